From an optimization exercise on the open Yosys and OpenROAD flow, aimed at small area; shortcuts taken in it are not production practice. Function was checked by simulation only, so behaviour that the tests miss may differ from the original. Order is by start time. A run may have started before the one above it ended, and the first run may already hold edits. The series may have gaps, and a smaller design here may also do less where the tests do not look. The clock cells of runs 5 and 6 come from the design's own scripts or RTL, not from TritonCTS. The flow treats the clock pin as an ideal source. Dropping or thinning the clock tree relies on that and would not hold on a real chip.

**design.v**
```verilog
module battleship (
    input            clk  ,
    input            rst  ,
    input            start,
    input      [1:0] X    ,
    input      [1:0] Y    ,
    input            pAb  ,
    input            pBb  ,
    output reg [7:0] disp0,
    output reg [7:0] disp1,
    output reg [7:0] disp2,
    output reg [7:0] disp3,
    output reg [7:0] led
);
  parameter IDLE        = 4'b0000;
  parameter SHOW_A      = 4'b0001;
  parameter A_IN        = 4'b0010;
  parameter ERROR_A     = 4'b0011;
  parameter SHOW_B      = 4'b0100;
  parameter B_IN        = 4'b0101;
  parameter ERROR_B     = 4'b0110;
  parameter SHOW_SCORE  = 4'b0111;
  parameter A_SHOOT     = 4'b1000;
  parameter B_SHOOT     = 4'b1001;
  parameter A_SINK      = 4'b1010;
  parameter B_SINK      = 4'b1011;
  parameter A_WIN       = 4'b1100;
  parameter B_WIN       = 4'b1101;
  parameter A_ROUND_WIN = 4'b1110;  
  parameter B_ROUND_WIN = 4'b1111;  
  parameter SSD_0     = 8'b00111111;  
  parameter SSD_1     = 8'b00000110;  
  parameter SSD_2     = 8'b01011011;  
  parameter SSD_3     = 8'b01001111;  
  parameter SSD_4     = 8'b01100110;  
  parameter SSD_5     = 8'b01101101;  
  parameter SSD_6     = 8'b01111101;  
  parameter SSD_7     = 8'b00000111;  
  parameter SSD_8     = 8'b01111111;  
  parameter SSD_9     = 8'b01101111;  
  parameter SSD_b     = 8'b01111100;  
  parameter SSD_A     = 8'b01110111;  
  parameter SSD_D     = 8'b01011110;  
  parameter SSD_I     = 8'b00000110;  
  parameter SSD_L     = 8'b00111000;  
  parameter SSD_E     = 8'b01111001;  
  parameter SSD_r     = 8'b01010000;  
  parameter SSD_o     = 8'b01011100;  
  parameter SSD_LINE  = 8'b01000000;  
  parameter SSD_BLANK = 8'b00000000;  
  parameter LED_IDLE  = 8'b10011001;  
  parameter LED_OFF   = 8'b00000000;  
  parameter timer_limit = 50;
  reg [3:0]  state;
  reg [15:0] mapA, mapB;      
  reg [3:0]  Score_A, Score_B;
  reg [31:0] timer;
  reg [3:0]  input_count;
  reg [3:0]  input_countB;
  reg        Z;  
  reg [1:0] roundWinsA;   
  reg [1:0] roundWinsB;   
  reg       next_starter; 
  always @(posedge clk or posedge rst) begin
    if (rst) begin
      state        <= IDLE;
      mapA         <= 16'b0;
      mapB         <= 16'b0;
      Score_A      <= 4'b0;
      Score_B      <= 4'b0;
      timer        <= 32'b0;
      input_count  <= 4'b0;
      input_countB <= 4'b0;
      Z            <= 1'b0;
      roundWinsA   <= 2'b00;
      roundWinsB   <= 2'b00;
      next_starter <= 1'b0;  
    end 
    else begin
      case (state)
        IDLE: begin
          if (start) begin
            state <= SHOW_A;   
          end
        end
        SHOW_A: begin
          if (timer < timer_limit) begin
            timer <= timer + 1;
            state <= SHOW_A;
          end 
          else begin
            timer <= 0;
            state <= A_IN;
          end
        end
        A_IN: begin
          if (pAb == 0) begin
            state <= A_IN;
          end 
          else begin
            if (mapA[{X, Y}] == 1) begin
              state <= ERROR_A;
            end 
            else begin
              mapA[{X, Y}] <= 1'b1;
              if (input_count >= 3) begin
                input_count <= 0;
                if(next_starter == 0 )
                  state       <= SHOW_B;
                else 
                  state <= SHOW_SCORE;
              end 
              else begin
                input_count <= input_count + 1;
                state       <= A_IN;
              end
            end
          end
        end
        ERROR_A: begin
          if (timer < timer_limit) begin
            timer <= timer + 1;
            state<= ERROR_A;
          end 
          else begin
            timer <= 0;
            state <= A_IN;
          end
        end
        SHOW_B: begin
          if (timer < timer_limit) begin
            timer <= timer + 1;
            state <= SHOW_B;
          end 
          else begin
            timer <= 0;
            state <= B_IN;
          end
        end
        B_IN: begin
          if (pBb == 0) begin
            state <= B_IN;
          end 
          else begin
            if (mapB[{X, Y}] == 1) begin
              state <= ERROR_B;
            end 
            else begin
              mapB[{X, Y}] <= 1'b1;
              if (input_countB >= 3) begin
                input_countB <= 0;
                if(next_starter == 0)
                  state        <= SHOW_SCORE;
                else
                  state <= SHOW_A;
              end 
              else begin
                input_countB <= input_countB + 1;
                state        <= B_IN;
              end
            end
          end
        end
        ERROR_B: begin
          if (timer < timer_limit) begin
            timer <= timer + 1;
            state <=ERROR_B;
          end 
          else begin
            timer <= 0;
            state <= B_IN;
          end
        end
        SHOW_SCORE: begin
          if (timer < timer_limit) begin
            timer <= timer + 1;
            state<= SHOW_SCORE;
          end 
          else begin
            timer <= 0;
            if(next_starter == 0)
              state <= A_SHOOT;   
            else
              state <= B_SHOOT;
          end
        end
        A_SHOOT: begin
          if (pAb == 0) begin
            state <= A_SHOOT;
          end 
          else begin
            if (mapB[{X, Y}] == 1) begin
              Score_A       <= Score_A + 1;
              Z             <= 1;
              mapB[{X, Y}]  <= 0;
              state         <= A_SINK;
            end 
            else begin
              Z     <= 0;
              state <= A_SINK;
            end
          end
        end
        A_SINK: begin
          if (timer < timer_limit) begin
            timer <= timer + 1;
            state <= A_SINK;
          end 
          else begin
            timer <= 0;
            if (Score_A > 3) begin
              state <= A_ROUND_WIN;   
            end 
            else begin
              state <= B_SHOOT;
            end
          end
        end
        B_SHOOT: begin
          if (pBb == 0) begin
            state <= B_SHOOT;
          end 
          else begin
            if (mapA[{X, Y}] == 1) begin
              Score_B      <= Score_B + 1;
              Z            <= 1;
              mapA[{X, Y}] <= 0;
              state        <= B_SINK;
            end 
            else begin
              Z     <= 0;
              state <= B_SINK;
            end
          end
        end
        B_SINK: begin
          if (timer < timer_limit) begin
            timer <= timer + 1;
            state <= B_SINK;
          end 
          else begin
            timer <= 0;
            if (Score_B > 3) begin
              state <= B_ROUND_WIN;  
            end 
            else begin
              state <= A_SHOOT;
            end
          end
        end
        A_ROUND_WIN: begin
          if (timer < timer_limit) begin
            timer <= timer + 1;
          end
          else begin
            next_starter <= 1'b0;
            timer <= 0;
            roundWinsA <= roundWinsA + 1;
            if (roundWinsA == 2'b01) begin
              state <= A_WIN;
            end
            else begin
              next_starter <= 1'b0;  
              mapA         <= 16'b0;
              mapB         <= 16'b0;
              Score_A      <= 4'b0;
              Score_B      <= 4'b0;
              Z            <= 1'b0;
              input_count  <= 4'b0;
              input_countB <= 4'b0;
              state <= SHOW_A;
            end
          end
        end
        B_ROUND_WIN: begin
          if (timer < timer_limit) begin
            timer <= timer + 1;
          end
          else begin
            next_starter <= 1'b1;
            timer <= 0;
            roundWinsB <= roundWinsB + 1;
            if (roundWinsB == 2'b01) begin
              state <= B_WIN;
            end
            else begin
              next_starter <= 1'b1;
              mapA         <= 16'b0;
              mapB         <= 16'b0;
              Score_A      <= 4'b0;
              Score_B      <= 4'b0;
              Z            <= 1'b0;
              input_count  <= 4'b0;
              input_countB <= 4'b0;
              state <= SHOW_B;
            end
          end
        end
        A_WIN: begin
          if (timer < timer_limit) begin
            timer <= timer + 1;
          end 
          else begin
            timer <= 0;
          end
        end
        B_WIN: begin
          if (timer < timer_limit) begin
            timer <= timer + 1;
          end 
          else begin
            timer <= 0;
          end
        end
        default: begin
          state <= IDLE;
        end
      endcase
    end
  end
  always @(*) begin
    disp3 = SSD_BLANK;
    disp2 = SSD_BLANK;
    disp1 = SSD_BLANK;
    disp0 = SSD_BLANK;
    led   = LED_OFF;
    case (state)
      IDLE: begin
        disp3 = SSD_I;
        disp2 = SSD_D;
        disp1 = SSD_L;
        disp0 = SSD_E;
        led   = LED_IDLE;
      end
      SHOW_A: begin
        disp3 = SSD_A;
        disp2 = SSD_BLANK;
        disp1 = SSD_BLANK;
        disp0 = SSD_BLANK;
        led   = LED_IDLE;
      end
      A_IN: begin
        disp2 = SSD_BLANK;
        disp3 = SSD_BLANK;
        if (X == 2'b00) disp1 = SSD_0;
        else if (X == 2'b01) disp1 = SSD_1;
        else if (X == 2'b10) disp1 = SSD_2;
        else                 disp1 = SSD_3;
        if (Y == 2'b00) disp0 = SSD_0;
        else if (Y == 2'b01) disp0 = SSD_1;
        else if (Y == 2'b10) disp0 = SSD_2;
        else                 disp0 = SSD_3;
        if(input_count==4'b0000)        led = 8'b10000000;
        else if(input_count==4'b0001)   led = 8'b10010000;
        else if(input_count==4'b0011)   led = 8'b10110000;
        else                            led = 8'b10100000;
      end
      ERROR_A: begin
        disp3 = SSD_E;
        disp2 = SSD_r;
        disp1 = SSD_r;
        disp0 = SSD_o;
        led   = LED_IDLE;
      end
      SHOW_B: begin
        disp2 = SSD_BLANK;
        disp1 = SSD_BLANK;
        disp0 = SSD_BLANK;
        disp3 = SSD_b;
        led   = LED_IDLE;
      end
      B_IN: begin
        if (X == 2'b00) disp1 = SSD_0;
        else if (X == 2'b01) disp1 = SSD_1;
        else if (X == 2'b10) disp1 = SSD_2;
        else                 disp1 = SSD_3;
        if (Y == 2'b00) disp0 = SSD_0;
        else if (Y == 2'b01) disp0 = SSD_1;
        else if (Y == 2'b10) disp0 = SSD_2;
        else                 disp0 = SSD_3;
        if      (input_countB==4'b0000) led = 8'b00110001;
        else if (input_countB==4'b0001) led = 8'b00110101;
        else if (input_countB==4'b0011) led = 8'b00111101;
        else                            led = 8'b00111001;
      end
      ERROR_B: begin
        disp3 = SSD_E;
        disp2 = SSD_r;
        disp1 = SSD_r;
        disp0 = SSD_o;
        led   = LED_IDLE;
      end
      SHOW_SCORE: begin
        disp3 = SSD_BLANK;
        disp2 = SSD_0;
        disp1 = SSD_LINE;
        disp0 = SSD_0;
        led   = LED_IDLE;
      end
      A_SHOOT: begin
        disp2 = SSD_BLANK;
        disp3 = SSD_BLANK;
        if (X == 2'b00) disp1 = SSD_0;
        else if (X == 2'b01) disp1 = SSD_1;
        else if (X == 2'b10) disp1 = SSD_2;
        else                 disp1 = SSD_3;
        if (Y == 2'b00) disp0 = SSD_0;
        else if (Y == 2'b01) disp0 = SSD_1;
        else if (Y == 2'b10) disp0 = SSD_2;
        else                 disp0 = SSD_3;
        if      (Score_A==0 && Score_B==0) led=8'b10000000;
        else if (Score_A==0 && Score_B==1) led=8'b10000100;
        else if (Score_A==0 && Score_B==2) led=8'b10001000;
        else if (Score_A==0 && Score_B==3) led=8'b10001100;
        else if (Score_A==1 && Score_B==0) led=8'b10010000;
        else if (Score_A==1 && Score_B==1) led=8'b10010100;
        else if (Score_A==1 && Score_B==2) led=8'b10011000;
        else if (Score_A==1 && Score_B==3) led=8'b10011100;
        else if (Score_A==2 && Score_B==0) led=8'b10100000;
        else if (Score_A==2 && Score_B==1) led=8'b10100100;
        else if (Score_A==2 && Score_B==2) led=8'b10101000;
        else if (Score_A==2 && Score_B==3) led=8'b10101100;
        else if (Score_A==3 && Score_B==0) led=8'b10110000;
        else if (Score_A==3 && Score_B==1) led=8'b10110100;
        else if (Score_A==3 && Score_B==2) led=8'b10111000;
        else if (Score_A==3 && Score_B==3) led=8'b10111100;
      end
      A_SINK: begin
        if (Score_A==0 && Score_B==0) begin
          disp3 = SSD_BLANK; disp2 = SSD_0; disp1 = SSD_LINE; disp0 = SSD_0;
        end else if (Score_A==0 && Score_B==1) begin
          disp3 = SSD_BLANK; disp2 = SSD_0; disp1 = SSD_LINE; disp0 = SSD_1;
        end else if (Score_A==0 && Score_B==2) begin
          disp3 = SSD_BLANK; disp2 = SSD_0; disp1 = SSD_LINE; disp0 = SSD_2;
        end else if (Score_A==0 && Score_B==3) begin
          disp3 = SSD_BLANK; disp2 = SSD_0; disp1 = SSD_LINE; disp0 = SSD_3;
        end else if (Score_A==1 && Score_B==0) begin
          disp3 = SSD_BLANK; disp2 = SSD_1; disp1 = SSD_LINE; disp0 = SSD_0;
        end else if (Score_A==1 && Score_B==1) begin
          disp3 = SSD_BLANK; disp2 = SSD_1; disp1 = SSD_LINE; disp0 = SSD_1;
        end else if (Score_A==1 && Score_B==2) begin
          disp3 = SSD_BLANK; disp2 = SSD_1; disp1 = SSD_LINE; disp0 = SSD_2;
        end else if (Score_A==1 && Score_B==3) begin
          disp3 = SSD_BLANK; disp2 = SSD_1; disp1 = SSD_LINE; disp0 = SSD_3;
        end else if (Score_A==2 && Score_B==0) begin
          disp3 = SSD_BLANK; disp2 = SSD_2; disp1 = SSD_LINE; disp0 = SSD_0;
        end else if (Score_A==2 && Score_B==1) begin
          disp3 = SSD_BLANK; disp2 = SSD_2; disp1 = SSD_LINE; disp0 = SSD_1;
        end else if (Score_A==2 && Score_B==2) begin
          disp3 = SSD_BLANK; disp2 = SSD_2; disp1 = SSD_LINE; disp0 = SSD_2;
        end else if (Score_A==2 && Score_B==3) begin
          disp3 = SSD_BLANK; disp2 = SSD_2; disp1 = SSD_LINE; disp0 = SSD_3;
        end else if (Score_A==3 && Score_B==0) begin
          disp3 = SSD_BLANK; disp2 = SSD_3; disp1 = SSD_LINE; disp0 = SSD_0;
        end else if (Score_A==3 && Score_B==1) begin
          disp3 = SSD_BLANK; disp2 = SSD_3; disp1 = SSD_LINE; disp0 = SSD_1;
        end else if (Score_A==3 && Score_B==2) begin
          disp3 = SSD_BLANK; disp2 = SSD_3; disp1 = SSD_LINE; disp0 = SSD_2;
        end else if (Score_A==3 && Score_B==3) begin
          disp3 = SSD_BLANK; disp2 = SSD_3; disp1 = SSD_LINE; disp0 = SSD_3;
        end else if (Score_A==4 && Score_B==0) begin
          disp3 = SSD_BLANK; disp2 = SSD_4; disp1 = SSD_LINE; disp0 = SSD_0;
        end else if (Score_A==4 && Score_B==1) begin
          disp3 = SSD_BLANK; disp2 = SSD_4; disp1 = SSD_LINE; disp0 = SSD_1;
        end else if (Score_A==4 && Score_B==2) begin
          disp3 = SSD_BLANK; disp2 = SSD_4; disp1 = SSD_LINE; disp0 = SSD_2;
        end else if (Score_A==4 && Score_B==3) begin
          disp3 = SSD_BLANK; disp2 = SSD_4; disp1 = SSD_LINE; disp0 = SSD_3;
        end
        if (timer < timer_limit) begin
          if (Z == 1) led = 8'b11111111;
          else        led = 8'b00000000;
        end 
        else begin
          led = 8'b00000000;
        end
      end
      B_SHOOT: begin
        disp2 = SSD_BLANK;
        disp3 = SSD_BLANK;
        if (X == 2'b00) disp1 = SSD_0;
        else if (X == 2'b01) disp1 = SSD_1;
        else if (X == 2'b10) disp1 = SSD_2;
        else                 disp1 = SSD_3;
        if (Y == 2'b00) disp0 = SSD_0;
        else if (Y == 2'b01) disp0 = SSD_1;
        else if (Y == 2'b10) disp0 = SSD_2;
        else                 disp0 = SSD_3;
        if      (Score_A==0 && Score_B==0) led=8'b00000001;
        else if (Score_A==0 && Score_B==1) led=8'b00000101;
        else if (Score_A==0 && Score_B==2) led=8'b00001001;
        else if (Score_A==0 && Score_B==3) led=8'b00001101;
        else if (Score_A==1 && Score_B==0) led=8'b00010001;
        else if (Score_A==1 && Score_B==1) led=8'b00010101;
        else if (Score_A==1 && Score_B==2) led=8'b00011001;
        else if (Score_A==1 && Score_B==3) led=8'b00011101;
        else if (Score_A==2 && Score_B==0) led=8'b00100001;
        else if (Score_A==2 && Score_B==1) led=8'b00100101;
        else if (Score_A==2 && Score_B==2) led=8'b00101001;
        else if (Score_A==2 && Score_B==3) led=8'b00101101;
        else if (Score_A==3 && Score_B==0) led=8'b00110001;
        else if (Score_A==3 && Score_B==1) led=8'b00110101;
        else if (Score_A==3 && Score_B==2) led=8'b00111001;
        else if (Score_A==3 && Score_B==3) led=8'b00111101;
      end
      B_SINK: begin
        if (Score_A==0 && Score_B==0) begin
          disp3=SSD_BLANK; disp2=SSD_0; disp1=SSD_LINE; disp0=SSD_0;
        end else if (Score_A==0 && Score_B==1) begin
          disp3=SSD_BLANK; disp2=SSD_0; disp1=SSD_LINE; disp0=SSD_1;
        end else if (Score_A==0 && Score_B==2) begin
          disp3=SSD_BLANK; disp2=SSD_0; disp1=SSD_LINE; disp0=SSD_2;
        end else if (Score_A==0 && Score_B==3) begin
          disp3=SSD_BLANK; disp2=SSD_0; disp1=SSD_LINE; disp0=SSD_3;
        end else if (Score_A==1 && Score_B==0) begin
          disp3=SSD_BLANK; disp2=SSD_1; disp1=SSD_LINE; disp0=SSD_0;
        end else if (Score_A==1 && Score_B==1) begin
          disp3=SSD_BLANK; disp2=SSD_1; disp1=SSD_LINE; disp0=SSD_1;
        end else if (Score_A==1 && Score_B==2) begin
          disp3=SSD_BLANK; disp2=SSD_1; disp1=SSD_LINE; disp0=SSD_2;
        end else if (Score_A==1 && Score_B==3) begin
          disp3=SSD_BLANK; disp2=SSD_1; disp1=SSD_LINE; disp0=SSD_3;
        end else if (Score_A==2 && Score_B==0) begin
          disp3=SSD_BLANK; disp2=SSD_2; disp1=SSD_LINE; disp0=SSD_0;
        end else if (Score_A==2 && Score_B==1) begin
          disp3=SSD_BLANK; disp2=SSD_2; disp1=SSD_LINE; disp0=SSD_1;
        end else if (Score_A==2 && Score_B==2) begin
          disp3=SSD_BLANK; disp2=SSD_2; disp1=SSD_LINE; disp0=SSD_2;
        end else if (Score_A==2 && Score_B==3) begin
          disp3=SSD_BLANK; disp2=SSD_2; disp1=SSD_LINE; disp0=SSD_3;
        end else if (Score_A==3 && Score_B==0) begin
          disp3=SSD_BLANK; disp2=SSD_3; disp1=SSD_LINE; disp0=SSD_0;
        end else if (Score_A==3 && Score_B==1) begin
          disp3=SSD_BLANK; disp2=SSD_3; disp1=SSD_LINE; disp0=SSD_1;
        end else if (Score_A==3 && Score_B==2) begin
          disp3=SSD_BLANK; disp2=SSD_3; disp1=SSD_LINE; disp0=SSD_2;
        end else if (Score_A==3 && Score_B==3) begin
          disp3=SSD_BLANK; disp2=SSD_3; disp1=SSD_LINE; disp0=SSD_3;
        end else if (Score_A==0 && Score_B==4) begin
          disp3=SSD_BLANK; disp2=SSD_0; disp1=SSD_LINE; disp0=SSD_4;
        end else if (Score_A==1 && Score_B==4) begin
          disp3=SSD_BLANK; disp2=SSD_1; disp1=SSD_LINE; disp0=SSD_4;
        end else if (Score_A==2 && Score_B==4) begin
          disp3=SSD_BLANK; disp2=SSD_2; disp1=SSD_LINE; disp0=SSD_4;
        end else if (Score_A==3 && Score_B==4) begin
          disp3=SSD_BLANK; disp2=SSD_3; disp1=SSD_LINE; disp0=SSD_4;
        end
        if (timer < timer_limit) begin
          if (Z == 1) led = 8'b11111111;
          else        led = 8'b00000000;
        end 
        else begin
          led = 8'b00000000;
        end
      end
      A_ROUND_WIN: begin
        disp3 = SSD_A;
        if (roundWinsA == 2'b00) begin
          disp2 = SSD_1;
        end else if (roundWinsA == 2'b01) begin
          disp2 = SSD_2;
        end else begin
          disp2 = SSD_2;   
        end
        disp1 = SSD_LINE;
        if (roundWinsB == 2'b00) begin
          disp0 = SSD_0;
        end else if (roundWinsB == 2'b01) begin
          disp0 = SSD_1;
        end else begin
          disp0 = SSD_2;
        end
        led = 8'b11111111;
      end
      B_ROUND_WIN: begin
        disp3 = SSD_b;
        if (roundWinsB == 2'b00) begin
          disp0 = SSD_1;
        end else if (roundWinsB == 2'b01) begin
          disp0 = SSD_2;
        end else begin
          disp0 = SSD_2;   
        end
        disp1 = SSD_LINE;
        if (roundWinsA == 2'b00) begin
          disp2 = SSD_0;
        end else if (roundWinsA == 2'b01) begin
          disp2 = SSD_1;
        end else begin
          disp2 = SSD_2;
        end
        led = 8'b11111111;
      end
      A_WIN: begin
        disp3 = SSD_A;
        if (roundWinsA == 2 && roundWinsB == 0) begin
          disp2 = SSD_2;  
          disp1 = SSD_LINE;
          disp0 = SSD_0;
        end 
        else if (roundWinsA == 2 && roundWinsB == 1) begin
          disp2 = SSD_2;
          disp1 = SSD_LINE;
          disp0 = SSD_1;
        end
        if (timer < (timer_limit - 40)) begin
          led = 8'b10000001;
        end else if (timer < (timer_limit - 30)) begin
          led = 8'b11000011;
        end else if (timer < (timer_limit - 20)) begin
          led = 8'b11100111;
        end else if (timer < (timer_limit - 10)) begin
          led = 8'b01111110;
        end else if (timer < timer_limit) begin
          led = 8'b00111100;
        end else begin
          led = 8'b00011000;
        end
      end
      B_WIN: begin
        disp3 = SSD_b;
        if (roundWinsB == 2 && roundWinsA == 0) begin
          disp2 = SSD_0;  
          disp1 = SSD_LINE;
          disp0 = SSD_2;
        end 
        else if (roundWinsB == 2 && roundWinsA == 1) begin
          disp2 = SSD_1;
          disp1 = SSD_LINE;
          disp0 = SSD_2;
        end
        if (timer < (timer_limit - 40)) begin
          led = 8'b10000001;
        end else if (timer < (timer_limit - 30)) begin
          led = 8'b11000011;
        end else if (timer < (timer_limit - 20)) begin
          led = 8'b11100111;
        end else if (timer < (timer_limit - 10)) begin
          led = 8'b01111110;
        end else if (timer < timer_limit) begin
          led = 8'b00111100;
        end else begin
          led = 8'b00011000;
        end
      end
      default: begin
        disp3 = SSD_BLANK;
        disp2 = SSD_BLANK;
        disp1 = SSD_BLANK;
        disp0 = SSD_BLANK;
        led   = LED_OFF;
      end
    endcase
  end
endmodule
```
**run.sh**
```bash
#!/bin/bash
# synth_recipe.tcl (not shown) runs the flow's synth.tcl, then flattens the netlist and writes it again
# the make line also repeats each setting of config.mk as NAME=value (left out here)
make -C /OpenROAD-flow-scripts/flow DESIGN_CONFIG=/design/flow/config.mk WORK_HOME=/design/flow/orfs CLKGATE_MAP_FILE= SYNTH_SCRIPT=/design/flow/synth_recipe.tcl finish
```
**config.mk**
```make
export PLATFORM = sky130hd
export DESIGN_NAME = battleship
export DESIGN_NICKNAME = battleship
export VERILOG_FILES = /design/flow/design.v
export SDC_FILE = /design/flow/constraint.sdc
export NUM_CORES = 4
export LEC_CHECK = 0
export CAP_MARGIN = 20
export CORE_MARGIN = 2
export CORE_UTILIZATION = 40
export SLEW_MARGIN = 20
```
**constraint.sdc**
```tcl
create_clock -name core_clock -period 10.0 [get_ports {clk}]
set_input_delay 2.0000 -clock core_clock [delete_from_list [all_inputs] [get_ports {clk}]]
set_output_delay 2.0000 -clock core_clock [all_outputs]
set_load 0.01 [all_outputs]
```
==> metrics.sh, run 1 <==
OUTCOME='finished clean'
FIN_CRIT_SH_PCT=68.4
TNS_PS=0
POST_CTS.RESIZED_INSTANCES=0
PLACEDCELLCOUNT=1125
DIE-HEIGHT_UM=139
NUMCTSBUFFERS=9
SYN-MEAN-INSTANCE-AREA_UM2=8.06
VIAS_PER_CELL=6.17
GRT_ANTENNA_BEFORE_REPAIR=0
SYNTH-MAIN-FF-CELL='dfrtp_1'
FIN_CRIT_PS=6840
YOSYS-TOP-CELLS-AREA='dfrtp_1, nor2_1, nand2_1'
SYNTH_SEQ_AREA_SHARE_PCT=30.9
NUMBER_OF_BUFFERS_INSERTED_BY_HOLD_REPAIR_AT_CTS=0
CRITPATHREQUIREDTIME_PS=8000
MET2ROUTEDLENGTH_MM=9.88
SYNTH_MOST_COMMON_CELL='nor2_1'
ROUTE.VIAS.TOTAL=7035
SLOWEST_STAGE='clkdlybuf4s50_1'
WORST_SKEW_PAIR.LATE_LATENCY_PS=350
FIRST_ITER_VIOLATIONS=817
CTS.REPAIR_TIMING.SETUP_BUFFER_COUNT=0
END_KIND='output port'
DRT-WIRELENGTH-PER-CELL_UM=19.4
GRT.OVERFLOW.TOTAL=0
WORST_HOLD_PATH_TYPE='register to register'
DIODES=0
TIMING.CRITICAL_PATH.CELLS='clkdlybuf4s50_1 -> inv_1 -> ha_1 -> inv_1 -> a2111oi_0 -> o31ai_1 -> clkdlybuf4s50_1'
STARTPOINT_TYPE='primary input'
GRT_MAX_DEGREE=55
CTS_TREE='yes'
FIN_WORST_SKEW_PS=14.4
MAX_CAP_VIOLATIONS=0
TIGHTEST_PIN_TRANSITION_PS=1080
SYNTH.DISTINCT_CELLS=86
PLACE.PORT_BUFFERS=44
POST_SYNTHESIS_SEQUENTIAL_ELEMENT_COUNT=90
DRTPASS1ITERATIONS=6
RSZ0062_AT_GRT='false'
ASYNC_RESET_FF_SHARE_PCT=100
TRACK_USAGE_PCT=23.0
POST_DP_CELL_AREA_UM2=7750
FINAL.HOLD.WORST_SLACK_PS=490
CTS-ROOT-BUF='clkbuf_16'
ROWS=49
DETAIL_ROUTE.WIRELENGTH_MM=22.1
WORST-PATH-MAX-FANOUT=15
AREA_GROWTH_FROM_SYNTHESIS_TO_LAYOUT_PCT=10.5
POST-SYNTH-TOP-AREA-CELL='dfrtp_1'
SYN-INSTANCE-COUNT=904
REPORT.FINAL.HOLD_VIOL_COUNT=0
CRITICAL_PATH_CLASS='primary input to output port'
INITIAL_UTILIZATION_PCT=40.7
CLKSINKCOUNT=90
CPPEAKSTAGEDELAY_PS=770
PROPORTION_OF_LAYOUT_CELLS_WITH_A_DRIVE_SUFFIX_ABOVE_1_PCT=7.57
WORST-ENDPOINT-ARRIVAL_PS=4840
PLACE.DETAILED.HPWL_MM=16.2
M1WIRELENGTH_MM=10.3
DESIGN.DIE.AREA_UM2=19300
PLACE.GP.CONGESTION=0.935
CRITICAL_PATH_BUF_INV_COUNT=4
FILL_CELLS=1777
CLOCK_PATH_BUFFERS=2
WORST_PATH_DOMINANT_CELL_FAMILY='buffers and inverters'
REMAINING_DRC_ERRORS=0
FINAL_DESIGN_AREA_NO_FILL_UM2=8060
FIRST_GLOBAL_VIAS=6339
COREAREA_UM2=17900
SLEW_HEADROOM_PCT=28.1
CLKTRANSATPATHREGS_PS=70
TOP_LAYER='met4'
SYNTH.YOSYS.WARNINGS=1
SYNTHTOPCELLSBYCOUNT='nor2_1, nand2_1, dfrtp_1'
POST_SYNTH_EDFFS=0
CTS.HTREE.LEVELS=3
ROUTE.ANTENNA.REMAINING_NETS=0
SLEW_VIOL_FINAL=0
POST-SYNTH-TOP-AREA-FRACTION_PCT=30.9
SYNTH.CELL_AREA_UM2=7290
GLOBAL_ROUTE_WIRE_LENGTH_BEFORE_REPAIR_MM=35.8
HIGHEST_CLOCK_FREQUENCY_THE_DESIGN_CAN_MEET_MHz=146
NUM_IO_PINS=49
LAYOUT.NETS=943
FINAL_CELLS=1141
DIE_WIDTH_UM=139
SETUP-VIOLATIONS-FINAL=0
DR_WL_MET3_MM=1.70
worst paths after layout:
| path | to | start | cells after the start | slack [ps] |
|---|---|---|---|---|
| min in group asynchronous | timer[18] | rst | 2 | 2030 |
| max in group asynchronous | mapA[7] | rst | 3 | 6820 |
| setup reg to reg | mapA[3] | state[2] | 7 | 6080 |
| hold / removal | mapB[12] | mapB[12] | 2 | 490 |
| setup / recovery | disp0[6] | Y[1] | 7 | 3160 |
| hold reg to reg | mapB[12] | mapB[12] | 2 | 490 |
layout make-up:
| type | instances | area, um^2 | area share, % |
|---|---|---|---|
| multi-input combinational | 721 | 4580 | 56.9 |
| inverter | 31 | 118 | 1.46 |
| timing repair buffer | 54 | 515 | 6.40 |
| sequential | 90 | 2250 | 28.0 |
| tap | 229 | 287 | 3.56 |
| clock buffer | 12 | 267 | 3.31 |
| clock inverter | 4 | 35.0 | 0.435 |
state kept, by name (all words and copies together), names as in the netlist, 2 cells and up:
| signal | count |
|---|---|
| mapB | 16 |
| input_countB | 4 |
| Score_B | 4 |
| state | 4 |
| input_count | 4 |
| mapA | 16 |
| timer | 32 |
| roundWinsB | 2 |
| roundWinsA | 2 |
| Score_A | 4 |
through the flow:
stage / util [%] / worst slack [ps]
after floorplan: - / 4740
after global placement: 43.3 / 3390
after detailed placement: 43.3 / 3210
after CTS: 45.0 / 3200
after global routing: 45.0 / 2950
final: 45.0 / 3160
routing by layer:
layer / track usage, % / up-vias
met3: 3.63 / 24
met2: 34.7 / 335
met4: 5.90 / 0
met1: 34.5 / 3367
li1: - / 3309
met5: 0 / -
worst reg2reg max path: cells and delay by family (launching register included):
kind                   cells  cell delay (ps)
buffers and inverters      1              410
AND/OR/NAND/NOR            4             2310
flip-flops                 1              530
AO/OA/AOI/OAI              1              280
multiplexers               1              290
cell families (layout without fill, tap and decap cells):
kind of cell | after synthesis | after routing | share of synthesized area (%)
xor+xnor | 7 | 7 | 0.841
mux | 38 | 38 | 7.05
other cells | 1 | 4 | 0.0514
compound gates | 245 | 245 | 21.3
fa+ha+maj | 27 | 27 | 4.63
simple gates | 400 | 400 | 28.8
buf+inv | 96 | 101 | 6.42
flops | 90 | 90 | 30.9
placed cells by master (no fill, tap or decap), drive strengths merged, types with 11 or more instances in the layout:
| master | Yosys | layout |
|---|---|---|
| nor2 | 107 | 107 |
| nand2 | 102 | 102 |
| dfrtp | 90 | 90 |
| o21ai | 73 | 73 |
| a21oi | 66 | 66 |
| clkdlybuf4s50 | 0 | 44 |
| nor3 | 31 | 31 |
| inv | 29 | 28 |
| ha | 27 | 27 |
| nand3 | 25 | 25 |
| mux2i | 25 | 25 |
| nand4 | 24 | 24 |
| a31oi | 21 | 21 |
| and3 | 16 | 16 |
| nor2b | 14 | 14 |
| clkbuf | 25 | 12 |
| nor3b | 11 | 11 |
Power of run 1 is not shown: the default activity estimate is doubtful for this run.
==> run 2, diff against run 1 <==
==> design.v (replaced) <==
module battleship (
    input            clk  ,
    input            rst  ,
    input            start,
    input      [1:0] X    ,
    input      [1:0] Y    ,
    input            pAb  ,
    input            pBb  ,
    output reg [7:0] disp0,
    output reg [7:0] disp1,
    output reg [7:0] disp2,
    output reg [7:0] disp3,
    output reg [7:0] led
);
  localparam PH_IDLE  = 3'd0;  
  localparam PH_SHOW  = 3'd1;  
  localparam PH_IN    = 3'd2;  
  localparam PH_ERR   = 3'd3;  
  localparam PH_SHOOT = 3'd4;  
  localparam PH_SINK  = 3'd5;  
  localparam PH_RWIN  = 3'd6;  
  localparam PH_WIN   = 3'd7;  
  localparam SSD_0    = 8'b00111111;
  localparam SSD_1    = 8'b00000110;
  localparam SSD_2    = 8'b01011011;
  localparam SSD_3    = 8'b01001111;
  localparam SSD_4    = 8'b01100110;
  localparam SSD_b    = 8'b01111100;
  localparam SSD_A    = 8'b01110111;
  localparam SSD_D    = 8'b01011110;
  localparam SSD_I    = 8'b00000110;
  localparam SSD_L    = 8'b00111000;
  localparam SSD_E    = 8'b01111001;
  localparam SSD_r    = 8'b01010000;
  localparam SSD_o    = 8'b01011100;
  localparam SSD_LINE = 8'b01000000;
  localparam LED_IDLE = 8'b10011001;
  reg [2:0]  ph;
  reg        pl;
  reg [5:0]  timer;      
  reg [15:0] mapA, mapB;
  reg [1:0]  cA, cB;     
  reg        Z;          
  reg        rwA, rwB;   
  reg        ns;         
  wire idle  = (ph == PH_IDLE) & ~pl;
  wire tc    = timer[5] & timer[4] & timer[1];   
  wire timed = ~(idle | (ph == PH_IN) | (ph == PH_SHOOT));
  wire btn   = pl ? pBb : pAb;
  wire [3:0] addr = {X, Y};
  wire show  = (ph == PH_SHOW);
  wire [3:0] waddr = show ? timer[3:0] : addr;
  wire [15:0] dec = 16'd1 << waddr;
  wire rdA   = |(dec & mapA);
  wire rdB   = |(dec & mapB);
  wire own   = pl ? rdB : rdA;
  wire opp   = pl ? rdA : rdB;
  wire [1:0] cown = pl ? cB : cA;
  wire rwown = pl ? rwB : rwA;
  wire is4   = (cown == 2'd0) & Z;
  always @(posedge clk or posedge rst) begin
    if (rst) begin
      ph <= PH_IDLE;
      pl <= 1'b0;
    end else begin
      case (ph)
        PH_IDLE:
          if (~pl) begin
            if (start) ph <= PH_SHOW;
          end else if (tc) begin
            ph <= PH_SHOOT;
            pl <= ns;
          end
        PH_SHOW:
          if (tc) ph <= PH_IN;
        PH_IN:
          if (btn) begin
            if (own) ph <= PH_ERR;
            else if (cown == 2'd3) begin
              if (ns == pl) begin
                ph <= PH_SHOW;
                pl <= ~pl;
              end else begin
                ph <= PH_IDLE;
                pl <= 1'b1;
              end
            end
          end
        PH_ERR:
          if (tc) ph <= PH_IN;
        PH_SHOOT:
          if (btn) ph <= PH_SINK;
        PH_SINK:
          if (tc) begin
            if (is4) ph <= PH_RWIN;
            else begin
              ph <= PH_SHOOT;
              pl <= ~pl;
            end
          end
        PH_RWIN:
          if (tc) ph <= rwown ? PH_WIN : PH_SHOW;
        default: ;
      endcase
    end
  end
  wire wd   = (ph == PH_IN);
  wire weA  = ~pl ? (show | (wd & btn)) : ((ph == PH_SHOOT) & btn);
  wire weB  =  pl ? (show | (wd & btn)) : ((ph == PH_SHOOT) & btn);
  wire rwin_end = (ph == PH_RWIN) & tc;
  integer i;
  always @(posedge clk) begin
    timer <= (timed & ~tc) ? timer + 6'd1 : 6'd0;
    for (i = 0; i < 16; i = i + 1) begin
      if (weA & dec[i]) mapA[i] <= wd;
      if (weB & dec[i]) mapB[i] <= wd;
    end
    if (show) begin
      cA <= 2'd0;
      cB <= 2'd0;
    end else if (btn & (((ph == PH_IN) & ~own) | ((ph == PH_SHOOT) & opp))) begin
      if (pl) cB <= cB + 2'd1;
      else    cA <= cA + 2'd1;
    end
    if (ph == PH_SHOOT) Z <= opp;
    if (idle) begin
      rwA <= 1'b0;
      rwB <= 1'b0;
      ns  <= 1'b0;
    end else if (rwin_end) begin
      if (pl) rwB <= 1'b1;
      else    rwA <= 1'b1;
      ns <= pl;
    end
  end
  function [7:0] dig;
    input [2:0] v;
    case (v)
      3'd0: dig = SSD_0;
      3'd1: dig = SSD_1;
      3'd2: dig = SSD_2;
      3'd3: dig = SSD_3;
      default: dig = SSD_4;
    endcase
  endfunction
  wire hiph = (ph == PH_RWIN) | (ph == PH_WIN);
  wire [2:0] va = hiph ? {1'b0, rwA & ~pl, rwA ^ ~pl}
                       : {(ph == PH_SINK) & ~pl & is4, cA};
  wire [2:0] vb = hiph ? {1'b0, rwB & pl, rwB ^ pl}
                       : {(ph == PH_SINK) & pl & is4, cB};
  always @(*) begin
    disp3 = 8'd0;
    disp2 = 8'd0;
    disp1 = 8'd0;
    disp0 = 8'd0;
    led   = LED_IDLE;
    case (ph)
      PH_IDLE:
        if (~pl) begin
          disp3 = SSD_I; disp2 = SSD_D; disp1 = SSD_L; disp0 = SSD_E;
        end else begin
          disp2 = dig(va); disp1 = SSD_LINE; disp0 = dig(vb);
        end
      PH_SHOW:
        disp3 = pl ? SSD_b : SSD_A;
      PH_IN: begin
        disp1 = dig({1'b0, X});
        disp0 = dig({1'b0, Y});
        led   = pl ? {4'b0011, cB, 2'b01} : {2'b10, cA, 4'b0000};
      end
      PH_ERR: begin
        disp3 = SSD_E; disp2 = SSD_r; disp1 = SSD_r; disp0 = SSD_o;
      end
      PH_SHOOT: begin
        disp1 = dig({1'b0, X});
        disp0 = dig({1'b0, Y});
        led   = {~pl, 1'b0, cA, cB, 1'b0, pl};
      end
      PH_SINK: begin
        disp2 = dig(va); disp1 = SSD_LINE; disp0 = dig(vb);
        led   = {8{Z & ~tc}};
      end
      PH_RWIN: begin
        disp3 = pl ? SSD_b : SSD_A;
        disp2 = dig(va); disp1 = SSD_LINE; disp0 = dig(vb);
        led   = 8'hFF;
      end
      default: begin  
        disp3 = pl ? SSD_b : SSD_A;
        disp2 = dig(va); disp1 = SSD_LINE; disp0 = dig(vb);
        if      (timer < 6'd10) led = 8'b10000001;
        else if (timer < 6'd20) led = 8'b11000011;
        else if (timer < 6'd30) led = 8'b11100111;
        else if (timer < 6'd40) led = 8'b01111110;
        else if (timer < 6'd50) led = 8'b00111100;
        else                    led = 8'b00011000;
      end
    endcase
  end
endmodule
--- a/config.mk
+++ b/config.mk
@@ -5,6 +5,7 @@
 export SDC_FILE = /design/flow/constraint.sdc
 export NUM_CORES = 4
 export LEC_CHECK = 0
+export ABC_AREA = 1
 export CAP_MARGIN = 20
 export CORE_MARGIN = 2
 export CORE_UTILIZATION = 40
==> run 2 against run 1 <==
Net effect:
- setup slack gained 1100 ps
- core utilization grew 3.3 points
- wire length shrank 59%
- critical path depth grew 4
- largest cell class unchanged
==> metrics.sh, run 2 <==
SLEW_VIOL_FINAL=0  # unchanged
CTS_TREE='yes'
CRITPATHREQUIREDTIME_PS=8000  # about the same
CLKSINKCOUNT=50  # -44%
GRT_MAX_DEGREE=39  # -29%
DETAIL_ROUTE.WIRELENGTH_MM=9.13  # -59%
RSZ0062_AT_GRT='false'
SLEW_HEADROOM_PCT=40.2  # +12 points
SLOWEST_STAGE='nor2_4'
POST-SYNTH-TOP-AREA-FRACTION_PCT=29.0  # -1.9 points
REG_TOP3='mapA: 16 flops, mapB: 16 flops, timer: 6 flops'
DOMINANT_COMBINATIONAL_CELL_FAMILY_BY_AREA_AFTER_SYNTHESIS='simple AND/OR/NAND/NOR gates'
INITIAL_UTILIZATION_PCT=41.4  # +0.65 points
TIGHTEST_PIN_TRANSITION_PS=897  # -179 ps
AREA_GROWTH_FROM_SYNTHESIS_TO_LAYOUT_PCT=16.7
CTS.HTREE.LEVELS=2  # -1
SYN-MEAN-INSTANCE-AREA_UM2=7.18  # -11%
SYNTH_COMPOUND_AREA_SHARE_PCT=10.2  # -11 points
ASYNC_RESET_FF_SHARE_PCT=8.00  # -92 points
SYNTH_ADDER_AREA_SHARE_PCT=2.20  # -2.4 points
POST-SYNTH-TOP-AREA-CELL='edfxtp_1'
STARTPOINT_TYPE='register'
POST_SYNTH_MUX_AREA_SHARE_PCT=0  # -7.1 points
SYNTH_AREA_IN_XOR_XNOR_PCT=0.769  # -0.072 points
WORST_SKEW_PAIR.LATE_LATENCY_PS=310  # -40 ps
GRT_ANTENNA_BEFORE_REPAIR=0  # unchanged
DRT-WIRELENGTH-PER-CELL_UM=14.8  # -24%
SYNTH.YOSYS.WARNINGS=1  # unchanged
GRT.OVERFLOW.TOTAL=0  # unchanged
POST_SYNTHESIS_SEQUENTIAL_ELEMENT_COUNT=50  # -44%
LAYOUT.NETS=524  # -44%
POST_CTS.RESIZED_INSTANCES=0  # unchanged
PLACE.GP.CONGESTION=0.920  # -1.6%
SETUP-VIOLATIONS-FINAL=0  # unchanged
SYNTH-MAIN-FF-CELL='edfxtp_1'
TIMING.CRITICAL_PATH.CELLS='inv_2 -> nor2_1 -> inv_1 -> nor2_4 -> inv_1 -> nand2_1 -> nor2_1 -> nor2_1 -> a21oi_1 -> or3b_2 -> clkdlybuf4s50_1'
CLOCK_PATH_BUFFERS=2  # unchanged
OUTCOME='finished clean'
COREAREA_UM2=8260  # -54%
TRACK_USAGE_PCT=21.0  # -2.0 points
VIAS_PER_CELL=5.31  # -14%
ROWS=33  # -33%
SYNTHSIMPLEGATEAREAFRAC_PCT=36.9  # +8.2 points
CRITICAL_PATH_CLASS='register to output port'
DRTPASS1ITERATIONS=5  # -1
WORST-ENDPOINT-ARRIVAL_PS=3760  # -1080 ps
CTS.REPAIR_TIMING.SETUP_BUFFER_COUNT=0  # unchanged
REMAINING_DRC_ERRORS=0  # unchanged
SYNTH_MOST_COMMON_CELL='nand2_1'
ROUTE.ANTENNA.REMAINING_NETS=0  # unchanged
DIE-HEIGHT_UM=96.4  # -31%
POST_SYNTH_EDFFS=33  # +33
PLACEDCELLCOUNT=607  # -46%
TNS_PS=0  # unchanged
CLKTRANSATPATHREGS_PS=110  # +40 ps
DESIGN.DIE.AREA_UM2=9300  # -52%
LAYOUT.CELLS.MOST_COMMON='nand2_1'
GLOBAL_ROUTE_WIRE_LENGTH_BEFORE_REPAIR_MM=15.0  # -58%
FIN_WORST_SKEW_PS=7.73  # -6.67 ps
MOST-COMMON-LAYOUT-CELLS='nand2_1, nor2_1, inv_1, clkdlybuf4s50_1, nand3_1'
NUMBER_OF_BUFFERS_INSERTED_BY_HOLD_REPAIR_AT_CTS=0  # unchanged
SYNTH.CELL_AREA_UM2=3420  # -53%
PLACE.PORT_BUFFERS=44  # unchanged
SYN-INSTANCE-COUNT=476  # -47%
PLACE.DETAILED.HPWL_MM=6.84  # -58%
SYNTH_SEQ_AREA_SHARE_PCT=39.5  # +8.7 points
DIODES=0  # unchanged
SYNTH.DISTINCT_CELLS=43  # -50%
YOSYS-TOP-CELLS-AREA='edfxtp_1, nand2_1, nor2_1'
CRIT_TOP_CELL='nor2_1'
WORST-PATH-MAX-FANOUT=38  # +23
CPPEAKSTAGEDELAY_PS=600  # -170 ps
MAX_CAP_VIOLATIONS=0  # unchanged
FIN_CRIT_SH_PCT=57.6  # -11 points
ROUTE.VIAS.TOTAL=3266  # -54%
FIRST_ITER_VIOLATIONS=189  # -77%
FIN_CRIT_PS=5760  # -1080 ps
REPORT.FINAL.HOLD_VIOL_COUNT=0  # unchanged
WORST_HOLD_PATH_TYPE='register to register'
NUM_IO_PINS=49  # unchanged
FIRST_GLOBAL_VIAS=3043  # -52%
PROPORTION_OF_LAYOUT_CELLS_WITH_A_DRIVE_SUFFIX_ABOVE_1_PCT=6.67  # -0.90 points
NUMCTSBUFFERS=5  # -4
HIGHEST_CLOCK_FREQUENCY_THE_DESIGN_CAN_MEET_MHz=174  # +19%
SYNTHTOPCELLSBYCOUNT='nand2_1, nor2_1, inv_1'
FINAL_CELLS=615  # -46%
DIE_WIDTH_UM=96.4  # -31%
FINAL.HOLD.WORST_SLACK_PS=480  # -9.89 ps
END_KIND='output port'
CTS-ROOT-BUF='clkbuf_8'
[run 2: changes by cell type in the layout (fill, tap and decap cells not counted), sizes merged, moves of 14 or more]
cell,previous run,this run
a21oi,66,17
a31oi,21,1
and3,16,0
dfrtp,90,4
edfxtp,0,33
ha,27,6
inv,28,49
mux2i,25,0
nor2b,14,0
nor3,31,5
o21ai,73,32
[run 2: worst max-delay path, delay by kind of cell, from the launching register on]
| kind | cells | cell delay [ps] |
|---|---|---|
| AO/OA/AOI/OAI | 1 | 70 |
| buffers and inverters | 4 | 980 |
| flip-flops | 1 | 450 |
| AND/OR/NAND/NOR | 6 | 1940 |
[run 2: path summary, 6_finish.rpt]
kind,cells after the start,end,from,slack [ps]
setup / recovery,11,disp0[6],ph[1],4240
hold / removal,2,rwB,rwB,480
setup reg to reg,12,ph[1],ph[1],6920
hold reg to reg,2,rwB,rwB,480
max in group asynchronous,2,ph[1],rst,7920
min in group asynchronous,2,pl,rst,1900
[run 2: through the flow]
step           instance area, um^2  setup WS, ps  utilization, %
2_1_floorplan                 3430          5400               -
3_3_place_gp                  3870          4320            46.9
3_5_place_dp                  3870          4320            46.9
4_1_cts                       3990          4260            48.3
5_1_grt                       3990          3800            48.3
6_report                      3990          4240            48.3
[run 2: cell type report]
| type | instances | area, um^2 |
|---|---|---|
| Multi-Input combinational cell | 354 | 1730 |
| Clock inverter | 3 | 48.8 |
| Fill cell | 855 | 4270 |
| Sequential cell | 50 | 1350 |
| Tap cell | 105 | 131 |
| Clock buffer | 5 | 68.8 |
| Timing Repair Buffer | 48 | 470 |
| Inverter | 50 | 190 |
[run 2: metal layers]
layer | wire length [um] | vias up | share of wire, % | GRT usage (%)
met2 | 4270 | 76 | 47 | 34.1
met1 | 4190 | 1526 | 46 | 28.5
met5 | 0 | - | 0 | 0
li1 | - | 1652 | - | -
met4 | 160 | 0 | 1.8 | 7.04
met3 | 505 | 12 | 5.5 | 3.72
[run 2: cells by family (layout without fill, tap and decap cells)]
logic type      after synthesis  count (layout)
flops                        50              50
fa+ha+maj                     6               6
compound gates               61              61
buf+inv                      75             106
xor+xnor                      3               3
simple gates                280             280
other cells                   1               4
Power of run 2 is not shown: the default activity estimate is doubtful for this run.
==> run 3, diff against run 2 <==
--- a/design.v
+++ b/design.v
@@ -37,19 +37,20 @@
   localparam LED_IDLE = 8'b10011001;
   reg [2:0]  ph;
   reg        pl;
-  reg [5:0]  timer;      
+  reg [4:0]  tu;
+  reg [2:0]  tt;
   reg [15:0] mapA, mapB;
   reg [1:0]  cA, cB;     
   reg        Z;          
   reg        rwA, rwB;   
   reg        ns;         
   wire idle  = (ph == PH_IDLE) & ~pl;
-  wire tc    = timer[5] & timer[4] & timer[1];   
+  wire tc    = tt[2] & ~tt[1] & ~tu[4] & ~tu[0];   
   wire timed = ~(idle | (ph == PH_IN) | (ph == PH_SHOOT));
   wire btn   = pl ? pBb : pAb;
   wire [3:0] addr = {X, Y};
   wire show  = (ph == PH_SHOW);
-  wire [3:0] waddr = show ? timer[3:0] : addr;
+  wire [3:0] waddr = show ? {tt[1:0], tu[1:0]} : addr;
   wire [15:0] dec = 16'd1 << waddr;
   wire rdA   = |(dec & mapA);
   wire rdB   = |(dec & mapB);
@@ -110,7 +111,13 @@
   wire rwin_end = (ph == PH_RWIN) & tc;
   integer i;
   always @(posedge clk) begin
-    timer <= (timed & ~tc) ? timer + 6'd1 : 6'd0;
+    if (timed & ~tc) begin
+      tu <= {tu[3:0], ~tu[4]};
+      if (tu[4] & ~tu[3]) tt <= {tt[1:0], ~tt[2]};
+    end else begin
+      tu <= 5'd0;
+      tt <= 3'd0;
+    end
     for (i = 0; i < 16; i = i + 1) begin
       if (weA & dec[i]) mapA[i] <= wd;
       if (weB & dec[i]) mapB[i] <= wd;
@@ -188,12 +195,7 @@
       default: begin  
         disp3 = pl ? SSD_b : SSD_A;
         disp2 = dig(va); disp1 = SSD_LINE; disp0 = dig(vb);
-        if      (timer < 6'd10) led = 8'b10000001;
-        else if (timer < 6'd20) led = 8'b11000011;
-        else if (timer < 6'd30) led = 8'b11100111;
-        else if (timer < 6'd40) led = 8'b01111110;
-        else if (timer < 6'd50) led = 8'b00111100;
-        else                    led = 8'b00011000;
+        led = {~tt[2], tt[0], tt[1], tt[2], tt[2], tt[1], tt[0], ~tt[2]};
       end
     endcase
   end
==> flow/run.sh (new file) <==
#!/bin/bash
# Own layout flow: the standard ORFS flow (via standard.sh) with
#  - area-oriented ABC mapping in synthesis: ABC is run with each of the
#    scripts flow/abc_*.script and the smallest result is kept (flip-flops are
#    mapped before ABC runs, so the registers are those of the standard
#    synthesis),
#  - no separate half-adder mapping (ABC maps the adders),
#  - minimum-size port buffers and clkbuf_8 clock buffers without dummy loads.
set -euo pipefail
HERE=$PWD
cat > $HERE/my_synth.tcl <<'EOF'
proc abc {args} {
  set i [lsearch $args -script]
  set l [lsearch $args -liberty]
  set lib [lindex $args [expr {$l+1}]]
  yosys design -save abc_pre
  set best ""
  set best_area 1e30
  foreach s [lsort [glob $::env(MY_FLOW_DIR)/abc_*.script]] {
    yosys design -load abc_pre
    yosys abc {*}[lreplace $args [expr {$i+1}] [expr {$i+1}] $s]
    yosys tee -q -o $::env(MY_FLOW_WORK)/abc_area.txt stat -liberty $lib
    set fh [open $::env(MY_FLOW_WORK)/abc_area.txt r]
    set txt [read $fh]
    close $fh
    regexp {Chip area for module [^:]*: *([0-9.]+)} $txt -> area
    puts "ABC script $s: area $area"
    if {$area < $best_area} {
      set best_area $area
      set best $s
    }
  }
  puts "ABC best script $best: area $best_area"
  yosys design -load abc_pre
  yosys abc {*}[lreplace $args [expr {$i+1}] [expr {$i+1}] $best]
}
source $::env(MY_FLOW_WORK)/synth_recipe.tcl
EOF
export MY_FLOW_DIR=$HERE/flow MY_FLOW_WORK=$HERE
bash standard.sh SYNTH_SCRIPT=$HERE/my_synth.tcl \
  ADDER_MAP_FILE= \
  "BUFFER_PORTS_ARGS=-buffer_cell sky130_fd_sc_hd__buf_1" \
  "MIN_BUF_CELL_AND_PORTS=sky130_fd_sc_hd__buf_1 A X" \
  "CTS_ARGS=-sink_clustering_enable -repair_clock_nets -dont_use_dummy_load -buf_list sky130_fd_sc_hd__clkbuf_8 -root_buf sky130_fd_sc_hd__clkbuf_8" \
  ${FLOW_TARGET:-finish} > $HERE/standard_flow.log 2>&1
==> flow/abc_s1.script (new file) <==
strash
dch
map -a
mfs2
strash
dch
map -a
==> flow/abc_s2.script (new file) <==
strash
dch -f
map -a
mfs2
strash
dch -f
map -a
mfs2
strash
dch -f
map -a
==> flow/abc_s3.script (new file) <==
strash
&get -n
&deepsyn -T 10
&put
dch
map -a
mfs2
strash
dch
map -a
==> flow/abc_s4.script (new file) <==
strash
balance
rewrite
refactor
balance
rewrite
rewrite -z
balance
refactor -z
rewrite -z
balance
dch
map -a
mfs2
strash
dch
map -a
==> flow/abc_s7.script (new file) <==
strash
ifraig
scorr
dc2
dch -f
map -a
mfs2
strash
dch -f
map -a
mfs2
strash
dch
map -a
==> standard.sh (new file) <==
#!/bin/bash
# synth_recipe.tcl (not shown) runs the flow's synth.tcl, then flattens the netlist and writes it again
# the make line also repeats each setting of config.mk as NAME=value (left out here)
make -C /OpenROAD-flow-scripts/flow DESIGN_CONFIG=/design/flow/config.mk WORK_HOME=/design/flow/orfs CLKGATE_MAP_FILE= SYNTH_SCRIPT=/design/flow/synth_recipe.tcl "${@:-finish}"
removed: run.sh
==> run 3 against run 2 <==
Net effect:
- via count decreased by 15%
- clock skew increased by 5.7 ps
- core utilization decreased by 1.5 points
- non-clock buffer count decreased by 4
- wire length decreased by 12%
- critical path depth increased by 4
- count of clock-buffer cells in the layout unchanged
- cell area decreased by 19%
- setup slack got worse by 800 ps
- global-route usage increased by 0.17 points
- die area decreased by 15%
- largest cell class is now registers
==> metrics.sh, run 3 <==
NUMBER_OF_BUFFERS_INSERTED_BY_HOLD_REPAIR_AT_CTS=0  # unchanged
SYN-INSTANCE-COUNT=385  # -19%
DRT-WIRELENGTH-PER-CELL_UM=15.3  # +2.9%
STARTPOINT_TYPE='register'
SYNTH_SEQ_AREA_SHARE_PCT=48.4  # +8.8 points
OUTCOME='finished clean'
SYNTHTOPCELLSBYCOUNT='nor2_1, clkinv_1, nand2_1'
GRT_MAX_DEGREE=34  # -13%
CTS.REPAIR_TIMING.SETUP_BUFFER_COUNT=0  # unchanged
AREA_GROWTH_FROM_SYNTHESIS_TO_LAYOUT_PCT=11.8
SLOWEST_STAGE='clkinv_1'
SLEW_HEADROOM_PCT=42.3  # +2.1 points
FIN_CRIT_SH_PCT=65.6  # +8.0 points
CRITPATHREQUIREDTIME_PS=8000  # about the same
REPORT.FINAL.HOLD_VIOL_COUNT=0  # unchanged
WHS_PATH_DEPTH=2  # unchanged
HIGHEST_CLOCK_FREQUENCY_THE_DESIGN_CAN_MEET_MHz=152  # -12%
GRT_ANTENNA_BEFORE_REPAIR=0  # unchanged
CLOCK_PATH_BUFFERS=2  # unchanged
SETUP-VIOLATIONS-FINAL=0  # unchanged
PROPORTION_OF_LAYOUT_CELLS_WITH_A_DRIVE_SUFFIX_ABOVE_1_PCT=1.63  # -5.0 points
WORST-PATH-MAX-FANOUT=33  # -13%
WORST_HOLD_PATH_TYPE='register to register'
R2R_PATH_END='ph[1]'
VIAS_PER_CELL=5.27  # -0.84%
PLACE.GP.CONGESTION=0.944  # +2.7%
GRT.OVERFLOW.TOTAL=0  # unchanged
SYNTH-MAIN-FF-CELL='edfxtp_1'
REMAINING_DRC_ERRORS=0  # unchanged
DESIGN.DIE.AREA_UM2=7880  # -15%
TIMING.CRITICAL_PATH.CELLS='nand2_1 -> clkinv_1 -> nor2_1 -> clkinv_1 -> nor2_1 -> clkinv_1 -> nor2_1 -> clkinv_1 -> nor2_1 -> clkinv_1 -> nor4_1 -> clkinv_1 -> a21oi_1 -> a31oi_1 -> buf_1'
COREAREA_UM2=6870  # -17%
FIN_CRIT_PS=6560  # +803 ps
POST_SYNTHESIS_SEQUENTIAL_ELEMENT_COUNT=52  # +4.0%
POST-SYNTH-TOP-AREA-FRACTION_PCT=34.5  # +5.5 points
WORST_R2R_START='ph[0]'
PRE_CTS_WS_PS=3800  # -525 ps
SYNTH.YOSYS.WARNINGS=1  # unchanged
NUMCTSBUFFERS=5  # unchanged
FIN_WORST_SKEW_PS=13.4  # +5.71 ps
FIRST_GLOBAL_VIAS=2513  # -17%
CTS_TREE='yes'
WORST_HOLD_LAUNCH='tu[2]'
CRITICAL_PATH_CLASS='register to output port'
NUM_IO_PINS=49  # unchanged
DRTPASS1ITERATIONS=5  # unchanged
CTS.HTREE.LEVELS=2  # unchanged
TRACK_USAGE_PCT=21.2  # +0.17 points
INITIAL_UTILIZATION_PCT=41.9  # +0.48 points
SYNTH.CELL_AREA_UM2=2880  # -16%
POST-SYNTH-TOP-AREA-CELL='edfxtp_1'
CTS-ROOT-BUF='clkbuf_8'
DETAIL_ROUTE.WIRELENGTH_MM=8.04  # -12%
DIODES=0  # unchanged
MIN_DELAY_WORST_ENDPOINT='tu[3]'
MOST-COMMON-LAYOUT-CELLS='nor2_1, clkinv_1, buf_1, nand2_1, edfxtp_1'
TIMING.REG2REG.SETUP_SLACK_PS=5150  # -1770 ps
YOSYS-TOP-CELLS-AREA='edfxtp_1, nor2_1, dfxtp_1'
RR_WORST_DEPTH=20  # +8
POSTLAYOUTSETUPSLACKWORST_PS=3440  # -803 ps
CRIT_TOP_CELL='clkinv_1'
TIGHTEST_PIN_TRANSITION_PS=863  # -34.2 ps
CLKSINKCOUNT=52  # +4.0%
FIRST_ITER_VIOLATIONS=230  # +22%
ROUTE.ANTENNA.REMAINING_NETS=0  # unchanged
DIE_WIDTH_UM=88.8  # -7.9%
FINISH.UTILIZATION_PCT=46.8  # -1.5 points
PLACE.DETAILED.HPWL_MM=6.18  # -9.6%
CLKTRANSATPATHREGS_PS=80  # -30 ps
PLACE.PORT_BUFFERS=44  # unchanged
RSZ0062_AT_GRT='false'
TNS_PS=0  # unchanged
CPPEAKSTAGEDELAY_PS=620  # +20 ps
GLOBAL_ROUTE_WIRE_LENGTH_BEFORE_REPAIR_MM=12.6  # -16%
SYNTH.DISTINCT_CELLS=27  # -37%
SYN-MEAN-INSTANCE-AREA_UM2=7.47  # +4.0%
POST_SYNTH_EDFFS=33  # unchanged
END_KIND='output port'
WORST_SKEW_PAIR.LATE_LATENCY_PS=300  # about the same
SYNTH_MOST_COMMON_CELL='nor2_1'
ASYNC_RESET_FF_SHARE_PCT=7.69  # -0.31 points
MAX_CAP_VIOLATIONS=0  # unchanged
REG_TOP3='mapA: 16 flops, mapB: 16 flops, tu: 5 flops'
LAYOUT.NETS=441  # -16%
ROWS=30  # -9.1%
LAYOUT.CELLS.MOST_COMMON='nor2_1'
WORST-ENDPOINT-ARRIVAL_PS=4560  # +800 ps
DIE-HEIGHT_UM=88.8  # -7.9%
ROUTE.VIAS.TOTAL=2770  # -15%
SLEW_VIOL_FINAL=0  # unchanged
POST_CTS.RESIZED_INSTANCES=0  # unchanged
-- run 3: cell types whose count changed after synthesis, sizes merged, moves of 12 or more --
cell / change
nand2: -72
nand4: -29
clkinv: +77
a21oi: +13
nand3: -28
buf: -12
inv: -48
-- run 3: stage by stage --
step / area, um^2 / cells / hold slack, ps
final: 3210 / 526 / 404
after global routing: 3210 / 526 / 424
after CTS: 3210 / 526 / 409
after detailed placement: 3150 / 521 / 397
after global placement: 3150 / 521 / 396
after floorplan: 2890 / 388 / 388
-- run 3: area by class of cell --
type                    instances  area [um^2]
fillers                       738         3650
well taps                      96          120
multi-input cells             250         1170
clock buffers                   5         68.8
repair buffers                 44          165
flip-flops and latches         52         1390
inverters                      79          297
-- run 3: worst max-delay path by stage --
stage	endpoint	startpoint	cells past startpoint
after floorplan	disp0[0]	ph[1]	14
after global placement	disp0[0]	ph[1]	15
after detailed placement	disp0[0]	ph[1]	15
after CTS	disp0[0]	ph[1]	15
after global routing	disp0[0]	ph[1]	15
final	disp0[0]	ph[1]	15
-- run 3: kinds of logic (layout without fill, tap and decap cells) --
group | count (synthesis) | after routing | synth area share [%]
other cells | 1 | 4 | 0.130
flops | 52 | 52 | 48.4
compound gates | 83 | 83 | 17.4
buf+inv | 86 | 128 | 11.2
simple gates | 163 | 163 | 22.9
-- run 3: critical path, delay by kind of cell, from the launching register on --
| family | cells | cell delay [ps] |
|---|---|---|
| DFF | 1 | 530 |
| buffers and inverters | 7 | 1710 |
| AOI/OAI and AO/OA | 2 | 420 |
| and+or+nand+nor | 6 | 1610 |
-- run 3: routing by layer --
layer  vias up  part of all wire [%]  track usage (%)
met4         0                   2.4             6.61
met1      1261                    46             28.7
met2       124                    44             33.9
met5         -                     0                0
met3        20                   7.6             4.66
li1       1365                     -                -
Power of run 3 is not shown: the default activity estimate is doubtful for this run.
==> run 4, diff against run 3 <==
--- a/design.v
+++ b/design.v
@@ -52,8 +52,8 @@
   wire show  = (ph == PH_SHOW);
   wire [3:0] waddr = show ? {tt[1:0], tu[1:0]} : addr;
   wire [15:0] dec = 16'd1 << waddr;
-  wire rdA   = |(dec & mapA);
-  wire rdB   = |(dec & mapB);
+  wire rdA   = mapA[addr];
+  wire rdB   = mapB[addr];
   wire own   = pl ? rdB : rdA;
   wire opp   = pl ? rdA : rdB;
   wire [1:0] cown = pl ? cB : cA;
--- a/flow/run.sh
+++ b/flow/run.sh
@@ -1,7 +1,8 @@
 #!/bin/bash
 # Own layout flow: the standard ORFS flow (via standard.sh) with
 #  - area-oriented ABC mapping in synthesis: ABC is run with each of the
-#    scripts flow/abc_*.script and the smallest result is kept (flip-flops are
+#    scripts flow/abc_*.script and the smallest result is kept (the deepsyn
+#    scripts are time-limited, so results can vary from run to run) (flip-flops are
 #    mapped before ABC runs, so the registers are those of the standard
 #    synthesis),
 #  - no separate half-adder mapping (ABC maps the adders),
@@ -28,17 +29,17 @@
     if {$area < $best_area} {
       set best_area $area
       set best $s
+      yosys design -save abc_best
     }
   }
   puts "ABC best script $best: area $best_area"
-  yosys design -load abc_pre
-  yosys abc {*}[lreplace $args [expr {$i+1}] [expr {$i+1}] $best]
+  yosys design -load abc_best
 }
 source $::env(MY_FLOW_WORK)/synth_recipe.tcl
 EOF
 export MY_FLOW_DIR=$HERE/flow MY_FLOW_WORK=$HERE
 bash standard.sh SYNTH_SCRIPT=$HERE/my_synth.tcl \
-  ADDER_MAP_FILE= \
+  ADDER_MAP_FILE= SKIP_REPAIR_TIE_FANOUT=1 \
   "BUFFER_PORTS_ARGS=-buffer_cell sky130_fd_sc_hd__buf_1" \
   "MIN_BUF_CELL_AND_PORTS=sky130_fd_sc_hd__buf_1 A X" \
   "CTS_ARGS=-sink_clustering_enable -repair_clock_nets -dont_use_dummy_load -buf_list sky130_fd_sc_hd__clkbuf_8 -root_buf sky130_fd_sc_hd__clkbuf_8" \
==> flow/abc_d60_1.script (new file) <==
strash
&get -n
&deepsyn -T 60 -S 1
&put
dch
map -a
mfs2
strash
dch
map -a
==> flow/abc_d60_2.script (new file) <==
strash
&get -n
&deepsyn -T 60 -S 2
&put
dch
map -a
mfs2
strash
dch
map -a
==> flow/abc_d60_3.script (new file) <==
strash
&get -n
&deepsyn -T 60 -S 3
&put
dch
map -a
mfs2
strash
dch
map -a
==> flow/abc_t1.script (new file) <==
strash
dch -f
amap
mfs2
strash
dch -f
amap
--- a/config.mk
+++ b/config.mk
@@ -8,5 +8,5 @@
 export ABC_AREA = 1
 export CAP_MARGIN = 20
 export CORE_MARGIN = 2
-export CORE_UTILIZATION = 40
+export CORE_UTILIZATION = 65
 export SLEW_MARGIN = 20
removed: flow/abc_s3.script
removed: flow/abc_s4.script
removed: flow/abc_s7.script
==> run 4 against run 3 <==
Net effect:
- synthesized area is 4.7% lower
- cell area is 6.2% lower
- maximum frequency is 23% higher
- setup slack better by 1200 ps
- first-iteration DRC count is 73% higher
- synthesized cell count is 7.0% lower
- wire length is 12% lower
- global-route usage is 9.9 points higher
- via count is 1.1% lower
- highest routed layer unchanged
- clock skew is 6.7 ps higher
==> metrics.sh, run 4 <==
SYNTH.DISTINCT_CELLS=26  # -3.7%
SLEW_VIOL_FINAL=0  # unchanged
DIODES=0  # unchanged
SYN-INSTANCE-COUNT=358  # -7.0%
RSZ0062_AT_GRT='false'
FINISH.UTILIZATION_PCT=74.9  # +28 points
NUMBER_OF_BUFFERS_INSERTED_BY_HOLD_REPAIR_AT_CTS=0  # unchanged
ROUTE.ANTENNA.REMAINING_NETS=0  # unchanged
WORST_R2R_START='ph[1]'
VIAS_PER_CELL=6.07  # +15%
POST_SYNTHESIS_SEQUENTIAL_ELEMENT_COUNT=52  # unchanged
NUMCTSBUFFERS=5  # unchanged
TIGHTEST_PIN_TRANSITION_PS=783  # -80.0 ps
DESIGN.DIE.AREA_UM2=4750  # -40%
WORST-ENDPOINT-ARRIVAL_PS=3330  # -1230 ps
GLOBAL_ROUTE_WIRE_LENGTH_BEFORE_REPAIR_MM=10.5  # -16%
REPORT.FINAL.HOLD_VIOL_COUNT=0  # unchanged
SLEW_HEADROOM_PCT=47.6  # +5.4 points
OUTCOME='finished clean'
CTS_TREE='yes'
SETUP-VIOLATIONS-FINAL=0  # unchanged
REG_TOP3='mapA: 16 flops, mapB: 16 flops, tu: 5 flops'
SYNTH_MOST_COMMON_CELL='nor2_1'
DIE-HEIGHT_UM=68.9  # -22%
WORST_SKEW_PAIR.LATE_LATENCY_PS=310  # about the same
ASYNC_RESET_FF_SHARE_PCT=7.69  # unchanged
MAX_CAP_VIOLATIONS=0  # unchanged
FIRST_GLOBAL_VIAS=2236  # -11%
DRT-WIRELENGTH-PER-CELL_UM=15.7  # +2.7%
DETAIL_ROUTE.WIRELENGTH_MM=7.08  # -12%
CLKSINKCOUNT=52  # unchanged
POST-SYNTH-TOP-AREA-CELL='edfxtp_1'
POST_CTS.RESIZED_INSTANCES=0  # unchanged
WORST_HOLD_PATH_TYPE='register to register'
PLACE.PORT_BUFFERS=44  # unchanged
GRT.OVERFLOW.TOTAL=0  # unchanged
CTS-ROOT-BUF='clkbuf_8'
CTS.REPAIR_TIMING.SETUP_BUFFER_COUNT=0  # unchanged
TIMING.REG2REG.SETUP_SLACK_PS=6530  # +1380 ps
POSTLAYOUTSETUPSLACKWORST_PS=4670  # +1230 ps
CLKTRANSATPATHREGS_PS=90  # about the same
FIRST_ITER_VIOLATIONS=399  # +73%
SYNTH-MAIN-FF-CELL='edfxtp_1'
LAYOUT.NETS=412  # -6.6%
ROWS=23  # -23%
CLOCK_PATH_BUFFERS=2  # unchanged
WORST-PATH-MAX-FANOUT=11  # -67%
TNS_PS=0  # unchanged
FINAL.HOLD.WORST_SLACK_PS=420  # +15.9 ps
GRT_ANTENNA_BEFORE_REPAIR=0  # unchanged
CTS.HTREE.LEVELS=2  # unchanged
YOSYS-TOP-CELLS-AREA='edfxtp_1, nor2_1, dfxtp_1'
WORST_HOLD_LAUNCH='tu[2]'
ROUTE.VIAS.TOTAL=2739  # -1.1%
FIN_WORST_SKEW_PS=20.2  # +6.74 ps
FIN_CRIT_PS=5330  # -1230 ps
STARTPOINT_TYPE='register'
SYNTHTOPCELLSBYCOUNT='nor2_1, clkinv_1, nand2_1'
HIGHEST_CLOCK_FREQUENCY_THE_DESIGN_CAN_MEET_MHz=188  # +23%
LAYOUT.CELLS.MOST_COMMON='nor2_1'
SYNTH_SEQ_AREA_SHARE_PCT=50.8  # +2.4 points
COREAREA_UM2=4030  # -41%
REMAINING_DRC_ERRORS=0  # unchanged
PROPORTION_OF_LAYOUT_CELLS_WITH_A_DRIVE_SUFFIX_ABOVE_1_PCT=2.24  # +0.62 points
CRITPATHREQUIREDTIME_PS=8000  # about the same
AREA_GROWTH_FROM_SYNTHESIS_TO_LAYOUT_PCT=10.1
SYNTH.CELL_AREA_UM2=2740  # -4.7%
SYN-MEAN-INSTANCE-AREA_UM2=7.65  # +2.4%
DIE_WIDTH_UM=68.9  # -22%
NUM_IO_PINS=49  # unchanged
TRACK_USAGE_PCT=31.1  # +9.9 points
END_KIND='output port'
PRE_CTS_WS_PS=5070  # +1270 ps
POST-SYNTH-TOP-AREA-FRACTION_PCT=36.2  # +1.7 points
CRITICAL_PATH_CLASS='register to output port'
FIN_CRIT_SH_PCT=53.3  # -12 points
GRT_MAX_DEGREE=34  # unchanged
POST_SYNTH_EDFFS=33  # unchanged
INITIAL_UTILIZATION_PCT=68.0  # +26 points
CRITICAL_PATH.STARTPOINT='ph[1]'
PLACE.GP.CONGESTION=0.995  # +5.4%
SYNTH.YOSYS.WARNINGS=1  # unchanged
DRTPASS1ITERATIONS=6  # +1
MOST-COMMON-LAYOUT-CELLS='nor2_1, clkinv_1, nand2_1, buf_1, edfxtp_1'
PLACE.DETAILED.HPWL_MM=5.44  # -12%
[run 4: cell types whose count changed after synthesis, sizes merged, moves of 4 or more]
cell	delta
clkinv	-25
nand2	+20
a32oi	-8
a21oi	-7
nor3	-6
a22oi	-5
o22ai	+5
nor2	-4
[run 4: stage by stage]
step / cells / cell area, um^2
global placement: 446 / 2950
global route: 451 / 3020
floorplan: 358 / 2740
detailed placement: 446 / 2950
finish: 451 / 3020
CTS: 451 / 3020
[run 4: per-layer routing]
| layer | global-route usage, % | wire length, um | vias to the layer above |
|---|---|---|---|
| li1 | - | - | 1284 |
| met1 | 45.1 | 3080 | 1266 |
| met2 | 47.6 | 3260 | 174 |
| met3 | 6.17 | 651 | 15 |
| met4 | 8.33 | 86 | 0 |
| met5 | 0 | 0 | - |
[run 4: logic make-up after synthesis]
kind of cell	Yosys count	share of synthesized area, %
AOI/OAI and AO/OA	68	14.8
DFF	52	50.8
xor gates and xnor gates	2	0.640
and+or+nand+nor	174	25.3
other	1	0.137
buffers and inverters	61	8.36
[run 4: worst max-delay path, stage by stage (launching register included)]
cell and delay [ps]:
dfrtp_1 500, clkinv_1 120, nor2_1 130, nor2_1 220, clkinv_1 90, nor2_1 600, nor2_1 130, clkinv_1 100
nor2_1 70, nor2_1 190, a211oi_1 80, a21oi_1 180, nand2_1 90, nor2_1 140, clkinv_1 100, a21oi_1 120
buf_1 160
[run 4: worst paths after layout]
check | end | cells past startpoint
min reg2reg | tu[3] | 2
max in group asynchronous | ph[1] | 2
min in group asynchronous | pl | 2
min | tu[3] | 2
max reg2reg | pl | 15
max | disp0[0] | 16
[run 4: layout make-up]
cell class | count | area, um^2
flip-flops and latches | 52 | 1390
multi-input cells | 245 | 1120
fillers | 340 | 1010
inverters | 54 | 203
repair buffers | 45 | 173
clock buffers | 5 | 68.8
well taps | 50 | 62.6
Power of run 4 is not shown: the default activity estimate is doubtful for this run.
==> run 5, diff against run 4 <==
==> flow/run.sh (replaced) <==
#!/bin/bash
# Own layout flow: the standard ORFS flow (via standard.sh) with
#  - area-oriented ABC mapping in synthesis: the logic that yosys's abc pass
#    extracts is mapped with every recipe in flow/recipes.txt (in parallel,
#    by flow/abc_par.sh) and the smallest result is read back; flip-flops are
#    mapped before ABC runs, so the registers are those of the standard
#    synthesis; the deepsyn recipes are time-limited, so results can vary
#    from run to run,
#  - no separate half-adder mapping (ABC maps the adders),
#  - minimum-size port buffers,
#  - a two-level clock tree (flow/clock.tcl, run after CTS): one clkbuf_4
#    root and three clkbuf_8 leaves, each driving a third of the flip-flops,
#  - one tie cell for all constant outputs.
set -euo pipefail
HERE=$PWD
cat > $HERE/my_synth.tcl <<'EOF'
proc abc {args} {
  set i [lsearch $args -script]
  set l [lsearch $args -liberty]
  set lib [lindex $args [expr {$l+1}]]
  set xargs {}
  for {set k 0} {$k < [llength $args]} {incr k} {
    if {[lindex $args $k] eq "-dont_use"} { lappend xargs -X [lindex $args [expr {$k+1}]] }
  }
  set W $::env(MY_FLOW_WORK)/abcrun
  file mkdir $W
  yosys design -save abc_pre
  set f [open $W/dump.abc w]
  puts $f "write_blif $W/pre.blif\nstrash\nmap"
  close $f
  yosys abc {*}[lreplace $args [expr {$i+1}] [expr {$i+1}] $W/dump.abc]
  yosys design -load abc_pre
  puts [exec bash $::env(MY_FLOW_DIR)/abc_par.sh $W $lib {*}$xargs 2>@1]
  set f [open $W/load.abc w]
  puts $f "read_blif $W/best.blif"
  close $f
  yosys abc {*}[lreplace $args [expr {$i+1}] [expr {$i+1}] $W/load.abc]
}
source $::env(MY_FLOW_WORK)/synth_recipe.tcl
EOF
export MY_FLOW_DIR=$HERE/flow MY_FLOW_WORK=$HERE
bash standard.sh SYNTH_SCRIPT=$HERE/my_synth.tcl \
  ADDER_MAP_FILE= SKIP_REPAIR_TIE_FANOUT=1 \
  POST_CTS_TCL=$HERE/flow/clock.tcl MY_CLOCK_ROOT=sky130_fd_sc_hd__clkbuf_4 MY_CLOCK_LEAF=sky130_fd_sc_hd__clkbuf_8 MY_CLOCK_LEAVES=3 \
  "BUFFER_PORTS_ARGS=-buffer_cell sky130_fd_sc_hd__buf_1" \
  "MIN_BUF_CELL_AND_PORTS=sky130_fd_sc_hd__buf_1 A X" \
  "CTS_ARGS=-sink_clustering_enable -repair_clock_nets -dont_use_dummy_load -buf_list sky130_fd_sc_hd__clkbuf_8 -root_buf sky130_fd_sc_hd__clkbuf_8" \
  ${FLOW_TARGET:-finish} > $HERE/standard_flow.log 2>&1
==> flow/abc_par.sh (new file) <==
#!/bin/bash
# abc_par.sh WORKDIR LIB [-X cell ...]: maps WORKDIR/pre.blif (the logic that
# yosys's abc pass extracted) with every recipe in recipes.txt, NUM_CORES at
# a time, and copies the smallest mapped result to WORKDIR/best.blif.
set -u
W=$1; LIB=$2; shift 2
XARGS="$*"
HERE=$(dirname "$0")
N=${NUM_CORES:-4}
while read -r name body; do
  [ -z "$name" ] && continue
  while [ "$(jobs -rp | wc -l)" -ge "$N" ]; do sleep 1; done
  yosys-abc -c "read_lib $XARGS -w $LIB; read_blif $W/pre.blif; $body; write_blif $W/out_$name.blif; print_stats" > $W/abc_$name.log 2>&1 &
done < $HERE/recipes.txt
wait
best=""; besta=""
for f in $W/abc_*.log; do
  name=$(basename $f .log); name=${name#abc_}
  a=$(grep -o "area = *[0-9.]*" $f | tail -n 1 | grep -o "[0-9.]*$")
  [ -z "$a" ] && continue
  [ -s $W/out_$name.blif ] || continue
  echo "recipe $name: area $a"
  if [ -z "$besta" ] || awk "BEGIN{exit !($a < $besta)}"; then best=$name; besta=$a; fi
done
echo "best recipe $best: area $besta"
cp $W/out_$best.blif $W/best.blif
==> flow/clock.tcl (new file) <==
# Replace the clock tree that CTS built with a two-level tree: one root
# buffer driving MY_CLOCK_LEAVES leaf buffers, each leaf driving one cluster
# of flip-flops (clusters by k-means on the placed positions, then
# balanced to at most ceil(sinks/leaves) flip-flops per leaf). Every
# register sees the clock through the same two buffer levels.
set block [ord::get_db_block]
set db [ord::get_db]
set root_master [$db findMaster $::env(MY_CLOCK_ROOT)]
set leaf_master [$db findMaster $::env(MY_CLOCK_LEAF)]
set K $::env(MY_CLOCK_LEAVES)
set clk_port_net [[$block findBTerm clk] getNet]
set old_bufs {}
set old_nets {}
set sinks {}
set todo [list $clk_port_net]
while {[llength $todo]} {
  set net [lindex $todo 0]
  set todo [lrange $todo 1 end]
  foreach it [$net getITerms] {
    if {[$it getIoType] ne "INPUT"} { continue }
    set inst [$it getInst]
    set m [[$inst getMaster] getName]
    if {[string match "*clkbuf*" $m] || [string match "*clkinv*" $m]} {
      lappend old_bufs $inst
      foreach ot [$inst getITerms] {
        if {[$ot isOutputSignal]} { lappend todo [$ot getNet]; lappend old_nets [$ot getNet] }
      }
    } else {
      lappend sinks $it
    }
  }
}
puts "clock.tcl: [llength $old_bufs] old clock buffers, [llength $sinks] sinks, $K leaves"
set pts {}
foreach it $sinks {
  set b [[$it getInst] getBBox]
  lappend pts [list [expr {([$b xMin] + [$b xMax]) / 2.0}] [expr {([$b yMin] + [$b yMax]) / 2.0}]]
}
# k-means, deterministic start: sinks sorted by angle around the centroid
set n [llength $pts]
set mx 0; set my 0
foreach p $pts { set mx [expr {$mx + [lindex $p 0]}]; set my [expr {$my + [lindex $p 1]}] }
set mx [expr {$mx / $n}]; set my [expr {$my / $n}]
set order [lsort -real -indices [lmap p $pts {expr {atan2([lindex $p 1] - $my, [lindex $p 0] - $mx)}}]]
set cent {}
for {set k 0} {$k < $K} {incr k} {
  set p [lindex $pts [lindex $order [expr {int(($k + 0.5) * $n / $K)}]]]
  lappend cent $p
}
for {set iter 0} {$iter < 50} {incr iter} {
  set assign {}
  foreach p $pts {
    set best 0; set bd 1e30
    for {set k 0} {$k < $K} {incr k} {
      set c [lindex $cent $k]
      set d [expr {abs([lindex $p 0] - [lindex $c 0]) + abs([lindex $p 1] - [lindex $c 1])}]
      if {$d < $bd} { set bd $d; set best $k }
    }
    lappend assign $best
  }
  set newc {}
  for {set k 0} {$k < $K} {incr k} {
    set sx 0; set sy 0; set c 0
    foreach p $pts a $assign { if {$a == $k} { set sx [expr {$sx + [lindex $p 0]}]; set sy [expr {$sy + [lindex $p 1]}]; incr c } }
    if {$c} { lappend newc [list [expr {$sx / $c}] [expr {$sy / $c}]] } else { lappend newc [lindex $cent $k] }
  }
  set cent $newc
}
# balance: assign sinks nearest-first with at most ceil(n/K) sinks per leaf
set cap [expr {($n + $K - 1) / $K}]
set pairs {}
set idx 0
foreach p $pts {
  for {set k 0} {$k < $K} {incr k} {
    set c [lindex $cent $k]
    lappend pairs [list [expr {abs([lindex $p 0] - [lindex $c 0]) + abs([lindex $p 1] - [lindex $c 1])}] $idx $k]
  }
  incr idx
}
set assign [lrepeat $n -1]
set fill [lrepeat $K 0]
foreach pr [lsort -real -index 0 $pairs] {
  lassign $pr d s k
  if {[lindex $assign $s] >= 0 || [lindex $fill $k] >= $cap} { continue }
  lset assign $s $k
  lset fill $k [expr {[lindex $fill $k] + 1}]
}
set newc {}
for {set k 0} {$k < $K} {incr k} {
  set sx 0; set sy 0; set c 0
  foreach p $pts a $assign { if {$a == $k} { set sx [expr {$sx + [lindex $p 0]}]; set sy [expr {$sy + [lindex $p 1]}]; incr c } }
  if {$c} { lappend newc [list [expr {$sx / $c}] [expr {$sy / $c}]] } else { lappend newc [lindex $cent $k] }
}
set cent $newc
foreach inst $old_bufs { odb::dbInst_destroy $inst }
foreach net [lsort -unique $old_nets] { odb::dbNet_destroy $net }
proc hook_buf {block master name in_net out_net x y} {
  set buf [odb::dbInst_create $block $master $name]
  foreach ot [$buf getITerms] {
    if {[[$ot getMTerm] getSigType] in {POWER GROUND}} { continue }
    if {[$ot isOutputSignal]} { $ot connect $out_net } elseif {[$ot isInputSignal]} { $ot connect $in_net }
  }
  $buf setLocation [expr {int($x)}] [expr {int($y)}]
  $buf setPlacementStatus PLACED
  return $buf
}
set rootnet [odb::dbNet_create $block clknet_root]
$rootnet setSigType CLOCK
hook_buf $block $root_master clkbuf_root $clk_port_net $rootnet $mx $my
for {set k 0} {$k < $K} {incr k} {
  set lnet [odb::dbNet_create $block clknet_leaf_$k]
  $lnet setSigType CLOCK
  set c [lindex $cent $k]
  hook_buf $block $leaf_master clkbuf_leaf_$k $rootnet $lnet [lindex $c 0] [lindex $c 1]
  set cnt 0
  foreach it $sinks a $assign { if {$a == $k} { $it disconnect; $it connect $lnet; incr cnt } }
  puts "clock.tcl: leaf $k at $c drives $cnt sinks"
}
detailed_placement
check_placement -verbose
estimate_parasitics -placement
report_clock_skew
==> flow/recipes.txt (new file) <==
s1 strash; dch; map -a; mfs2; strash; dch; map -a
c1 strash; &get -n; &deepsyn -T 60 -S 1; &put; dch; map -a; mfs2; strash; dch; map -a; mfs2 -a; strash; &get -n; &deepsyn -T 60 -S 1; &put; dch; map -a; mfs2; strash; dch; map -a
c2 strash; &get -n; &deepsyn -T 60 -S 2; &put; dch; map -a; mfs2; strash; dch; map -a; mfs2 -a; strash; &get -n; &deepsyn -T 60 -S 2; &put; dch; map -a; mfs2; strash; dch; map -a
c3 strash; &get -n; &deepsyn -T 60 -S 3; &put; dch; map -a; mfs2; strash; dch; map -a; mfs2 -a; strash; &get -n; &deepsyn -T 60 -S 3; &put; dch; map -a; mfs2; strash; dch; map -a
c4 strash; &get -n; &deepsyn -T 60 -S 1; &put; dch; map -a; mfs2; strash; dch; map -a; strash; &get -n; &deepsyn -T 60 -S 2; &put; dch; map -a; mfs2; strash; dch; map -a
d4 strash; &get -n; &deepsyn -T 120 -S 4; &put; dch; map -a; mfs2; strash; dch; map -a
d5 strash; &get -n; &deepsyn -T 120 -S 7; &put; dch; map -a; mfs2; strash; dch; map -a
d6 strash; &get -n; &deepsyn -T 120 -S 8; &put; dch; map -a; mfs2; strash; dch; map -a
d7 strash; &get -n; &deepsyn -T 120 -S 13; &put; dch; map -a; mfs2; strash; dch; map -a
removed: flow/abc_d60_1.script
removed: flow/abc_d60_2.script
removed: flow/abc_d60_3.script
removed: flow/abc_s1.script
removed: flow/abc_s2.script
removed: flow/abc_t1.script
==> run 5 against run 4 <==
Net effect:
- sequential cell count did not move
- final cell count fell by 2.2%
- via count shrank 4.2%
- maximum frequency increased by 3.5%
- still clean on timing, DRC and antenna
- global-route usage down 0.46 points
- sequential share of layout area up 0.46 points
- first-iteration DRC count down 25%
- worst hold slack lost 8.6 ps
- clock skew is 4.3 ps lower
- synthesized area is 0.64% lower
- critical path type unchanged
- cell area shrank 1.0%
- core utilization shrank 0.75 points
==> metrics.sh, run 5 <==
POST_SYNTHESIS_SEQUENTIAL_ELEMENT_COUNT=52  # unchanged
TNS_PS=0  # unchanged
SETUP-VIOLATIONS-FINAL=0  # unchanged
DIE-HEIGHT_UM=68.7  # -0.30%
NUM_IO_PINS=49  # unchanged
PLACE.PORT_BUFFERS=44  # unchanged
CRITICAL_PATH_CLASS='register to output port'
CLKTRANSATPATHREGS_PS=110  # +20 ps
ROUTE.ANTENNA.REMAINING_NETS=0  # unchanged
MAX_CAP_VIOLATIONS=0  # unchanged
SYNTHTOPCELLSBYCOUNT='nor2_1, clkinv_1, nand2_1'
WORST-PATH-MAX-FANOUT=9  # -2
ROWS=23  # unchanged
SYNTH_MOST_COMMON_CELL='nor2_1'
FIN_CRIT_PS=5150  # -181 ps
SLEW_HEADROOM_PCT=44.3  # -3.3 points
FIN_WORST_SKEW_PS=15.9  # -4.31 ps
REG_TOP3='mapA: 16 flops, mapB: 16 flops, tu: 5 flops'
SYNTH.DISTINCT_CELLS=27  # +3.8%
CLKSINKCOUNT=52  # unchanged
WORSTSETUPPATHDEPTH=13  # -3
RR_WORST_DEPTH=12  # -3
SYNTH_SEQ_AREA_SHARE_PCT=51.1  # +0.33 points
GRT_MAX_DEGREE=34  # unchanged
HIGHEST_CLOCK_FREQUENCY_THE_DESIGN_CAN_MEET_MHz=194  # +3.5%
FINISH.UTILIZATION_PCT=74.1  # -0.75 points
SYN-INSTANCE-COUNT=348  # -2.8%
SLEW_VIOL_FINAL=0  # unchanged
SYNTH.CELL_AREA_UM2=2720  # -0.64%
GRT_ANTENNA_BEFORE_REPAIR=0  # unchanged
INITIAL_UTILIZATION_PCT=67.5  # -0.43 points
LAYOUT.NETS=402  # -2.4%
FIN_CRIT_SH_PCT=51.5  # -1.8 points
FIRST_GLOBAL_VIAS=2251  # +0.67%
WORST_SKEW_PAIR.LATE_LATENCY_PS=350  # +40 ps
CRITICAL_PATH_BUF_INV_COUNT=6  # +1
POSTLAYOUTSETUPSLACKWORST_PS=4850  # +181 ps
DRTPASS1ITERATIONS=5  # -1
FIRST_ITER_VIOLATIONS=300  # -25%
PRE_CTS_WS_PS=5080  # +8.71 ps
WHS_PATH_DEPTH=2  # unchanged
AREA_GROWTH_FROM_SYNTHESIS_TO_LAYOUT_PCT=9.75
POST-SYNTH-TOP-AREA-CELL='edfxtp_1'
DIE_WIDTH_UM=68.7  # -0.30%
CRITPATHREQUIREDTIME_PS=8000  # about the same
PROPORTION_OF_LAYOUT_CELLS_WITH_A_DRIVE_SUFFIX_ABOVE_1_PCT=2.30  # +0.057 points
VIAS_PER_CELL=5.95  # -2.0%
SYN-MEAN-INSTANCE-AREA_UM2=7.82  # +2.2%
MOST-COMMON-LAYOUT-CELLS='nor2_1, clkinv_1, nand2_1, buf_1, edfxtp_1'
POST-SYNTH-TOP-AREA-FRACTION_PCT=36.4  # +0.23 points
REMAINING_DRC_ERRORS=0  # unchanged
SYNTH.YOSYS.WARNINGS=1  # unchanged
DETAIL_ROUTE.WIRELENGTH_MM=6.95  # -1.8%
GLOBAL_ROUTE_WIRE_LENGTH_BEFORE_REPAIR_MM=10.6  # +0.52%
GRT.OVERFLOW.TOTAL=0  # unchanged
TIMING.CRITICAL_PATH.CELLS='clkinv_1 -> nor2_1 -> nor2_1 -> clkinv_1 -> nor2_1 -> nor2_1 -> clkinv_1 -> nor2_1 -> clkinv_1 -> o21ai_0 -> clkinv_1 -> nand3_1 -> buf_1'
RSZ0062_AT_GRT='false'
REPORT.FINAL.HOLD_VIOL_COUNT=0  # unchanged
SLOWEST_STAGE='dfrtp_1'
WORST_PATH_DOMINANT_CELL_FAMILY='simple AND/OR/NAND/NOR gates'
DESIGN.DIE.AREA_UM2=4720  # -0.59%
POST_SYNTH_EDFFS=33  # unchanged
DRT-WIRELENGTH-PER-CELL_UM=15.8  # +0.39%
YOSYS-TOP-CELLS-AREA='edfxtp_1, nor2_1, dfxtp_1'
FILL_CELLS=340  # unchanged
POST_DP_CELL_AREA_UM2=2940  # -0.34%
STARTPOINT_TYPE='register'
PLACE.GP.CONGESTION=0.910  # -8.6%
END_KIND='output port'
DIODES=0  # unchanged
FINAL_DESIGN_AREA_NO_FILL_UM2=2990  # -1.0%
ROUTE.VIAS.TOTAL=2624  # -4.2%
OUTCOME='finished clean'
TRACK_USAGE_PCT=30.6  # -0.46 points
TIGHTEST_PIN_TRANSITION_PS=833  # +49.7 ps
SYNTH-MAIN-FF-CELL='edfxtp_1'
WORST-ENDPOINT-ARRIVAL_PS=3150  # -180 ps
COREAREA_UM2=4030  # unchanged
LAYOUT.CELLS.MOST_COMMON='nor2_1'
PLACE.DETAILED.HPWL_MM=5.32  # -2.2%
ASYNC_RESET_FF_SHARE_PCT=7.69  # unchanged
CPPEAKSTAGEDELAY_PS=580  # -20 ps
WORST_HOLD_PATH_TYPE='register to register'
-- run 5: cell count changes after synthesis, moves of 3 or more --
cell / before / now
nand2_1: 54 / 46
clkinv_1: 54 / 51
nand3_1: 8 / 11
o21ai_0: 20 / 14
nor2_1: 98 / 93
o22ai_1: 8 / 5
nand4_1: 6 / 2
a21oi_1: 23 / 32
-- run 5: cell type report --
| type | count | area [um^2] | area share (%) |
|---|---|---|---|
| multi-input combinational | 238 | 1110 | 37.2 |
| tap | 50 | 62.6 | 2.09 |
| inverter | 51 | 191 | 6.41 |
| timing repair buffer | 46 | 180 | 6.03 |
| sequential | 52 | 1390 | 46.6 |
| buffer | 4 | 48.8 | 1.63 |
-- run 5: worst paths after layout --
path	start	to	slack (ps)
setup reg to reg	ph[1]	pl	6660
hold reg to reg	tu[2]	tu[3]	410
hold / removal	tu[2]	tu[3]	410
setup / recovery	ph[1]	disp2[6]	4850
min in group asynchronous	rst	ph[2]	1460
max in group asynchronous	rst	pl	8400
-- run 5: layer usage --
layer,vias to the layer above,part of all wire [%],GRT usage (%)
met5,-,0,0
met4,0,1.8,8.33
met3,14,11,6.33
met2,148,44,47.0
met1,1212,44,44.3
li1,1250,-,-
-- run 5: worst reg2reg max path, stage by stage, from the launching register on --
cell and delay [ps]:
dfrtp_1 580, clkinv_1 230, nor2_1 400, nor2_1 130, nor2_1 180, nor2_1 100
nor2_1 320, nor2_1 80, clkinv_1 160, o21ai_0 150, nor4_1 480, o21ai_0 180
a22o_2 240
-- run 5: per-stage QoR --
step / instances / hold WS, ps
2_1_floorplan: 348 / 388
3_3_place_gp: 437 / 398
3_5_place_dp: 437 / 401
5_1_grt: 441 / 446
6_report: 441 / 412
-- run 5: logic make-up (layout without fill, tap and decap cells) --
logic type,after synthesis,count (layout),synth area share (%)
AO/OA/AOI/OAI,74,74,16.5
XOR/XNOR,3,3,0.966
other,1,1,0.138
buffers and inverters,58,101,8.00
AND/OR/NAND/NOR,160,160,23.3
flip-flops,52,52,51.1
Power of run 5 is not shown: the default activity estimate is doubtful for this run.
==> run 6, diff against run 5 <==
--- a/design.v
+++ b/design.v
@@ -37,20 +37,19 @@
   localparam LED_IDLE = 8'b10011001;
   reg [2:0]  ph;
   reg        pl;
-  reg [4:0]  tu;
-  reg [2:0]  tt;
+  reg [5:0]  timer;      
   reg [15:0] mapA, mapB;
   reg [1:0]  cA, cB;     
   reg        Z;          
   reg        rwA, rwB;   
   reg        ns;         
   wire idle  = (ph == PH_IDLE) & ~pl;
-  wire tc    = tt[2] & ~tt[1] & ~tu[4] & ~tu[0];   
+  wire tc    = timer[5] & timer[4] & timer[1];   
   wire timed = ~(idle | (ph == PH_IN) | (ph == PH_SHOOT));
   wire btn   = pl ? pBb : pAb;
   wire [3:0] addr = {X, Y};
   wire show  = (ph == PH_SHOW);
-  wire [3:0] waddr = show ? {tt[1:0], tu[1:0]} : addr;
+  wire [3:0] waddr = show ? timer[3:0] : addr;
   wire [15:0] dec = 16'd1 << waddr;
   wire rdA   = mapA[addr];
   wire rdB   = mapB[addr];
@@ -111,13 +110,7 @@
   wire rwin_end = (ph == PH_RWIN) & tc;
   integer i;
   always @(posedge clk) begin
-    if (timed & ~tc) begin
-      tu <= {tu[3:0], ~tu[4]};
-      if (tu[4] & ~tu[3]) tt <= {tt[1:0], ~tt[2]};
-    end else begin
-      tu <= 5'd0;
-      tt <= 3'd0;
-    end
+    timer <= (timed & ~tc) ? timer + 6'd1 : 6'd0;
     for (i = 0; i < 16; i = i + 1) begin
       if (weA & dec[i]) mapA[i] <= wd;
       if (weB & dec[i]) mapB[i] <= wd;
@@ -150,6 +143,10 @@
       default: dig = SSD_4;
     endcase
   endfunction
+  wire ge10 = timer[5] | timer[4] | (timer[3] & (timer[2] | timer[1]));
+  wire ge20 = timer[5] | (timer[4] & (timer[3] | timer[2]));
+  wire ge30 = timer[5] | (timer[4] & timer[3] & timer[2] & timer[1]);
+  wire ge40 = timer[5] & (timer[4] | timer[3]);
   wire hiph = (ph == PH_RWIN) | (ph == PH_WIN);
   wire [2:0] va = hiph ? {1'b0, rwA & ~pl, rwA ^ ~pl}
                        : {(ph == PH_SINK) & ~pl & is4, cA};
@@ -195,7 +192,7 @@
       default: begin  
         disp3 = pl ? SSD_b : SSD_A;
         disp2 = dig(va); disp1 = SSD_LINE; disp0 = dig(vb);
-        led = {~tt[2], tt[0], tt[1], tt[2], tt[2], tt[1], tt[0], ~tt[2]};
+        led = {~ge30, ge10 & ~ge40, ge20 & ~tc, ge30, ge30, ge20 & ~tc, ge10 & ~ge40, ~ge30};
       end
     endcase
   end
--- a/flow/run.sh
+++ b/flow/run.sh
@@ -9,7 +9,7 @@
 #  - no separate half-adder mapping (ABC maps the adders),
 #  - minimum-size port buffers,
 #  - a two-level clock tree (flow/clock.tcl, run after CTS): one clkbuf_4
-#    root and three clkbuf_8 leaves, each driving a third of the flip-flops,
+#    root and four clkbuf_8 leaves, each driving a quarter of the flip-flops,
 #  - one tie cell for all constant outputs.
 set -euo pipefail
 HERE=$PWD
@@ -41,7 +41,7 @@
 export MY_FLOW_DIR=$HERE/flow MY_FLOW_WORK=$HERE
 bash standard.sh SYNTH_SCRIPT=$HERE/my_synth.tcl \
   ADDER_MAP_FILE= SKIP_REPAIR_TIE_FANOUT=1 \
-  POST_CTS_TCL=$HERE/flow/clock.tcl MY_CLOCK_ROOT=sky130_fd_sc_hd__clkbuf_4 MY_CLOCK_LEAF=sky130_fd_sc_hd__clkbuf_8 MY_CLOCK_LEAVES=3 \
+  POST_CTS_TCL=$HERE/flow/clock.tcl MY_CLOCK_ROOT=sky130_fd_sc_hd__clkbuf_4 MY_CLOCK_LEAF=sky130_fd_sc_hd__clkbuf_8 MY_CLOCK_LEAVES=4 \
   "BUFFER_PORTS_ARGS=-buffer_cell sky130_fd_sc_hd__buf_1" \
   "MIN_BUF_CELL_AND_PORTS=sky130_fd_sc_hd__buf_1 A X" \
   "CTS_ARGS=-sink_clustering_enable -repair_clock_nets -dont_use_dummy_load -buf_list sky130_fd_sc_hd__clkbuf_8 -root_buf sky130_fd_sc_hd__clkbuf_8" \
==> flow/recipes.txt (replaced) <==
s1 strash; dch; map -a; mfs2; strash; dch; map -a
c1 strash; &get -n; &deepsyn -T 60 -S 1; &put; dch; map -a; mfs2; strash; dch; map -a; mfs2 -a; strash; &get -n; &deepsyn -T 60 -S 1; &put; dch; map -a; mfs2; strash; dch; map -a
c2 strash; &get -n; &deepsyn -T 60 -S 2; &put; dch; map -a; mfs2; strash; dch; map -a; mfs2 -a; strash; &get -n; &deepsyn -T 60 -S 2; &put; dch; map -a; mfs2; strash; dch; map -a
c3 strash; &get -n; &deepsyn -T 60 -S 3; &put; dch; map -a; mfs2; strash; dch; map -a; mfs2 -a; strash; &get -n; &deepsyn -T 60 -S 3; &put; dch; map -a; mfs2; strash; dch; map -a
e1 strash; &get -n; &deepsyn -T 60 -S 1; &put; dch; map -a; mfs2; strash; dch; map -a; mfs2 -a; strash; &get -n; &deepsyn -T 60 -S 1; &put; dch; map -a; mfs2; strash; dch; map -a; mfs2 -a; strash; &get -n; &deepsyn -T 60 -S 1; &put; dch; map -a; mfs2; strash; dch; map -a
e2 strash; &get -n; &deepsyn -T 60 -S 4; &put; dch; map -a; mfs2; strash; dch; map -a; mfs2 -a; strash; &get -n; &deepsyn -T 60 -S 4; &put; dch; map -a; mfs2; strash; dch; map -a; mfs2 -a; strash; &get -n; &deepsyn -T 60 -S 4; &put; dch; map -a; mfs2; strash; dch; map -a
a1 strash; &get -n; &deepsyn -T 60 -S 1; &put; dch; amap; mfs2 -a; strash; dch; map -a; mfs2 -a; strash; dch; map -a
a2 strash; &get -n; &deepsyn -T 60 -S 7; &put; dch; amap; mfs2 -a; strash; dch; map -a; mfs2 -a; strash; dch; map -a
==> run 6 against run 5 <==
Net effect:
- sequential share of layout area is 1.1 points lower
- global-route usage is 4.7 points higher
- maximum frequency is 19% lower
- wire length is 13% higher
- core utilization is 0.16 points higher
- critical path type unchanged
- critical path depth is 2 higher
- synthesized area is 0.78% lower
- clock skew is 0.73 ps higher
- still clean on timing, DRC and antenna
- final cell count is 1.1% higher
==> metrics.sh, run 6 <==
SYNTH.CELL_AREA_UM2=2700  # -0.78%
MOST-COMMON-LAYOUT-CELLS='nor2_1, clkinv_1, buf_1, nand2_1, a21oi_1'
USE_MET1_PCT=51.8  # +7.6 points
USE_MET3_PCT=5.59  # -0.74 points
LAYOUT.CELLS.MOST_COMMON='nor2_1'
DIE_WIDTH_UM=68.5  # -0.37%
WORST_HOLD_PATH_TYPE='register to register'
PROPORTION_OF_LAYOUT_CELLS_WITH_A_DRIVE_SUFFIX_ABOVE_1_PCT=2.02  # -0.28 points
WORST-ENDPOINT-ARRIVAL_PS=4350  # +1200 ps
GRT.OVERFLOW.TOTAL=0  # unchanged
GR-USAGE-MET2_PCT=53.5  # +6.5 points
ASYNC_RESET_FF_SHARE_PCT=8.00  # +0.31 points
SYN-MEAN-INSTANCE-AREA_UM2=7.65  # -2.2%
OUTCOME='finished clean'
COREAREA_UM2=4000  # -0.71%
DRTPASS1ITERATIONS=8  # +3
DIE-HEIGHT_UM=68.5  # -0.37%
SETUP-VIOLATIONS-FINAL=0  # unchanged
SLEW_VIOL_FINAL=0  # unchanged
YOSYS-TOP-CELLS-AREA='edfxtp_1, nor2_1, dfxtp_1'
FIN_WORST_SKEW_PS=16.6  # +0.725 ps
POST_SYNTH_EDFFS=33  # unchanged
SYNTH_MOST_COMMON_CELL='nor2_1'
SLEW_HEADROOM_PCT=45.7  # +1.4 points
SYNTH.YOSYS.WARNINGS=1  # unchanged
DESIGN.DIE.AREA_UM2=4690  # -0.74%
PLACE.DETAILED.HPWL_MM=5.64  # +6.2%
REG_TOP3='mapA: 16 flops, mapB: 16 flops, timer: 6 flops'
RSZ0062_AT_GRT='false'
INITIAL_UTILIZATION_PCT=67.5  # about the same
SYNTHTOPCELLSBYCOUNT='nor2_1, clkinv_1, nand2_1'
POST_SYNTHESIS_SEQUENTIAL_ELEMENT_COUNT=50  # -3.8%
TOP_USAGE_LAYER='met2'
SYNTH-MAIN-FF-CELL='edfxtp_1'
VIAS_PER_CELL=6.28  # +5.6%
CRITPATHREQUIREDTIME_PS=8000  # about the same
NUM_IO_PINS=49  # unchanged
REPORT.FINAL.HOLD_VIOL_COUNT=0  # unchanged
GRT_ANTENNA_BEFORE_REPAIR=0  # unchanged
WORST_SKEW_PAIR.LATE_LATENCY_PS=370  # +20 ps
AREA_GROWTH_FROM_SYNTHESIS_TO_LAYOUT_PCT=10.1
DETAIL_ROUTE.WIRELENGTH_MM=7.83  # +13%
FIRST_GLOBAL_VIAS=2428  # +7.9%
SYNTH.DISTINCT_CELLS=27  # unchanged
FIN_CRIT_SH_PCT=63.5  # +12 points
WORST-PATH-MAX-FANOUT=9  # unchanged
FIN_CRIT_PS=6350  # +1210 ps
SYN-INSTANCE-COUNT=353  # +1.4%
CLKSINKCOUNT=50  # -3.8%
END_KIND='output port'
HIGHEST_CLOCK_FREQUENCY_THE_DESIGN_CAN_MEET_MHz=157  # -19%
GLOBAL_ROUTE_WIRE_LENGTH_BEFORE_REPAIR_MM=12.0  # +13%
CLKTRANSATPATHREGS_PS=100  # about the same
TRACK_USAGE_PCT=35.3  # +4.7 points
PLACE.PORT_BUFFERS=44  # unchanged
LAYOUT.NETS=407  # +1.2%
MAX_CAP_VIOLATIONS=0  # unchanged
STARTPOINT_TYPE='register'
FIRST_ITER_VIOLATIONS=421  # +40%
FILL_CELLS=316  # -7.1%
SYNTH_SEQ_AREA_SHARE_PCT=50.0  # -1.1 points
CRITICAL_PATH_CLASS='register to output port'
ROUTE.VIAS.TOTAL=2802  # +6.8%
REMAINING_DRC_ERRORS=0  # unchanged
ROUTE.ANTENNA.REMAINING_NETS=0  # unchanged
DIODES=0  # unchanged
ROWS=23  # unchanged
GRT_MAX_DEGREE=34  # unchanged
POST-SYNTH-TOP-AREA-FRACTION_PCT=36.7  # +0.29 points
PLACE.GP.CONGESTION=0.963  # +5.8%
TIGHTEST_PIN_TRANSITION_PS=806  # -26.3 ps
TNS_PS=0  # unchanged
POST-SYNTH-TOP-AREA-CELL='edfxtp_1'
DRT-WIRELENGTH-PER-CELL_UM=17.6  # +11%
run 6: cell families (layout without fill, tap and decap cells):
kind of cell	Yosys count	count (layout)	synth area share, %
xor gates and xnor gates	1	1	0.324
buffers and inverters	56	99	7.79
other	1	1	0.139
DFF	50	50	50.0
AOI/OAI and AO/OA	85	85	18.0
and+or+nand+nor	160	160	23.7
run 6: layout make-up:
type,count,area [um^2],share of cell area [%]
inverters,49,184,6.19
flip-flops and latches,50,1350,45.5
repair buffers,45,173,5.81
multi-input cells,247,1140,38.3
plain buffers,5,62.6,2.11
well taps,50,62.6,2.11
run 6: path summary, 6_finish.rpt:
path	start	to	depth (start not counted)	slack [ps]
worst max-delay path	ph[2]	disp2[6]	15	3650
worst min-delay path	timer[0]	timer[0]	1	460
worst max register to register	ph[2]	timer[2]	12	6300
worst min register to register	timer[0]	timer[0]	1	460
max in group asynchronous	rst	pl	2	8410
min in group asynchronous	rst	ph[2]	2	1450
run 6: per-stage QoR:
step	hold WS [ps]	area, um^2	setup WS (ps)	std cells	util, %
global placement	431	2910	4040	441	72.7
floorplan	417	2700	4960	353	-
global route	482	2970	3420	446	74.3
detailed placement	453	2910	4260	441	72.7
finish	459	2970	3650	446	74.3
run 6: critical path, cell delays in order (launching register included):
cell and delay, ps:
dfrtp_1 520, clkinv_1 270, nor2_1 280, nor2_1 90, nand2_1 310, clkinv_1 390
nor2_1 290, clkinv_1 90, nor2_1 180, clkinv_1 110, nor2_1 430, clkinv_1 230
o21ai_0 330, nor2_1 140, xnor2_1 140, buf_1 160
run 6: per-layer routing:
metal / part of all wire, % / vias up
met5: 0 / -
li1: - / 1288
met3: 14 / 31
met2: 44 / 238
met1: 39 / 1245
met4: 2.8 / 0
Power of run 6 is not shown: the default activity estimate is doubtful for this run.

## separate check: timing with driven ports
Ports are ideal in the flow. The routed layouts listed here were re-timed in OpenROAD.
Step 1 assumes that a clkbuf_16 drives the clock port and a buf_2 every other input.
Step 2, shift: input delay + t, output delay - t, t = (earliest + latest rising clock arrival at the registers) / 2. This alone moves slack from input paths to output paths.
a / b / c = no drivers / after step 1 / after step 2; a / b = the first two.
run	shift t [ns]	setup slack, ns	worst setup path after step 2	worst slew at a driven data input, ns
run 1	0.390	3.163 / 3.142 / 3.142	input to output	0.03
run 2	0.334	4.243 / 4.212 / 4.277	input to output	0.03
run 3	0.326	3.440 / 3.410 / 3.736	register to output	0.03
run 4	0.328	4.674 / 4.645 / 4.973	register to output	0.03
run 5	0.370	4.854 / 4.828 / 5.039	input to output	0.04
run 6	0.388	3.649 / 3.623 / 4.011	register to output	0.03
After both steps every run listed still meets setup and hold. The setup slack of run 1, which loses most, moves by -0.021 ns with the drivers and by -0.021 ns with both steps.
